From an optimization exercise on the open Yosys and OpenROAD flow, aimed at small area and a short achievable clock period; shortcuts taken in it are not production practice.
Where RTL was checked, it was by simulation tests only, not by an equivalence proof against the original.
The runs stand in the order in which they began. Some may have run side by side, so a run need not build on the results above it, and the first need not be the original design.
Not every run is shown, and edits may drop behaviour that the tests do not exercise.
Function not checked in runs 2 to 7: the RTL went through the layout flow alone.
Power figures rest on the tool's default switching activity, not on a simulated workload.

==> flow/design.v <==
module quad(clk, rst, A, B, Z, zr, out);
parameter W=14;
input clk, rst, A, B, Z, zr;
reg [(W-1):0] c, i;
reg zl;
output [2*W:0] out;
assign out = { zl, i, c };
reg [2:0] Ad, Bd;
reg [2:0] Zc;
always @(posedge clk) Ad <= rst ? 3'b0 : {Ad[1:0], A};
always @(posedge clk) Bd <= rst ? 3'b0 : {Bd[1:0], B};
wire good_one = &Zc;
wire good_zero = ~|Zc;
reg last_good;
wire index_pulse = good_one && !last_good;
wire count_enable = Ad[1] ^ Ad[2] ^ Bd[1] ^ Bd[2];
wire count_direction = Ad[1] ^ Bd[2];
always @(posedge clk)
if(rst) begin
    Zc <= 0;
    last_good <= 0;
    c <= 0;
    i <= 0;
    zl <= 0;
end else begin
    if(Z && !good_one) Zc <= Zc + 2'b1;
    else if(!good_zero) Zc <= Zc - 2'b1;
    if(good_one) last_good <= 1;
    else if(good_zero) last_good <= 0;
    if(count_enable)
    begin
	if(count_direction) c <= c + 1'd1;
	else c <= c - 1'd1;
    end 
    if(index_pulse) begin
        i <= c;
        zl <= 1;
        end else if(zr) begin
        zl <= 0;
    end
end
endmodule
module pluto_spi_rspi(clk, SCK, MOSI, MISO, SSEL, LED, nRESET, quadA, quadB, quadZ, up, down, dout, din);
parameter QW=14;
input clk;
input SCK, SSEL, MOSI, nRESET;
output MISO;
output LED;
input [7:0] din;
input [3:0] quadA;
input [3:0] quadB;
input [3:0] quadZ;
wire rst = ~nRESET;
reg[9:0] real_dout;
output [9:0] dout; assign dout = real_dout;
wire[3:0] real_up;
output [3:0] up; assign up = real_up;
wire[3:0] real_down;
output [3:0] down; assign down = real_down;
reg Zpolarity;
wire pwm_at_top;
reg [10:0] pwmcnt;
wire [10:0] top = 11'd2047;
assign pwm_at_top = (pwmcnt == top);
reg [15:0] pwm0, pwm1, pwm2, pwm3;
always @(posedge clk) begin
    if(rst) pwmcnt <= 0;
    else if(pwm_at_top) pwmcnt <= 0;
    else pwmcnt <= pwmcnt + 11'd1;
end
wire [10:0] pwmrev = { 
    pwmcnt[4], pwmcnt[5], pwmcnt[6], pwmcnt[7], pwmcnt[8], pwmcnt[9],
    pwmcnt[10], pwmcnt[3:0]};
wire [10:0] pwmcmp0 = pwm0[14] ? pwmrev : pwmcnt;    
wire pwmact0 = pwm0[10:0] > pwmcmp0;
wire pwmact1 = pwm1[10:0] > pwmcmp0;
wire pwmact2 = pwm2[10:0] > pwmcmp0;
wire pwmact3 = pwm3[10:0] > pwmcmp0;
assign real_up[0] = pwm0[12] ^ (pwm0[15] ? 1'd0 : pwmact0);
assign real_up[1] = pwm1[12] ^ (pwm1[15] ? 1'd0 : pwmact1);
assign real_up[2] = pwm2[12] ^ (pwm2[15] ? 1'd0 : pwmact2);
assign real_up[3] = pwm3[12] ^ (pwm3[15] ? 1'd0 : pwmact3);
assign real_down[0] = pwm0[13] ^ (~pwm0[15] ? 1'd0 : pwmact0);
assign real_down[1] = pwm1[13] ^ (~pwm1[15] ? 1'd0 : pwmact1);
assign real_down[2] = pwm2[13] ^ (~pwm2[15] ? 1'd0 : pwmact2);
assign real_down[3] = pwm3[13] ^ (~pwm3[15] ? 1'd0 : pwmact3);
reg qtest;
wire [2*QW:0] quad0, quad1, quad2, quad3;
wire qr0 = 1'b0, qr1 = 1'b0, qr2 = 1'b0, qr3 = 1'b0;	 
quad q0(clk, rst, quadA[0], quadB[0], quadZ[0]^Zpolarity, qr0, quad0);
quad q1(clk, rst, quadA[1], quadB[1], quadZ[1]^Zpolarity, qr1, quad1);
quad q2(clk, rst, quadA[2], quadB[2], quadZ[2]^Zpolarity, qr2, quad2);
quad q3(clk, rst, quadA[3], quadB[3], quadZ[3]^Zpolarity, qr3, quad3);
reg [2:0] SCKr;
always @(posedge clk) SCKr <= rst ? 3'b0 : {SCKr[1:0], SCK};
wire SCK_risingedge = (SCKr[2:1]==2'b01);   
wire SCK_fallingedge = (SCKr[2:1]==2'b10);   
wire SCK_high = SCKr[1];   
reg [2:0] SSELr;
always @(posedge clk) SSELr <= rst ? 3'b0 : {SSELr[1:0], SSEL};
wire SSEL_active = ~SSELr[1];   
wire SSEL_startmessage = (SSELr[2:1]==2'b10);   
wire SSEL_endmessage = (SSELr[2:1]==2'b01);   
wire MOSI_data = MOSI;
reg [2:0] bitcnt;
reg byte_received;   
reg [4:0] spibytecnt;
reg [7:0] data_recvd;
reg [7:0] data_sent;
reg [7:0] data_outbuf;
always @(posedge clk) begin
	if(rst) begin
		bitcnt <= 0;
		byte_received <= 0;
		spibytecnt <= 0;
		data_recvd <= 0;
		data_sent <= 0;
	end else begin
	if(SSEL_startmessage) begin
		bitcnt <= 3'b000;
		spibytecnt <= 5'b00000;
	end
	if(SSEL_active) begin
		if(SCK_risingedge) begin
			data_recvd <= {data_recvd[6:0], MOSI_data};
			bitcnt <= bitcnt + 3'b001;
			if(bitcnt==3'b000)
				data_sent <= data_outbuf;
		end
		else if(SCK_fallingedge) begin
			data_sent <= {data_sent[6:0], 1'b0};
			if(bitcnt==3'b000) begin
				spibytecnt <= spibytecnt + 5'b00001;
			end
		end
		byte_received <= SCK_risingedge && (bitcnt==3'b111);
	end
	end
end
assign MISO = data_sent[7];   
reg [7:0] data_inbuf;
always @(posedge clk) begin
	if(rst) begin
		data_outbuf <= 0;
		data_inbuf <= 0;
		pwm0 <= 0;
		pwm1 <= 0;
		pwm2 <= 0;
		pwm3 <= 0;
		real_dout <= 0;
		Zpolarity <= 0;
		qtest <= 0;
	end else if(SSEL_active) begin
		if(spibytecnt == 5'b00000) begin	 
			data_outbuf <= quad0[7:0];
			if(byte_received)
				data_inbuf <= data_recvd;	 
		end
		else if(spibytecnt == 5'b00001) begin	 
			data_outbuf <= quad0[15:8];
			if(byte_received)
				pwm0 <= {data_recvd,data_inbuf};	 
		end
		else if(spibytecnt == 5'b00010) begin	 
			data_outbuf <= quad0[23:16];
			if(byte_received)
				data_inbuf <= data_recvd;	 
		end
		else if(spibytecnt == 5'b00011) begin	 
			data_outbuf <= {4'b0, quad0[27:24]};
			if(byte_received)
				pwm1 <= {data_recvd,data_inbuf};	 
		end
		else if(spibytecnt == 5'b00100) begin	 
			data_outbuf <= quad1[7:0];
			if(byte_received)
				data_inbuf <= data_recvd;	 
		end
		else if(spibytecnt == 5'b00101) begin	 
			data_outbuf <= quad1[15:8];
			if(byte_received)
				pwm2 <= {data_recvd,data_inbuf};	 
		end
		else if(spibytecnt == 5'b00110) begin	 
			data_outbuf <= quad1[23:16];
			if(byte_received)
				data_inbuf <= data_recvd;	 
		end
		else if(spibytecnt == 5'b00111) begin	 
			data_outbuf <= {4'b0, quad1[27:24]};
			if(byte_received)
				pwm3 <= {data_recvd,data_inbuf};	 
		end
		else if(spibytecnt == 5'b01000)  begin	 
			data_outbuf <= quad2[7:0];
			if(byte_received)
				data_inbuf <= data_recvd;	 
		end
		else if(spibytecnt == 5'b01001) begin	 
			data_outbuf <= quad2[15:8];
			if(byte_received) begin
				real_dout <= {data_recvd[1:0],data_inbuf};	 
				Zpolarity <= data_recvd[7];	 
				qtest <= data_recvd[5];	 
			end
		end
		else if(spibytecnt == 5'b01010) data_outbuf <= quad2[23:16];	 
		else if(spibytecnt == 5'b01011) data_outbuf <= {4'b0, quad2[27:24]};	 
		else if(spibytecnt == 5'b01100) data_outbuf <= quad3[7:0];
		else if(spibytecnt == 5'b01101) data_outbuf <= quad3[15:8];
		else if(spibytecnt == 5'b01110) data_outbuf <= quad3[23:16];
		else if(spibytecnt == 5'b01111) data_outbuf <= {4'b0, quad3[27:24]};
		else if(spibytecnt == 5'b10000) data_outbuf <= din;
		else if(spibytecnt == 5'b10001) data_outbuf <= {quadB, quadZ};
		else if(spibytecnt == 5'b10010) data_outbuf <= {4'b0, quadA};
		else if(spibytecnt == 5'b10011) data_outbuf <= 8'b0;
		else data_outbuf <= spibytecnt;
	end
end
assign LED = (real_up[0] ^ real_down[0]);
endmodule
==> flow/run.sh <==
#!/bin/bash
# synth_recipe.tcl (not shown) runs the flow's synth.tcl, then flattens the netlist and writes it again
# the make line also repeats each setting of config.mk as NAME=value (left out here)
make -C /OpenROAD-flow-scripts/flow DESIGN_CONFIG=/design/flow/config.mk WORK_HOME=/design/flow/orfs CLKGATE_MAP_FILE= SYNTH_SCRIPT=/design/flow/synth_recipe.tcl finish
==> flow/config.mk <==
export PLATFORM = sky130hd
export DESIGN_NAME = pluto_spi_rspi
export DESIGN_NICKNAME = pluto_spi_rspi
export VERILOG_FILES = /design/flow/design.v
export SDC_FILE = /design/flow/constraint.sdc
export NUM_CORES = 4
export LEC_CHECK = 0
export CAP_MARGIN = 20
export CORE_MARGIN = 2
export CORE_UTILIZATION = 40
export SLEW_MARGIN = 20
==> flow/constraint.sdc <==
create_clock -name core_clock -period 8.0 [get_ports {clk}]
set_input_delay 1.6000 -clock core_clock [delete_from_list [all_inputs] [get_ports {clk}]]
set_output_delay 1.6000 -clock core_clock [all_outputs]
set_load 0.01 [all_outputs]
==> impl_metrics.env, run 1 <==
export IMPL_die_h_microns=203
export IMPL_diodes=0
export IMPL_clock_skew_ns=0.0149
export IMPL_finalWirelength_microns=43700
export IMPL_hpwlAfterDp_microns=30900
export IMPL_wl_met2_microns=20000
export IMPL_crit_fanout=7
export IMPL_synth_edff_count=0
export IMPL_fmax_mhz=187
export IMPL_syn_to_final_growth_pct=11.5
export IMPL_start_util_pct=40.7
export IMPL_overflow=0
export IMPL_cp_slowest_cell="or4b_2"
export IMPL_setup_ws_ns=2.64
export IMPL_fin_crit_ns=5.36
export IMPL_start_kind="flip-flop"
export IMPL_cts_buffers=31
export IMPL_synth_area_leaders="dfxtp_1 (35%), ha_1 (8.0%), nand2_1 (7.0%), a21oi_1 (6.3%), mux2i_1 (4.5%)"
export IMPL_syn_nets=2056
export IMPL_hold_class="flip-flop to flip-flop"
export IMPL_cp_cell_sequence="mux2i_1, ha_1, and4_1, and3_1, or4b_2, nand4_1, clkdlybuf4s50_1"
export IMPL_min_from="q0.Ad[0]"
export IMPL_drc=0
export IMPL_synth_seq_area_share_pct=35.2
export IMPL_slew_headroom_pct=26.8
export IMPL_slowest_delay_ns=0.62
export IMPL_top_layer="met4"
export IMPL_r2r_end="data_outbuf[7]"
export IMPL_io_pins=45
export IMPL_final_setup_tns_ns=0
export IMPL_clk_latency_ns=0.58
export IMPL_yosysWarnings=2
export IMPL_num_rows=72
export IMPL_p_leak_uw=0.00663
export IMPL_outcome="timing/DRC/antenna clean"
export IMPL_yosys_most_used_dff="dfxtp_1"
export IMPL_finalSetupViolCount=0
export IMPL_rsz0062_at_grt="false"
export IMPL_seqPwrFrac_pct=40.1
export IMPL_dieArea_sq_mm=0.0411
export IMPL_power_density_mw_per_mm2=227
export IMPL_h_tree_depth=1
export IMPL_drive_above_1_share_pct=5.84
export IMPL_reg2reg_slack_ns=4.23
export IMPL_peakVddDrop_v=0.000177
export IMPL_grt_max_degree=82
export IMPL_whs_path_depth=1
export IMPL_num_fill_cells=3803
export IMPL_cts_resized=0
export IMPL_synth_top_cell_area_share_pct=35.2
export IMPL_netlist_instances=1922
export IMPL_synth_distinct_cells=95
export IMPL_nNetsFinal=2046
export IMPL_avgSynthCellArea_sq_um=8.21
export IMPL_rr_startpoint="spibytecnt[1]"
export IMPL_power_switching_uw=1220
export IMPL_cts_hold_fix_buffers=0
export IMPL_endpoint_kind="primary output"
export IMPL_cts_tree="done"
export IMPL_root_buffer="clkbuf_16"
export IMPL_finalCritPeriodShare_pct=67.0
export IMPL_grt_pass1_wl_microns=70300
export IMPL_grt_pass1_vias=12900
export IMPL_hold_path_end="q0.Ad[1]"
export IMPL_via_count=13700
export IMPL_crit_buf_inv=1
export IMPL_swShare_pct=30.4
export IMPL_cp_arrival_ns=3.76
export IMPL_p_int_uw=2780
export IMPL_gp_congestion=0.906
export IMPL_multi_input_area_sq_mm=0.00952
export IMPL_combPwrFrac_pct=21.8
export IMPL_pre_cts_ws_ns=3.24
export IMPL_cts_clk_slew_worst_paths_ns=0.06
export IMPL_ys_top_cells_by_count="nand2_1 (295), dfxtp_1 (278), a21oi_1 (200)"
export IMPL_seq_area_sq_mm=0.00557
export IMPL_yosys_area_top_type="dfxtp_1"
export IMPL_antenna_found_initial=0
export IMPL_cts_setup_buffers=0
export IMPL_crit_family="simple AND/OR/NAND/NOR gates"
export IMPL_wl_met3_microns=2290
export IMPL_core_sq_mm=0.0388
export IMPL_cts_sinks=278
export IMPL_synth_seq_cells=278
export IMPL_syn_area_sq_mm=0.0158
export IMPL_first_pass_iters=5
export IMPL_synthArstFlopShare_pct=0
export IMPL_maxCapViolCount=0
export IMPL_grt_usage_pct=21.1
export IMPL_clk_path_buf_depth=3
export IMPL_post_synth_top_count_cell="nand2_1"
export IMPL_wl_per_cell_microns=17.8
export IMPL_final_antenna_net_count=0
export IMPL_hold_violations=0
export IMPL_dr_first_iter_drc_count=1057
export IMPL_slew_viol_final=0
export IMPL_portBuffers=44
export IMPL_vias_per_cell=5.57
export IMPL_tightest_slew_ns=1.09
export IMPL_met1_length_microns=20000
export IMPL_p_clk_share_pct=38.1
export IMPL_timing_worst_setup_path_type="flip-flop to primary output"
export IMPL_die_w_microns=203
export IMPL_ff2ff_path_depth=9
export IMPL_final_util_pct=45.3
export IMPL_crit_required_ns=6.40
flip-flops by register name (all words and copies together), names as in the netlist, 10 cells and up:
name       count
pwmcnt        11
real_dout     10
pwm2          14
q0.i          14
q3.i          14
q2.i          14
pwm0          15
q2.c          14
q1.i          14
q3.c          14
q1.c          14
pwm3          14
pwm1          14
q0.c          14
kinds of logic after synthesis:
family                   share of synthesized area [%]
AND/OR/NAND/NOR                                   23.7
AO/OA/AOI/OAI                                     19.6
flip-flops                                        35.2
buffers and inverters                             4.49
adder cells (fa/ha/maj)                           9.02
multiplexers                                      4.72
XOR/XNOR                                          3.27
routing by layer:
layer	track usage, %	up-vias
li1	-	6814
met1	29.1	6396
met2	34.5	383
met3	2.50	77
met4	6.80	0
met5	0	-
placed cells by master, fill, tap and decap left out, types with 26 or more instances in the layout:
master and n:
mux2i_1 71, nand3_1 51, dfxtp_1 278, nor2b_1 26
a211oi_1 38, xnor2_1 34, a21oi_1 200, ha_1 101
inv_1 50, nand2_1 295, clkbuf_16 31, nor2_1 167
and2_1 43, o21ai_0 63, nor3_1 40, clkdlybuf4s50_1 43
per-stage QoR:
stage	hold WS (ns)	power [uW]	instance area [sq um]	std cells
2_1_floorplan	0.412	2270	15800	1922
3_3_place_gp	0.416	2470	16500	2396
3_5_place_dp	0.421	2500	16500	2396
4_1_cts	0.429	4030	17600	2453
5_1_grt	0.442	4220	17600	2454
6_report	0.426	4000	17600	2454
worst max path at each step:
stage | start | endpoint | slack, ns | depth (start not counted)
6_report | pwm0[14] | up[3] | 2.64 | 7
5_1_grt | pwm0[14] | up[3] | 2.44 | 8
4_1_cts | pwm0[14] | up[3] | 2.62 | 7
3_5_place_dp | pwm0[14] | up[3] | 3.24 | 7
3_3_place_gp | pwm0[14] | up[3] | 3.28 | 7
2_1_floorplan | pwm0[14] | up[3] | 4.02 | 7
worst reg2reg max path, delay by kind of cell, from the launching register on:
family	cells	cell delay, ns
AOI/OAI and AO/OA	5	1.86
DFF	1	0.44
adders and majority gates	2	0.97
and+or+nand+nor	1	0.27
buffers and inverters	1	0.14
layout make-up:
cell class,instances,share of cell area (%)
Inverter,54,1.18
Clock inverter,18,1.35
Clock buffer,39,4.86
Multi-Input combinational cell,1486,54.1
Timing Repair Buffer,61,3.19
Sequential cell,278,31.6
Tap cell,518,3.68
power by group through the flow:
stage / Sequential, uW / Combinational, uW / Clock [uW]
2_1_floorplan: 1570 / 709 / 0
3_3_place_gp: 1630 / 844 / 0
3_5_place_dp: 1630 / 866 / 0
4_1_cts: 1600 / 871 / 1560
5_1_grt: 1610 / 992 / 1610
6_report: 1600 / 872 / 1520
==> run 2: changes to the inputs <==
==> flow/design.v (replaced) <==
module quad(clk, rst, A, B, Z, c, i);
parameter W = 14;
input clk, rst, A, B, Z;
output reg [W-1:0] c;    
output reg [W-1:0] i;    
reg [1:0] Ad, Bd;        
reg en;                  
reg dir;                 
reg [2:0] Zc;            
reg last_good;
always @(posedge clk) begin
    if (rst) begin
        Ad <= 2'b0;
        Bd <= 2'b0;
        en <= 1'b0;
    end else begin
        Ad <= {Ad[0], A};
        Bd <= {Bd[0], B};
        en <= Ad[0] ^ Ad[1] ^ Bd[0] ^ Bd[1];
    end
    dir <= Ad[0] ^ Bd[1];
end
wire good_one = &Zc;
wire good_zero = ~|Zc;
wire index_pulse = good_one & ~last_good;
wire [W-1:0] p = dir ? c : ~c;
wire [W-1:0] t;
assign t[0] = en;
genvar k;
generate for (k = 1; k < W; k = k + 1) begin : g_t
    assign t[k] = en & (&p[k-1:0]);
end endgenerate
always @(posedge clk) begin
    if (rst) begin
        Zc <= 3'b0;
        last_good <= 1'b0;
        c <= {W{1'b0}};
        i <= {W{1'b0}};
    end else begin
        if (Z && !good_one) Zc <= Zc + 3'd1;
        else if (!good_zero) Zc <= Zc - 3'd1;
        if (good_one) last_good <= 1'b1;
        else if (good_zero) last_good <= 1'b0;
        c <= c ^ t;
        if (index_pulse) i <= c;
    end
end
endmodule
module pluto_spi_rspi(clk, SCK, MOSI, MISO, SSEL, LED, nRESET, quadA, quadB, quadZ, up, down, dout, din);
parameter QW = 14;
input clk;
input SCK, SSEL, MOSI, nRESET;
output MISO;
output LED;
input [7:0] din;
input [3:0] quadA;
input [3:0] quadB;
input [3:0] quadZ;
output [9:0] dout;
output [3:0] up;
output [3:0] down;
wire rst = ~nRESET;
reg [9:0] real_dout;
assign dout = real_dout;
reg Zpolarity;
wire [QW-1:0] c0, c1, c2, c3, i0, i1, i2, i3;
quad q0(clk, rst, quadA[0], quadB[0], quadZ[0] ^ Zpolarity, c0, i0);
quad q1(clk, rst, quadA[1], quadB[1], quadZ[1] ^ Zpolarity, c1, i1);
quad q2(clk, rst, quadA[2], quadB[2], quadZ[2] ^ Zpolarity, c2, i2);
quad q3(clk, rst, quadA[3], quadB[3], quadZ[3] ^ Zpolarity, c3, i3);
wire [27:0] quad0 = {i0, c0};
wire [27:0] quad1 = {i1, c1};
wire [27:0] quad2 = {i2, c2};
wire [27:0] quad3 = {i3, c3};
reg [2:0] SCKr, SSELr;
always @(posedge clk) begin
    SCKr  <= rst ? 3'b0 : {SCKr[1:0], SCK};
    SSELr <= rst ? 3'b0 : {SSELr[1:0], SSEL};
end
wire SCK_risingedge  = ~SCKr[2] & SCKr[1];
wire SCK_fallingedge = SCKr[2] & ~SCKr[1];
wire SSEL_active = ~SSELr[1];
wire SSEL_startmessage = SSELr[2] & ~SSELr[1];
reg [2:0] bitcnt;
reg byte_received;
reg [4:0] spibytecnt;
reg [7:0] data_recvd;
reg [7:0] data_sent;
reg [7:0] data_outbuf;
reg [7:0] data_inbuf;
always @(posedge clk) begin
    if (rst) begin
        bitcnt <= 3'b0;
        byte_received <= 1'b0;
        spibytecnt <= 5'b0;
        data_sent <= 8'b0;
    end else begin
        if (SSEL_startmessage) begin
            bitcnt <= 3'b000;
            spibytecnt <= 5'b00000;
        end
        if (SSEL_active) begin
            if (SCK_risingedge) begin
                bitcnt <= bitcnt + 3'b001;
                if (bitcnt == 3'b000) data_sent <= data_outbuf;
            end else if (SCK_fallingedge) begin
                data_sent <= {data_sent[6:0], 1'b0};
                if (bitcnt == 3'b000) spibytecnt <= spibytecnt + 5'b00001;
            end
            byte_received <= SCK_risingedge && (bitcnt == 3'b111);
        end
    end
end
assign MISO = data_sent[7];
always @(posedge clk)
    if (SSEL_active & SCK_risingedge) data_recvd <= {data_recvd[6:0], MOSI};
reg [7:0] outmux;
always @(*) begin
    case (spibytecnt)
    5'd0:  outmux = quad0[7:0];
    5'd1:  outmux = quad0[15:8];
    5'd2:  outmux = quad0[23:16];
    5'd3:  outmux = {4'b0, quad0[27:24]};
    5'd4:  outmux = quad1[7:0];
    5'd5:  outmux = quad1[15:8];
    5'd6:  outmux = quad1[23:16];
    5'd7:  outmux = {4'b0, quad1[27:24]};
    5'd8:  outmux = quad2[7:0];
    5'd9:  outmux = quad2[15:8];
    5'd10: outmux = quad2[23:16];
    5'd11: outmux = {4'b0, quad2[27:24]};
    5'd12: outmux = quad3[7:0];
    5'd13: outmux = quad3[15:8];
    5'd14: outmux = quad3[23:16];
    5'd15: outmux = {4'b0, quad3[27:24]};
    5'd16: outmux = din;
    5'd17: outmux = {quadB, quadZ};
    5'd18: outmux = {4'b0, quadA};
    5'd19: outmux = 8'b0;
    default: outmux = {3'b0, spibytecnt};
    endcase
end
always @(posedge clk) begin
    if (rst) data_outbuf <= 8'b0;
    else if (SSEL_active) data_outbuf <= outmux;
end
wire wr = SSEL_active & byte_received;
wire ld_inbuf = wr & ~spibytecnt[0] & ~spibytecnt[4] & (~spibytecnt[3] | (spibytecnt[2:1] == 2'b00));
wire ld0 = wr & (spibytecnt == 5'd1);
wire ld1 = wr & (spibytecnt == 5'd3);
wire ld2 = wr & (spibytecnt == 5'd5);
wire ld3 = wr & (spibytecnt == 5'd7);
wire ldd = wr & (spibytecnt == 5'd9);
always @(posedge clk) begin
    if (rst) data_inbuf <= 8'b0;
    else if (ld_inbuf) data_inbuf <= data_recvd;
end
always @(posedge clk) begin
    if (rst) begin
        real_dout <= 10'b0;
        Zpolarity <= 1'b0;
    end else if (ldd) begin
        real_dout <= {data_recvd[1:0], data_inbuf};
        Zpolarity <= data_recvd[7];
    end
end
wire [10:0] nv_duty = {data_recvd[2:0], data_inbuf};
wire nv_iu = data_recvd[4];
wire nv_id = data_recvd[5];
wire nv_pdm = data_recvd[6];
wire nv_sd = data_recvd[7];
reg [10:0] duty0, duty1, duty2, duty3;
reg [3:0] iu, id, sd;
reg pdm;
reg [10:0] pnext;
always @(posedge clk) pnext <= rst ? 11'd1 : pnext + 11'd1;
wire [10:0] duty0_n = ld0 ? nv_duty : duty0;
wire [10:0] duty1_n = ld1 ? nv_duty : duty1;
wire [10:0] duty2_n = ld2 ? nv_duty : duty2;
wire [10:0] duty3_n = ld3 ? nv_duty : duty3;
wire [3:0] ldv = {ld3, ld2, ld1, ld0};
wire [3:0] iu_n = (ldv & {4{nv_iu}}) | (~ldv & iu);
wire [3:0] id_n = (ldv & {4{nv_id}}) | (~ldv & id);
wire [3:0] sd_n = (ldv & {4{nv_sd}}) | (~ldv & sd);
wire pdm_n = ld0 ? nv_pdm : pdm;
always @(posedge clk) begin
    if (rst) begin
        duty0 <= 11'b0; duty1 <= 11'b0; duty2 <= 11'b0; duty3 <= 11'b0;
        iu <= 4'b0; id <= 4'b0; sd <= 4'b0; pdm <= 1'b0;
    end else begin
        duty0 <= duty0_n; duty1 <= duty1_n; duty2 <= duty2_n; duty3 <= duty3_n;
        iu <= iu_n; id <= id_n; sd <= sd_n; pdm <= pdm_n;
    end
end
wire [10:0] prev = {pnext[4], pnext[5], pnext[6], pnext[7], pnext[8], pnext[9],
                    pnext[10], pnext[3:0]};
wire [10:0] cmp_n = pdm_n ? prev : pnext;
wire [3:0] act_n = {duty3_n > cmp_n, duty2_n > cmp_n, duty1_n > cmp_n, duty0_n > cmp_n};
reg [3:0] up_r, down_r;
reg led_r;
always @(posedge clk) begin
    if (rst) begin
        up_r <= 4'b0;
        down_r <= 4'b0;
        led_r <= 1'b0;
    end else begin
        up_r <= iu_n ^ (~sd_n & act_n);
        down_r <= id_n ^ (sd_n & act_n);
        led_r <= iu_n[0] ^ id_n[0] ^ act_n[0];
    end
end
assign up = up_r;
assign down = down_r;
assign LED = led_r;
endmodule
==> run 2 against run 1 <==
Still clean; clock power barely moved; worst setup slack gained 0.75 ns; combinational power is 67% lower; total power is 14% lower; count of clock-buffer cells in the layout up 7; synthesized cell count down 23%.
==> impl_metrics.env, run 2 <==
export IMPL_outcome="timing/DRC/antenna clean"
export IMPL_power_switching_uw=855
export IMPL_syn_area_sq_mm=0.0137
export IMPL_holdWs_ns=0.432
export IMPL_crit_fanout=19
export IMPL_finalWirelength_microns=33200
export IMPL_num_rows=67
export IMPL_rr_startpoint="spibytecnt[2]"
export IMPL_ys_top_cells_by_count="dfxtp_1 (279), nand2_1 (183), and2_1 (112)"
export IMPL_slew_viol_final=0
export IMPL_slew_headroom_pct=22.4
export IMPL_synth_distinct_cells=64
export IMPL_die_h_microns=189
export IMPL_cts_sinks=287
export IMPL_yosysWarnings=2
export IMPL_first_pass_iters=6
export IMPL_hold_class="flip-flop to flip-flop"
export IMPL_peakVddDrop_v=0.000161
export IMPL_crit_required_ns=8.44
export IMPL_p_leak_uw=0.00624
export IMPL_synth_seq_area_share_pct=42.4
export IMPL_wl_per_cell_microns=17.0
export IMPL_clock_skew_ns=0.0232
export IMPL_finalSetupViolCount=0
export IMPL_slowest_delay_ns=1.03
export IMPL_vias_per_cell=5.34
export IMPL_p_int_uw=2570
export IMPL_cts_setup_buffers=0
export IMPL_synth_seq_cells=287
export IMPL_synthArstFlopShare_pct=0
export IMPL_h_tree_depth=2
export IMPL_cts_clk_slew_worst_paths_ns=0.06
export IMPL_hold_violations=0
export IMPL_fmax_mhz=217
export IMPL_synth_edff_count=8
export IMPL_grt_pass1_vias=9870
export IMPL_grt_pass1_wl_microns=53600
export IMPL_r2r_end="down_r[2]"
export IMPL_start_kind="flip-flop"
export IMPL_gp_congestion=0.861
export IMPL_cp_cell_sequence="nor4bb_2, nand2_1, mux2_2, ha_1, nand4_1, a2111oi_2, a21oi_1, nor3b_1, mux2i_1"
export IMPL_crit_buf_inv=0
export IMPL_cts_tree="done"
export IMPL_dr_first_iter_drc_count=830
export IMPL_rsz0062_at_grt="false"
export IMPL_clk_path_buf_depth=3
export IMPL_cp_arrival_ns=5.05
export IMPL_drc=0
export IMPL_clk_latency_ns=0.51
export IMPL_tightest_slew_ns=1.15
export IMPL_antenna_found_initial=0
export IMPL_seqPwrFrac_pct=46.8
export IMPL_layout_commonest_cell="dfxtp_1"
export IMPL_finalCritPeriodShare_pct=57.6
export IMPL_hpwlAfterDp_microns=22800
export IMPL_p_clk_share_pct=44.9
export IMPL_final_antenna_net_count=0
export IMPL_crit_family="simple AND/OR/NAND/NOR gates"
export IMPL_min_from="SSELr[0]"
export IMPL_io_pins=45
export IMPL_power_density_mw_per_mm2=220
export IMPL_cts_resized=0
export IMPL_syn_nets=1553
export IMPL_cts_hold_fix_buffers=0
export IMPL_dieArea_sq_mm=0.0359
export IMPL_root_buffer="clkbuf_16"
export IMPL_ff2ff_path_depth=9
export IMPL_drive_above_1_share_pct=7.69
export IMPL_yosys_area_top_type="dfxtp_1"
export IMPL_cp_slowest_cell="nor4bb_2"
export IMPL_diodes=0
export IMPL_portBuffers=44
export IMPL_core_sq_mm=0.0337
export IMPL_die_w_microns=189
export IMPL_swShare_pct=25.0
export IMPL_post_synth_top_count_cell="dfxtp_1"
export IMPL_yosys_most_used_dff="dfxtp_1"
export IMPL_avgSynthCellArea_sq_um=9.27
export IMPL_final_util_pct=46.2
export IMPL_synth_top_cell_area_share_pct=40.6
export IMPL_overflow=0
export IMPL_syn_to_final_growth_pct=13.3
export IMPL_cts_buffers=35
export IMPL_synth_area_leaders="dfxtp_1 (41%), and2_1 (5.1%), a21boi_0 (5.1%), nand2_1 (5.0%), mux2i_1 (4.0%)"
export IMPL_reg2reg_slack_ns=3.39
export IMPL_grt_usage_pct=18.7
export IMPL_grt_max_degree=99
export IMPL_hold_path_end="SSELr[1]"
export IMPL_via_count=10500
export IMPL_nNetsFinal=1554
export IMPL_combPwrFrac_pct=8.3
export IMPL_whs_path_depth=1
export IMPL_endpoint_kind="flip-flop"
export IMPL_timing_worst_setup_path_type="flip-flop to flip-flop"
export IMPL_final_setup_tns_ns=0
export IMPL_maxCapViolCount=0
export IMPL_final_cell_mix="dfxtp_1 (279), nand2_1 (183), and2_1 (112)"
export IMPL_fin_crit_ns=4.61
export IMPL_netlist_instances=1483
export IMPL_start_util_pct=40.8
-- run 2: cell count changes after synthesis, moves of 28 or more --
cell | before | now
inv_1 | 50 | 20
and2_1 | 43 | 112
ha_1 | 101 | 41
mux2_2 | 3 | 35
nor3_1 | 40 | 12
nand2_1 | 295 | 183
nor2_1 | 167 | 35
a21oi_1 | 200 | 30
a211oi_1 | 38 | 1
a21boi_0 | 5 | 93
a22oi_1 | 10 | 51
-- run 2: worst max path at each step --
stage / start / cells past startpoint / end
detailed placement: spibytecnt[2] / 9 / down_r[2]
global placement: spibytecnt[2] / 9 / down_r[2]
global route: spibytecnt[2] / 9 / down_r[2]
floorplan: spibytecnt[1] / 17 / led_r
CTS: spibytecnt[2] / 9 / down_r[2]
finish: spibytecnt[2] / 9 / down_r[2]
-- run 2: final cells by class --
cell class / instances / area [sq um]
fill: 3279 / 18100
multi-input combinational: 1090 / 7500
sequential: 287 / 5830
clock buffer: 46 / 1010
tap: 448 / 561
timing repair buffer: 50 / 487
clock inverter: 15 / 115
inverter: 20 / 75.1
-- run 2: metal layers --
metal	track usage (%)	wire [microns]	vias to the layer above
met5	0	0	-
met4	5.84	790	0
met3	2.84	1810	51
met2	29.0	14400	243
met1	26.6	16200	4980
li1	-	-	5179
-- run 2: cells by family after synthesis --
| logic type | Yosys count | synth area share (%) |
|---|---|---|
| flops | 287 | 42.4 |
| fa+ha+maj | 48 | 4.53 |
| xor+xnor | 101 | 6.44 |
| mux | 91 | 6.96 |
| compound gates | 296 | 15.2 |
| buf+inv | 106 | 3.11 |
| simple gates | 554 | 21.4 |
-- run 2: metrics by stage --
stage / power (uW) / setup slack, ns / instance area [sq um] / instances
final: 3430 / 3.39 / 15600 / 1956
after global placement: 1910 / 3.58 / 14400 / 1895
after global routing: 3590 / 3.15 / 15600 / 1956
after floorplan: 1830 / 4.54 / 13700 / 1483
after detailed placement: 1920 / 3.48 / 14400 / 1895
after CTS: 3470 / 3.48 / 15600 / 1956
-- run 2: power groups by stage --
stage          logic, uW  clock network (uW)  registers (uW)
2_1_floorplan        242                   0            1590
4_1_cts              287                1570            1600
6_report             284                1540            1600
3_3_place_gp         278                   0            1630
3_5_place_dp         286                   0            1630
5_1_grt              324                1650            1620
==> run 3: changes to the inputs <==
--- a/flow/config.mk
+++ b/flow/config.mk
@@ -9,3 +9,4 @@
 export CORE_MARGIN = 2
-export CORE_UTILIZATION = 40
+export CORE_UTILIZATION = 60
+export SETUP_SLACK_MARGIN = 5.0
 export SLEW_MARGIN = 20
==> run 3 against run 2 <==
Final cell count is 6.0% lower; largest power group unchanged; still clean on timing, DRC and antenna; critical path type unchanged; global-route usage is 9.1 points higher; critical endpoint is now led_r; sequential cell count unchanged; clock skew is 0.013 ns lower; critical path depth up 4; sequential power is essentially flat.
==> impl_metrics.env, run 3 <==
export IMPL_yosys_area_top_type="dfxtp_1"
export IMPL_endpoint_kind="flip-flop"
export IMPL_fmax_mhz=321
export IMPL_clock_skew_ns=0.0106
export IMPL_synth_distinct_cells=64
export IMPL_grt_pass1_vias=9777
export IMPL_reg2reg_slack_ns=4.88
export IMPL_hold_path_end="SSELr[1]"
export IMPL_fin_crit_ns=3.12
export IMPL_netlist_instances=1483
export IMPL_rsz0062_at_grt="true"
export IMPL_yosys_most_used_dff="dfxtp_1"
export IMPL_portBuffers=44
export IMPL_final_area_sq_mm=0.0161
export IMPL_drc=0
export IMPL_nNetsFinal=1600
export IMPL_clk_latency_ns=0.55
export IMPL_start_kind="flip-flop"
export IMPL_synth_seq_cells=287
export IMPL_peakVddDrop_v=0.000167
export IMPL_finalCritPeriodShare_pct=39.0
export IMPL_hpwlAfterDp_microns=23000
export IMPL_via_count=10800
export IMPL_min_from="SSELr[0]"
export IMPL_syn_nets=1553
export IMPL_final_cell_mix="dfxtp_1 (273), nand2_1 (178), and2_1 (112)"
export IMPL_synthArstFlopShare_pct=0
export IMPL_drive_above_1_share_pct=12.9
export IMPL_h_tree_depth=1
export IMPL_critPathLaunch="spibytecnt[1]"
export IMPL_holdWs_ns=0.436
export IMPL_die_h_microns=155
export IMPL_io_pins=45
export IMPL_syn_area_sq_mm=0.0137
export IMPL_root_buffer="clkbuf_16"
export IMPL_p_total_uw=3310
export IMPL_layout_commonest_cell="dfxtp_1"
export IMPL_p_leak_uw=0.00664
export IMPL_r2r_end="led_r"
export IMPL_core_sq_mm=0.0226
export IMPL_antenna_found_initial=0
export IMPL_slew_headroom_pct=30.9
export IMPL_synth_edff_count=8
export IMPL_slew_viol_final=0
export IMPL_tightest_slew_ns=1.03
export IMPL_finalWirelength_microns=34400
export IMPL_overflow=0
export IMPL_wl_per_cell_microns=18.7
export IMPL_hold_class="flip-flop to flip-flop"
export IMPL_diodes=0
export IMPL_gp_congestion=0.924
export IMPL_yosysWarnings=2
export IMPL_dr_first_iter_drc_count=846
export IMPL_final_setup_tns_ns=0
export IMPL_post_synth_top_count_cell="dfxtp_1"
export IMPL_power_density_mw_per_mm2=206
export IMPL_cts_tree="done"
export IMPL_start_util_pct=60.9
export IMPL_final_antenna_net_count=0
export IMPL_grt_usage_pct=27.7
export IMPL_cts_buffers=30
export IMPL_crit_fanout=6
export IMPL_synth_area_leaders="dfxtp_1 (41%), and2_1 (5.1%), a21boi_0 (5.1%), nand2_1 (5.0%), mux2i_1 (4.0%)"
export IMPL_maxCapViolCount=0
export IMPL_rr_startpoint="spibytecnt[1]"
export IMPL_avgSynthCellArea_sq_um=9.27
export IMPL_cts_sinks=287
export IMPL_finalSetupViolCount=0
export IMPL_grt_pass1_wl_microns=53700
export IMPL_num_rows=55
export IMPL_ys_top_cells_by_count="dfxtp_1 (279), nand2_1 (183), and2_1 (112)"
export IMPL_clk_path_buf_depth=3
export IMPL_syn_to_final_growth_pct=16.8
export IMPL_timing_worst_setup_path_type="flip-flop to flip-flop"
export IMPL_grt_max_degree=119
export IMPL_vias_per_cell=5.88
export IMPL_place_area_sq_mm=0.0143
export IMPL_cts_clk_slew_worst_paths_ns=0.06
export IMPL_synth_seq_area_share_pct=42.4
export IMPL_cp_arrival_ns=3.55
export IMPL_first_pass_iters=6
export IMPL_dieArea_sq_mm=0.0241
export IMPL_hold_violations=0
export IMPL_ff2ff_path_depth=13
export IMPL_synth_top_cell_area_share_pct=40.6
export IMPL_crit_required_ns=8.44
export IMPL_whs_path_depth=1
export IMPL_die_w_microns=155
export IMPL_outcome="timing/DRC/antenna clean"
==> run 3: cells by family after synthesis <==
kind of cell | after synthesis | synth area share, %
buffers and inverters | 106 | 3.11
flip-flops | 287 | 42.4
multiplexers | 91 | 6.96
AND/OR/NAND/NOR | 554 | 21.4
adder cells (fa/ha/maj) | 48 | 4.53
XOR/XNOR | 101 | 6.44
AO/OA/AOI/OAI | 296 | 15.2
==> run 3: worst max path at each step <==
| stage | to | slack (ns) | cells after the start |
|---|---|---|---|
| detailed placement | down_r[2] | 3.80 | 9 |
| floorplan | led_r | 5.00 | 17 |
| global route | down_r[0] | 4.74 | 14 |
| CTS | led_r | 4.97 | 16 |
| finish | led_r | 4.88 | 13 |
| global placement | up_r[2] | 3.90 | 11 |
==> run 3: stage by stage <==
step | setup slack (ns) | instances | util [%]
5_1_grt | 4.74 | 1839 | 71.1
2_1_floorplan | 5.00 | 1483 | -
6_report | 4.88 | 1839 | 71.1
4_1_cts | 4.97 | 1810 | 69.5
3_3_place_gp | 3.90 | 1733 | 63.4
3_5_place_dp | 3.80 | 1733 | 63.4
==> run 3: final cells by class <==
class | count | area, sq um
multi-input cells | 1091 | 7870
fillers | 1786 | 6520
repair buffers | 100 | 898
well taps | 285 | 357
flip-flops and latches | 287 | 5850
clock buffers | 40 | 850
inverters | 20 | 77.6
clock inverters | 16 | 155
==> run 3: what timing repair did <==
item	CTS	global route
resized for setup	67	25
setup endpoints to repair	36	12
cloned	0	1
hold buffers	0	0
buffers inserted	21	28
pin swaps	16	25
==> run 3: power by group <==
part	internal (uW)	switching (uW)	total, uW
combinational	154	143	297
clock	838	574	1410
sequential	1500	104	1600
total	2490	821	3310
==> run 3: worst max-delay path: stages (launching register included) <==
cell and delay [ns]:
dfxtp_4 0.36, inv_4 0.06, ha_4 0.14, nor4b_4 0.21, buf_4 0.19, a21bo_4 0.16, buf_4 0.12, a21bo_1 0.20
and2_1 0.38, xor2_1 0.23, or4_4 0.57, o211ai_4 0.13, xnor2_1 0.10, and2_1 0.15
==> run 3: layer usage <==
metal | track usage, % | part of all wire (%)
met1 | 41.7 | 48
met2 | 41.5 | 43
met3 | 4.93 | 7.0
met4 | 6.51 | 1.9
met5 | 0 | 0
==> run 4: changes to the inputs <==
--- a/flow/config.mk
+++ b/flow/config.mk
@@ -10,2 +10,5 @@
 export CORE_UTILIZATION = 60
+export CTS_BUF_LIST = sky130_fd_sc_hd__clkbuf_8 sky130_fd_sc_hd__clkbuf_16
+export CTS_CLUSTER_DIAMETER = 60
+export CTS_CLUSTER_SIZE = 20
 export SETUP_SLACK_MARGIN = 5.0
==> run 4 against run 3 <==
Sequential share of layout area fell by 0.16 points; critical path depth rose by 2; routed wire length rose by 1.9%; register-to-register slack improved by 0.04 ns; die area did not move; utilization rose by 0.30 points; total power fell by 3.5%; worst setup slack improved by 0.042 ns; synthesized cell count did not move; largest cell class unchanged.
==> impl_metrics.env, run 4 <==
export IMPL_syn_to_final_growth_pct=17.3
export IMPL_rsz0062_at_grt="true"
export IMPL_slowest_delay_ns=0.44
export IMPL_grt_pass1_vias=9707
export IMPL_root_buffer="clkbuf_16"
export IMPL_clk_latency_ns=0.56
export IMPL_setup_ws_ns=4.92
export IMPL_avgSynthCellArea_sq_um=9.27
export IMPL_start_kind="flip-flop"
export IMPL_yosys_area_top_type="dfxtp_1"
export IMPL_vias_per_cell=5.89
export IMPL_via_count=10900
export IMPL_cp_slowest_cell="or4_4"
export IMPL_peakVddDrop_v=0.000170
export IMPL_dr_first_iter_drc_count=936
export IMPL_synth_seq_area_share_pct=42.4
export IMPL_tightest_slew_ns=1.01
export IMPL_start_util_pct=60.9
export IMPL_seq_area_sq_mm=0.00585
export IMPL_finalCritPeriodShare_pct=38.4
export IMPL_num_fill_cells=1764
export IMPL_dieArea_sq_mm=0.0241
export IMPL_final_cell_mix="dfxtp_1 (273), nand2_1 (179), and2_1 (111)"
export IMPL_nNetsFinal=1618
export IMPL_drc=0
export IMPL_outcome="timing/DRC/antenna clean"
export IMPL_cp_arrival_ns=3.52
export IMPL_final_area_sq_mm=0.0161
export IMPL_multi_input_area_sq_mm=0.00793
export IMPL_fmax_mhz=325
export IMPL_synth_distinct_cells=64
export IMPL_antenna_found_initial=0
export IMPL_fin_crit_ns=3.08
export IMPL_finalSetupViolCount=0
export IMPL_die_h_microns=155
export IMPL_finalWirelength_microns=35000
export IMPL_syn_area_sq_mm=0.0137
export IMPL_grt_max_degree=119
export IMPL_crit_family="simple AND/OR/NAND/NOR gates"
export IMPL_final_antenna_net_count=0
export IMPL_clock_skew_ns=0.0206
export IMPL_syn_nets=1553
export IMPL_layout_commonest_cell="dfxtp_1"
export IMPL_timing_worst_setup_path_type="flip-flop to flip-flop"
export IMPL_maxCapViolCount=0
export IMPL_cts_sinks=287
export IMPL_grt_pass1_wl_microns=53400
export IMPL_hpwlAfterDp_microns=23000
export IMPL_cp_cell_sequence="inv_4, ha_4, nor4b_4, buf_4, nand2_8, buf_4, mux2_2, ha_1, nand4_1, nor2_1, o21ai_1, or4_4, o211ai_4, xnor2_1, and2_1"
export IMPL_ys_top_cells_by_count="dfxtp_1 (279), nand2_1 (183), and2_1 (112)"
export IMPL_p_leak_uw=0.00669
export IMPL_synth_top_cell_area_share_pct=40.6
export IMPL_portBuffers=44
export IMPL_core_sq_mm=0.0226
export IMPL_wl_per_cell_microns=18.9
export IMPL_place_area_sq_mm=0.0143
export IMPL_num_rows=55
export IMPL_first_pass_iters=5
export IMPL_overflow=0
export IMPL_hold_class="flip-flop to flip-flop"
export IMPL_die_w_microns=155
export IMPL_synthArstFlopShare_pct=0
export IMPL_h_tree_depth=1
export IMPL_cts_clk_slew_worst_paths_ns=0.08
export IMPL_crit_buf_inv=3
export IMPL_cts_buffers=26
export IMPL_post_synth_top_count_cell="dfxtp_1"
export IMPL_final_setup_tns_ns=0
export IMPL_yosysWarnings=2
export IMPL_gp_congestion=0.924
export IMPL_clk_path_buf_depth=3
export IMPL_slew_viol_final=0
export IMPL_synth_edff_count=8
export IMPL_netlist_instances=1483
export IMPL_hold_violations=0
export IMPL_synth_area_leaders="dfxtp_1 (41%), and2_1 (5.1%), a21boi_0 (5.1%), nand2_1 (5.0%), mux2i_1 (4.0%)"
export IMPL_power_density_mw_per_mm2=198
export IMPL_slew_headroom_pct=32.2
export IMPL_io_pins=45
export IMPL_drive_above_1_share_pct=14.4
export IMPL_crit_required_ns=8.45
export IMPL_cts_tree="done"
export IMPL_critPathMostFrequentCell="buf_4"
export IMPL_crit_fanout=7
export IMPL_cts_hold_fix_buffers=0
export IMPL_yosys_most_used_dff="dfxtp_1"
export IMPL_diodes=0
export IMPL_grt_usage_pct=27.6
export IMPL_pre_cts_ws_ns=3.80
export IMPL_synth_seq_cells=287
export IMPL_endpoint_kind="flip-flop"
run 4: changes by cell type in the layout (fill, tap and decap cells not counted), moves of 5 or more:
cell / before / now
buf_4: 49 / 70
clkinv_2: 7 / 0
inv_8: 0 / 6
clkbuf_1: 5 / 0
clkbuf_16: 31 / 26
run 4: what timing repair did:
item,in CTS,in global routing
gates resized for setup,57,43
endpoints found under the setup margin,38,11
gates cloned,0,2
pin swaps,12,24
buffers inserted,21,48
run 4: final timing paths:
check / start / to / slack (ns) / depth (start not counted)
worst min register to register: q2.Bd[1] / q2.dir / 0.44 / 1
worst max register to register: spibytecnt[1] / led_r / 4.92 / 15
worst min-delay path: q2.Bd[1] / q2.dir / 0.44 / 1
worst max-delay path: spibytecnt[1] / led_r / 4.92 / 15
run 4: cells by family after synthesis:
family          Yosys count  synth area share, %
compound gates          296                 15.2
xor+xnor                101                 6.44
fa+ha+maj                48                 4.53
buf+inv                 106                 3.11
flops                   287                 42.4
mux                      91                 6.96
simple gates            554                 21.4
run 4: power by group:
| part | leakage [uW] | switching [uW] | total (uW) | internal [uW] |
|---|---|---|---|---|
| clock network | 0.000443 | 644 | 1300 | 651 |
| registers | 0.00234 | 104 | 1600 | 1500 |
| logic | 0.00391 | 143 | 298 | 155 |
run 4: metal layers:
layer  share of wire [%]  GRT usage (%)  vias up
li1                    -              -     5315
met1                  48           41.9     5249
met2                  44           41.0      302
met3                 6.3           4.54       46
met4                 1.6           6.33        0
met5                   0              0        -
run 4: final cells by class:
| cell class | count | share of cell area [%] |
|---|---|---|
| Clock buffer | 27 | 4.12 |
| Clock inverter | 21 | 1.44 |
| Inverter | 20 | 0.481 |
| Multi-Input combinational cell | 1092 | 49.2 |
| Sequential cell | 287 | 36.3 |
| Timing Repair Buffer | 121 | 6.27 |
| Tap cell | 285 | 2.21 |
run 4: through the flow:
stage          cells  hold slack [ns]  power [uW]  utilization (%)
3_3_place_gp    1733            0.420        1910             63.4
5_1_grt         1853            0.451        3320             71.4
4_1_cts         1802            0.447        3210             68.8
3_5_place_dp    1733            0.425        1920             63.4
2_1_floorplan   1483            0.412        1830                -
6_report        1853            0.445        3190             71.4
==> run 5: changes to the inputs <==
--- a/flow/config.mk
+++ b/flow/config.mk
@@ -10,5 +10,5 @@
 export CORE_UTILIZATION = 60
-export CTS_BUF_LIST = sky130_fd_sc_hd__clkbuf_8 sky130_fd_sc_hd__clkbuf_16
-export CTS_CLUSTER_DIAMETER = 60
-export CTS_CLUSTER_SIZE = 20
+export CTS_BUF_LIST = sky130_fd_sc_hd__clkbuf_16
+export CTS_CLUSTER_DIAMETER = 80
+export CTS_CLUSTER_SIZE = 25
 export SETUP_SLACK_MARGIN = 5.0
==> run 5 against run 4 <==
Total power is 15% lower; routed wire length is 3.8% lower; worst setup slack worse by 0.016 ns; die area stayed put; hold slack hardly changed; count of clock-buffer cells in the layout is 12 lower; global-route usage is 0.12 points lower; highest routed layer unchanged; cell area is 3.9% lower; still clean; synthesized cell count stayed put; sequential power hardly changed; combinational power hardly changed; maximum frequency is 0.53% lower.
==> impl_metrics.env, run 5 <==
export IMPL_outcome="timing/DRC/antenna clean"
export IMPL_fin_crit_ns=3.09
export IMPL_power_density_mw_per_mm2=175
export IMPL_crit_required_ns=8.38
export IMPL_slowest_delay_ns=0.45
export IMPL_tightest_slew_ns=1.01
export IMPL_p_leak_uw=0.00647
export IMPL_dieArea_sq_mm=0.0241
export IMPL_finalCritPeriodShare_pct=38.6
export IMPL_netlist_instances=1483
export IMPL_stdcell_count=1808
export IMPL_cts_buffers=15
export IMPL_die_w_microns=155
export IMPL_clk_latency_ns=0.50
export IMPL_via_count=10600
export IMPL_synth_top_cell_area_share_pct=40.6
export IMPL_p_int_uw=2000
export IMPL_place_area_sq_mm=0.0143
export IMPL_syn_to_final_growth_pct=12.7
export IMPL_final_antenna_net_count=0
export IMPL_grt_pass1_wl_microns=53200
export IMPL_first_pass_iters=5
export IMPL_critPathMostFrequentCell="buf_4"
export IMPL_ys_top_cells_by_count="dfxtp_1 (279), nand2_1 (183), and2_1 (112)"
export IMPL_cts_sinks=287
export IMPL_vias_per_cell=5.87
export IMPL_clk_path_buf_depth=3
export IMPL_grt_max_degree=119
export IMPL_hpwlAfterDp_microns=23000
export IMPL_crit_buf_inv=2
export IMPL_h_tree_depth=1
export IMPL_peakVddDrop_v=0.000175
export IMPL_drive_above_1_share_pct=11.4
export IMPL_combPwrFrac_pct=10.9
export IMPL_nNetsFinal=1589
export IMPL_synth_area_leaders="dfxtp_1 (41%), and2_1 (5.1%), a21boi_0 (5.1%), nand2_1 (5.0%), mux2i_1 (4.0%)"
export IMPL_post_synth_top_count_cell="dfxtp_1"
export IMPL_hold_class="flip-flop to flip-flop"
export IMPL_synth_seq_cells=287
export IMPL_swShare_pct=26.2
export IMPL_final_area_sq_mm=0.0155
export IMPL_layout_commonest_cell="dfxtp_1"
export IMPL_finalWirelength_microns=33700
export IMPL_endpoint_kind="flip-flop"
export IMPL_portBuffers=44
export IMPL_dr_first_iter_drc_count=949
export IMPL_dp_cells=1733
export IMPL_gp_congestion=0.924
export IMPL_io_pins=45
export IMPL_syn_nets=1553
export IMPL_synth_edff_count=8
export IMPL_final_setup_tns_ns=0
export IMPL_num_rows=55
export IMPL_power_switching_uw=710
export IMPL_maxCapViolCount=0
export IMPL_pre_cts_ws_ns=3.80
export IMPL_grt_pass1_vias=9556
export IMPL_slew_headroom_pct=32.4
export IMPL_cts_tree="done"
export IMPL_rsz0062_at_grt="true"
export IMPL_setup_ws_ns=4.91
export IMPL_reg2reg_slack_ns=4.91
export IMPL_synthArstFlopShare_pct=0
export IMPL_wl_per_cell_microns=18.6
export IMPL_crit_family="simple AND/OR/NAND/NOR gates"
export IMPL_die_h_microns=155
export IMPL_cp_cell_sequence="nor4b_4, buf_4, nand2_8, buf_4, mux2_2, ha_1, nand4_1, nor2_1, o21ai_1, or4_4, o211ai_4, xnor2_1, and2_1"
export IMPL_core_sq_mm=0.0226
export IMPL_finalSetupViolCount=0
export IMPL_cts_hold_fix_buffers=0
export IMPL_slew_viol_final=0
export IMPL_root_buffer="clkbuf_16"
export IMPL_drc=0
export IMPL_yosys_most_used_dff="dfxtp_1"
export IMPL_start_kind="flip-flop"
export IMPL_diodes=0
export IMPL_start_util_pct=60.9
export IMPL_p_clk_share_pct=29.9
export IMPL_hold_violations=0
export IMPL_crit_fanout=16
export IMPL_cp_slowest_cell="dfxtp_2"
export IMPL_final_util_pct=68.6
export IMPL_cts_clk_slew_worst_paths_ns=0.10
export IMPL_clock_skew_ns=0.0194
export IMPL_synth_distinct_cells=64
export IMPL_antenna_found_initial=0
export IMPL_seqPwrFrac_pct=59.1
export IMPL_grt_usage_pct=27.5
export IMPL_yosys_area_top_type="dfxtp_1"
export IMPL_yosysWarnings=2
export IMPL_overflow=0
export IMPL_cp_arrival_ns=3.48
export IMPL_synth_seq_area_share_pct=42.4
export IMPL_final_cell_mix="dfxtp_1 (273), nand2_1 (179), and2_1 (111)"
export IMPL_timing_worst_setup_path_type="flip-flop to flip-flop"
export IMPL_avgSynthCellArea_sq_um=9.27
export IMPL_syn_area_sq_mm=0.0137
export IMPL_fmax_mhz=323
-- run 5: cell types whose count changed in the layout (fill, tap and decap cells not counted), sizes merged --
cell           before  now
buf                76   61
clkbuf             29   15
clkdlybuf4s50      23   26
clkinv              6    0
dlygate4sd2        20    7
dlymetal6s2s        0   10
inv                34   25
mux2               37   36
-- run 5: what timing repair did --
action,4_1_cts,5_1_grt
buffers inserted,28,24
hold endpoints to repair,0,0
gates resized for setup,52,35
endpoints found under the setup margin,22,29
gates cloned,0,1
pin swaps,19,20
-- run 5: layout make-up --
class | count | area (sq um)
Clock buffer | 15 | 375
Clock inverter | 6 | 31.3
Fill cell | 1837 | 7080
Inverter | 20 | 77.6
Multi-Input combinational cell | 1091 | 7850
Sequential cell | 287 | 5850
Tap cell | 285 | 357
Timing Repair Buffer | 104 | 948
-- run 5: logic make-up (layout without fill, tap and decap cells) --
logic type | Yosys count | in the layout | synth area share [%]
and+or+nand+nor | 554 | 555 | 21.4
AOI/OAI and AO/OA | 296 | 296 | 15.2
DFF | 287 | 287 | 42.4
buffers and inverters | 106 | 145 | 3.11
xor gates and xnor gates | 101 | 101 | 6.44
muxes | 91 | 91 | 6.96
adders and majority gates | 48 | 48 | 4.53
-- run 5: layer usage --
layer / vias up / track usage (%) / wire [microns]
li1: 5228 / - / -
met1: 5046 / 42.5 / 16200
met2: 305 / 40.9 / 14700
met3: 39 / 4.04 / 2250
met4: 0 / 5.16 / 509
met5: - / 0 / 0
-- run 5: final timing paths --
path              depth (start not counted)        to           from
setup / recovery                         13     led_r  spibytecnt[4]
hold / removal                            1  SSELr[1]       SSELr[0]
setup reg to reg                         13     led_r  spibytecnt[4]
hold reg to reg                           1  SSELr[1]       SSELr[0]
-- run 5: power by group through the flow --
stage | clock, uW | sequential, uW | combinational [uW]
floorplan | 0 | 1590 | 243
global placement | 0 | 1630 | 278
detailed placement | 0 | 1630 | 286
CTS | 827 | 1600 | 291
global route | 876 | 1610 | 335
finish | 811 | 1600 | 296
-- run 5: per-stage QoR --
step | power (uW) | hold slack (ns)
final | 2710 | 0.445
after global routing | 2820 | 0.458
after CTS | 2720 | 0.448
after detailed placement | 1920 | 0.425
after global placement | 1910 | 0.420
after floorplan | 1830 | 0.412
==> run 6: changes to the inputs <==
--- a/flow/design.v
+++ b/flow/design.v
@@ -146,9 +146,20 @@
 end
-wire wr = SSEL_active & byte_received;
-wire ld_inbuf = wr & ~spibytecnt[0] & ~spibytecnt[4] & (~spibytecnt[3] | (spibytecnt[2:1] == 2'b00));
-wire ld0 = wr & (spibytecnt == 5'd1);
-wire ld1 = wr & (spibytecnt == 5'd3);
-wire ld2 = wr & (spibytecnt == 5'd5);
-wire ld3 = wr & (spibytecnt == 5'd7);
-wire ldd = wr & (spibytecnt == 5'd9);
+wire br_next = SSEL_active ? (SCK_risingedge & (bitcnt == 3'b111)) : byte_received;
+wire wr_next = ~SSELr[0] & br_next;
+wire [4:0] sbc_next = SSEL_startmessage ? 5'd0 : spibytecnt;
+reg ld_inbuf, ld0, ld1, ld2, ld3, ldd;
+always @(posedge clk) begin
+    if (rst) begin
+        ld_inbuf <= 1'b0;
+        {ld3, ld2, ld1, ld0} <= 4'b0;
+        ldd <= 1'b0;
+    end else begin
+        ld_inbuf <= wr_next & ~sbc_next[0] & ~sbc_next[4] & (~sbc_next[3] | (sbc_next[2:1] == 2'b00));
+        ld0 <= wr_next & (sbc_next == 5'd1);
+        ld1 <= wr_next & (sbc_next == 5'd3);
+        ld2 <= wr_next & (sbc_next == 5'd5);
+        ld3 <= wr_next & (sbc_next == 5'd7);
+        ldd <= wr_next & (sbc_next == 5'd9);
+    end
+end
 always @(posedge clk) begin
--- a/flow/config.mk
+++ b/flow/config.mk
@@ -7,2 +7,3 @@
 export LEC_CHECK = 0
+export ABC_AREA = 1
 export CAP_MARGIN = 20
==> run 6 against run 5 <==
First-iteration DRC count shrank 12%; clock skew grew 0.0034 ns; non-clock buffer count shrank 50; utilization shrank 3.0 points; die area shrank 1.1%; synthesized cell count grew 23%; worst setup slack gained 0.15 ns; maximum frequency grew 5.0%; sequential power is essentially flat; final cell count grew 18%; hold slack lost 0.014 ns; critical endpoint is now down[3].
==> impl_metrics.env, run 6 <==
export IMPL_use_met1_pct=34.9
export IMPL_yosysWarnings=2
export IMPL_final_setup_tns_ns=0
export IMPL_yosys_area_top_type="dfxtp_1"
export IMPL_drc=0
export IMPL_pre_cts_ws_ns=4.24
export IMPL_yosys_most_used_dff="dfxtp_1"
export IMPL_avgSynthCellArea_sq_um=7.43
export IMPL_synth_edff_count=8
export IMPL_peakVddDrop_v=0.000184
export IMPL_num_rows=55
export IMPL_syn_area_sq_mm=0.0136
export IMPL_grt_use_met2_pct=51.3
export IMPL_cp_depth=1
export IMPL_hold_violations=0
export IMPL_crit_required_ns=6.40
export IMPL_synth_distinct_cells=47
export IMPL_root_buffer="clkbuf_16"
export IMPL_crit_buf_inv=1
export IMPL_power_switching_uw=748
export IMPL_multi_input_area_sq_mm=0.00667
export IMPL_cp_cell_sequence="clkdlybuf4s50_1"
export IMPL_grt_pass1_vias=11000
export IMPL_seqPwrFrac_pct=57.0
export IMPL_swShare_pct=26.7
export IMPL_synthArstFlopShare_pct=0
export IMPL_hpwlAfterDp_microns=24900
export IMPL_layout_commonest_cell="nand2_1"
export IMPL_cts_hold_fix_buffers=0
export IMPL_whs_path_depth=2
export IMPL_fin_crit_ns=2.94
export IMPL_gp_congestion=0.926
export IMPL_via_count=11900
export IMPL_timing_worst_setup_path_type="flip-flop to primary output"
export IMPL_final_util_pct=65.6
export IMPL_clock_skew_ns=0.0229
export IMPL_core_sq_mm=0.0224
export IMPL_slew_viol_final=0
export IMPL_cts_tree="done"
export IMPL_num_fill_cells=2036
export IMPL_finalSetupViolCount=0
export IMPL_grt_usage_pct=28.7
export IMPL_rr_startpoint="ld0"
export IMPL_cts_buffers=16
export IMPL_grt_pass1_wl_microns=55300
export IMPL_die_w_microns=154
export IMPL_finalWirelength_microns=34300
export IMPL_dr_first_iter_drc_count=831
export IMPL_syn_to_final_growth_pct=8.43
export IMPL_cts_clk_slew_worst_paths_ns=0.09
export IMPL_nNetsFinal=1918
export IMPL_reg2reg_slack_ns=5.17
export IMPL_tightest_slew_ns=0.673
export IMPL_cp_arrival_ns=1.34
export IMPL_cp_slowest_cell="clkdlybuf4s50_1"
export IMPL_drive_above_1_share_pct=4.71
export IMPL_r2r_end="up_r[2]"
export IMPL_antenna_found_initial=0
export IMPL_ff2ff_path_depth=13
export IMPL_overflow=0
export IMPL_critPathLaunch="down_r[3]"
export IMPL_p_leak_uw=0.00648
export IMPL_rsz0062_at_grt="true"
export IMPL_endpoint="down[3]"
export IMPL_netlist_instances=1827
export IMPL_synth_top_cell_area_share_pct=42.0
export IMPL_combPwrFrac_pct=11.5
export IMPL_vias_per_cell=5.58
export IMPL_slowest_delay_ns=0.52
export IMPL_grtUsageMet3_pct=3.95
export IMPL_clk_latency_ns=0.51
export IMPL_start_kind="flip-flop"
export IMPL_synth_seq_cells=293
export IMPL_die_h_microns=154
export IMPL_clk_path_buf_depth=3
export IMPL_setup_ws_ns=5.06
export IMPL_crit_family="buffers and inverters"
export IMPL_power_density_mw_per_mm2=190
export IMPL_slew_headroom_pct=55.1
export IMPL_synth_area_leaders="dfxtp_1 (42%), nand2_1 (11%), a21oi_1 (7.5%), o21ai_0 (7.4%), inv_1 (5.1%)"
export IMPL_finalCritPeriodShare_pct=36.8
export IMPL_seq_area_sq_mm=0.00595
export IMPL_cts_sinks=293
export IMPL_p_clk_share_pct=31.5
export IMPL_maxCapViolCount=0
export IMPL_diodes=0
export IMPL_synth_seq_area_share_pct=43.8
export IMPL_wl_per_cell_microns=16.1
export IMPL_io_pins=45
export IMPL_hold_class="flip-flop to flip-flop"
export IMPL_grt_busiest_layer="met2"
export IMPL_p_int_uw=2050
export IMPL_grt_max_degree=101
export IMPL_h_tree_depth=1
export IMPL_first_pass_iters=6
export IMPL_final_cell_mix="nand2_1 (413), dfxtp_1 (283), a21oi_1 (202)"
export IMPL_post_synth_top_count_cell="nand2_1"
export IMPL_outcome="timing/DRC/antenna clean"
export IMPL_fmax_mhz=340
export IMPL_crit_fanout=1
export IMPL_dieArea_sq_mm=0.0239
export IMPL_final_antenna_net_count=0
export IMPL_endpoint_kind="primary output"
export IMPL_portBuffers=44
export IMPL_start_util_pct=60.5
export IMPL_syn_nets=1905
export IMPL_ys_top_cells_by_count="nand2_1 (415), dfxtp_1 (285), a21oi_1 (203)"
run 6: cell count changes after synthesis, sizes merged, moves of 112 or more:
| cell | before | now |
|---|---|---|
| nand2 | 184 | 426 |
| a21oi | 30 | 207 |
| inv | 20 | 194 |
| o21ai | 59 | 207 |
| nor2 | 35 | 148 |
| and2 | 112 | 0 |
run 6: final cells by class:
type,count,share of cell area [%]
clock buffers,17,2.89
clock inverters,7,0.348
inverters,197,5.07
multi-input cells,1278,45.3
flip-flops and latches,293,40.4
well taps,285,2.42
repair buffers,54,3.56
run 6: worst min path at each step:
stage / startpoint / endpoint / slack, ns
floorplan: SCKr[0] / SCKr[1] / 0.39
global placement: SCKr[0] / SCKr[1] / 0.40
detailed placement: SCKr[0] / SCKr[1] / 0.41
CTS: SCKr[0] / SCKr[1] / 0.43
global route: SCKr[0] / SCKr[1] / 0.46
finish: SCKr[0] / SCKr[1] / 0.43
run 6: kinds of logic after synthesis:
family,count (synthesis),synth area share [%]
AND/OR/NAND/NOR,706,22.1
AO/OA/AOI/OAI,484,19.5
flip-flops,293,43.8
buffers and inverters,256,7.30
adder cells (fa/ha/maj),53,5.10
XOR/XNOR,35,2.26
run 6: metal layers:
layer	vias up	share of wire (%)
li1	6089	-
met1	5438	42
met2	284	49
met3	79	4.5
met4	0	4.5
met5	-	0
run 6: per-stage QoR:
step / cell area (sq um) / hold WS (ns) / power (uW) / std cells
5_1_grt: 14700 / 0.459 / 2930 / 2131
2_1_floorplan: 13600 / 0.390 / 1860 / 1827
4_1_cts: 14700 / 0.433 / 2820 / 2129
6_report: 14700 / 0.430 / 2800 / 2131
3_5_place_dp: 14200 / 0.411 / 1950 / 2105
3_3_place_gp: 14200 / 0.402 / 1940 / 2105
run 6: power groups by stage:
stage | Combinational (uW) | Clock (uW) | Sequential [uW]
CTS | 322 | 903 | 1600
global route | 369 | 958 | 1610
floorplan | 244 | 0 | 1610
global placement | 313 | 0 | 1630
detailed placement | 321 | 0 | 1630
finish | 321 | 882 | 1600
run 6: timing repair:
action | 4_1_cts | 5_1_grt
gates resized for setup | 20 | 15
endpoints found under the setup margin | 32 | 18
pin swaps | 0 | 1
buffers inserted | 0 | 2
==> run 7: changes to the inputs <==
==> flow/flow/run.sh (new file) <==
#!/bin/bash
# Standard layout (standard.sh), with the port buffers made from
# buf_2 cells instead of the buffer that buffer_ports picks by default.
set -e
export BUFFER_PORTS_ARGS="-buffer_cell sky130_fd_sc_hd__buf_2"
bash standard.sh > standard.log 2>&1
==> flow/standard.sh (new file) <==
#!/bin/bash
# synth_recipe.tcl (not shown) runs the flow's synth.tcl, then flattens the netlist and writes it again
# the make line also repeats each setting of config.mk as NAME=value (left out here)
make -C /OpenROAD-flow-scripts/flow DESIGN_CONFIG=/design/flow/config.mk WORK_HOME=/design/flow/orfs CLKGATE_MAP_FILE= SYNTH_SCRIPT=/design/flow/synth_recipe.tcl "${@:-finish}"
removed: flow/run.sh
==> run 7 against run 6 <==
Still clean; routed wire length is 0.81% higher; critical path depth is 10 higher; via count is 0.30% higher; global-route usage is 0.19 points higher; highest routed layer unchanged.
==> impl_metrics.env, run 7 <==
export IMPL_final_cell_mix="nand2_1 (414), dfxtp_1 (283), a21oi_1 (202)"
export IMPL_hold_violations=0
export IMPL_pre_cts_ws_ns=4.26
export IMPL_die_h_microns=154
export IMPL_synth_edff_count=8
export IMPL_synth_area_leaders="dfxtp_1 (42%), nand2_1 (11%), a21oi_1 (7.5%), o21ai_0 (7.4%), inv_1 (5.1%)"
export IMPL_tightest_slew_ns=0.830
export IMPL_final_util_pct=64.7
export IMPL_portBuffers=44
export IMPL_die_w_microns=154
export IMPL_yosys_most_used_dff="dfxtp_1"
export IMPL_io_pins=45
export IMPL_syn_nets=1905
export IMPL_slowest_delay_ns=0.65
export IMPL_clk_latency_ns=0.52
export IMPL_finalCritPeriodShare_pct=34.5
export IMPL_peakVddDrop_v=0.000187
export IMPL_grt_max_degree=97
export IMPL_avgSynthCellArea_sq_um=7.43
export IMPL_outcome="timing/DRC/antenna clean"
export IMPL_cts_hold_fix_buffers=0
export IMPL_diodes=0
export IMPL_final_antenna_net_count=0
export IMPL_crit_required_ns=8.41
export IMPL_hpwlAfterDp_microns=24800
export IMPL_cts_sinks=293
export IMPL_layout_commonest_cell="nand2_1"
export IMPL_start_util_pct=60.5
export IMPL_hold_class="flip-flop to flip-flop"
export IMPL_slew_headroom_pct=44.5
export IMPL_yosys_area_top_type="dfxtp_1"
export IMPL_root_buffer="clkbuf_16"
export IMPL_cp_cell_sequence="inv_1, nor2_1, nand2_1, nand4_1, nor2_1, nand2_1, inv_2, nor3_1, nand4_1, nand2_1, nand2_1"
export IMPL_fmax_mhz=362
export IMPL_netlist_instances=1827
export IMPL_endpoint_kind="flip-flop"
export IMPL_cp_arrival_ns=3.17
export IMPL_synth_seq_area_share_pct=43.8
export IMPL_grt_usage_pct=28.9
export IMPL_antenna_found_initial=0
export IMPL_cts_tree="done"
export IMPL_cts_clk_slew_worst_paths_ns=0.10
export IMPL_wl_per_cell_microns=16.2
export IMPL_dr_first_iter_drc_count=843
export IMPL_grt_pass1_wl_microns=55600
export IMPL_final_area_sq_mm=0.0145
export IMPL_synth_seq_cells=293
export IMPL_crit_fanout=12
export IMPL_gp_congestion=0.981
export IMPL_cts_buffers=16
export IMPL_final_setup_tns_ns=0
export IMPL_timing_worst_setup_path_type="flip-flop to flip-flop"
export IMPL_critPathMostFrequentCell="nand2_1"
export IMPL_dieArea_sq_mm=0.0239
export IMPL_overflow=0
export IMPL_setup_ws_ns=5.24
export IMPL_grt_pass1_vias=11000
export IMPL_synth_top_cell_area_share_pct=42.0
export IMPL_slew_viol_final=0
export IMPL_fin_crit_ns=2.76
export IMPL_finalWirelength_microns=34600
export IMPL_cp_slowest_cell="nor2_1"
export IMPL_yosysWarnings=2
export IMPL_syn_to_final_growth_pct=6.92
export IMPL_p_leak_uw=0.00641
export IMPL_power_density_mw_per_mm2=194
export IMPL_core_sq_mm=0.0224
export IMPL_drive_above_1_share_pct=6.98
export IMPL_first_pass_iters=6
export IMPL_h_tree_depth=1
export IMPL_synthArstFlopShare_pct=0
export IMPL_num_rows=55
export IMPL_synth_distinct_cells=47
export IMPL_syn_area_sq_mm=0.0136
export IMPL_clock_skew_ns=0.0164
export IMPL_rsz0062_at_grt="true"
export IMPL_nNetsFinal=1919
export IMPL_place_area_sq_mm=0.0140
export IMPL_ys_top_cells_by_count="nand2_1 (415), dfxtp_1 (285), a21oi_1 (203)"
export IMPL_post_synth_top_count_cell="nand2_1"
export IMPL_finalSetupViolCount=0
export IMPL_drc=0
export IMPL_maxCapViolCount=0
export IMPL_clk_path_buf_depth=3
export IMPL_start_kind="flip-flop"
export IMPL_via_count=11900
export IMPL_vias_per_cell=5.59
[run 7: changes by cell type in the layout (fill, tap and decap cells not counted), moves of 2 or more]
cell             before  now
buf_2                 0   43
clkdlybuf4s50_1      29    0
dlygate4sd2_1        10    0
dlymetal6s2s_1        4    0
clkinv_1              1    3
[run 7: worst max-delay path: cells and delay by family (launching register included)]
kind	cells	cell delay (ns)
flops	1	0.54
simple gates	9	1.90
buf+inv	2	0.23
[run 7: path summary, 6_finish.rpt]
check	startpoint	endpoint	depth (start not counted)	slack, ns
max	spibytecnt[3]	data_outbuf[0]	11	5.24
min	SCKr[0]	SCKr[1]	2	0.43
max reg2reg	spibytecnt[3]	data_outbuf[0]	11	5.24
min reg2reg	SCKr[0]	SCKr[1]	2	0.43
[run 7: kinds of logic (layout without fill, tap and decap cells)]
kind of cell | after synthesis | in the layout | synth area share (%)
AOI/OAI and AO/OA | 484 | 484 | 19.5
buffers and inverters | 256 | 278 | 7.30
adders and majority gates | 53 | 53 | 5.10
xor gates and xnor gates | 35 | 35 | 2.26
DFF | 293 | 293 | 43.8
and+or+nand+nor | 706 | 706 | 22.1
[run 7: layout make-up]
type	count	area, sq um
fillers	2067	7910
flip-flops and latches	293	5950
inverters	197	747
clock inverters	9	56.3
multi-input cells	1278	6670
well taps	285	357
repair buffers	55	319
clock buffers	17	425
[run 7: per-stage QoR]
step / power [uW] / hold slack, ns / cells
6_report: 2810 / 0.432 / 2134
3_3_place_gp: 1930 / 0.399 / 2105
3_5_place_dp: 1940 / 0.421 / 2105
5_1_grt: 2930 / 0.453 / 2134
4_1_cts: 2830 / 0.435 / 2131
2_1_floorplan: 1860 / 0.390 / 1827
[run 7: power by group]
part	internal (uW)	switching, uW
logic	114	203
registers	1530	63.1
clock network	395	504
[run 7: metal layers]
| layer | vias up | part of all wire, % | routed length (microns) | GRT usage, % |
|---|---|---|---|---|
| met3 | 88 | 4.4 | 1510 | 2.94 |
| li1 | 6094 | - | - | - |
| met1 | 5449 | 42 | 14400 | 34.9 |
| met2 | 295 | 49 | 16900 | 52.0 |
| met5 | - | 0 | 0 | 0 |
| met4 | 0 | 5.1 | 1760 | 13.0 |
[run 7: repair_timing]
item / CTS / global route
buffers inserted: 0 / 3
pin swaps: 0 / 2
endpoints found under the setup margin: 22 / 26
gates resized for setup: 11 / 8
==> run 8: changes to the inputs <==
--- a/flow/design.v
+++ b/flow/design.v
@@ -208,3 +208,7 @@
 wire [10:0] cmp_n = pdm_n ? prev : pnext;
-wire [3:0] act_n = {duty3_n > cmp_n, duty2_n > cmp_n, duty1_n > cmp_n, duty0_n > cmp_n};
+wire [3:0] act_n;
+pwm_gt g0(duty0_n, cmp_n, act_n[0]);
+pwm_gt g1(duty1_n, cmp_n, act_n[1]);
+pwm_gt g2(duty2_n, cmp_n, act_n[2]);
+pwm_gt g3(duty3_n, cmp_n, act_n[3]);
 reg [3:0] up_r, down_r;
@@ -226 +230,11 @@
 endmodule
+module pwm_gt(a, b, gt);
+input [10:0] a, b;
+output reg gt;
+integer k;
+always @(*) begin
+    gt = 1'b0;
+    for (k = 0; k < 11; k = k + 1)
+        gt = (a[k] & ~b[k]) | ((a[k] | ~b[k]) & gt);
+end
+endmodule
==> run 8 against run 7 <==
Maximum frequency decreased by 2.5%; sequential cell count unchanged; first-iteration DRC count decreased by 9.4%; cell area decreased by 4.2%; die area decreased by 3.2%; worst setup slack got worse by 0.072 ns; clock power decreased by 9.3%; largest cell class unchanged.
==> impl_metrics.env, run 8 <==
export IMPL_outcome="timing/DRC/antenna clean"
export IMPL_start_util_pct=60.6
export IMPL_crit_required_ns=8.42
export IMPL_yosysWarnings=3
export IMPL_nNetsFinal=1834
export IMPL_cts_buffers=15
export IMPL_overflow=0
export IMPL_first_pass_iters=6
export IMPL_reg2reg_slack_ns=5.17
export IMPL_endpoint_kind="flip-flop"
export IMPL_cts_clk_slew_worst_paths_ns=0.11
export IMPL_io_pins=45
export IMPL_start_kind="flip-flop"
export IMPL_core_sq_mm=0.0217
export IMPL_portBuffers=44
export IMPL_cts_sinks=293
export IMPL_maxCapViolCount=0
export IMPL_fin_crit_ns=2.83
export IMPL_synthArstFlopShare_pct=0
export IMPL_syn_to_final_growth_pct=5.87
export IMPL_vias_per_cell=5.40
export IMPL_avgSynthCellArea_sq_um=7.35
export IMPL_wl_per_cell_microns=14.5
export IMPL_root_buffer="clkbuf_16"
export IMPL_die_w_microns=152
export IMPL_hold_class="flip-flop to flip-flop"
export IMPL_final_setup_tns_ns=0
export IMPL_rsz0062_at_grt="false"
export IMPL_clock_skew_ns=0.0247
export IMPL_finalSetupViolCount=0
export IMPL_synth_top_cell_area_share_pct=43.4
export IMPL_final_antenna_net_count=0
export IMPL_syn_nets=1825
export IMPL_post_synth_top_count_cell="nand2_1"
export IMPL_h_tree_depth=1
export IMPL_cts_setup_buffers=0
export IMPL_peakVddDrop_v=0.000239
export IMPL_dieArea_sq_mm=0.0231
export IMPL_antenna_found_initial=0
export IMPL_synth_distinct_cells=57
export IMPL_yosys_most_used_dff="dfxtp_1"
export IMPL_grt_max_degree=107
export IMPL_final_cell_mix="nand2_1 (395), dfxtp_1 (285), inv_1 (221)"
export IMPL_drc=0
export IMPL_ys_top_cells_by_count="nand2_1 (395), dfxtp_1 (285), inv_1 (218)"
export IMPL_gp_congestion=0.949
export IMPL_syn_area_sq_mm=0.0131
export IMPL_hold_violations=0
export IMPL_yosys_area_top_type="dfxtp_1"
export IMPL_cp_arrival_ns=3.26
export IMPL_hpwlAfterDp_microns=21300
export IMPL_netlist_instances=1787
export IMPL_slew_headroom_pct=27.5
export IMPL_clk_path_buf_depth=3
export IMPL_drive_above_1_share_pct=7.22
export IMPL_grt_pass1_vias=10400
export IMPL_crit_fanout=8
export IMPL_layout_commonest_cell="nand2_1"
export IMPL_synth_edff_count=8
export IMPL_p_leak_uw=0.00596
export IMPL_tightest_slew_ns=1.06
export IMPL_finalCritPeriodShare_pct=35.4
export IMPL_holdWs_ns=0.419
export IMPL_via_count=11200
export IMPL_synth_seq_area_share_pct=45.3
export IMPL_clk_latency_ns=0.51
export IMPL_cts_hold_fix_buffers=0
export IMPL_dr_first_iter_drc_count=764
export IMPL_synth_area_leaders="dfxtp_1 (43%), nand2_1 (11%), o21ai_0 (8.0%), inv_1 (6.2%), a21oi_1 (6.1%)"
export IMPL_synth_seq_cells=293
export IMPL_finalWirelength_microns=30200
export IMPL_timing_worst_setup_path_type="flip-flop to flip-flop"
export IMPL_cts_tree="done"
export IMPL_die_h_microns=152
export IMPL_grt_usage_pct=26.0
export IMPL_grt_pass1_wl_microns=50500
export IMPL_num_rows=54
export IMPL_slew_viol_final=0
export IMPL_power_density_mw_per_mm2=193
export IMPL_diodes=0
export IMPL_num_fill_cells=2045
export IMPL_fmax_mhz=353
## run 8: cell types whose count changed after synthesis, sizes merged, moves of 14 or more
cell / previous run / this run
a21oi: 207 / 160
ha: 49 / 9
inv: 194 / 227
nand2: 426 / 401
nor2: 148 / 163
o21ai: 207 / 221
or2: 4 / 18
## run 8: cells by family (layout without fill, tap and decap cells)
family | after synthesis | in the layout | share of synthesized area [%]
buffers and inverters | 288 | 301 | 8.65
and+or+nand+nor | 689 | 689 | 22.1
xor gates and xnor gates | 46 | 46 | 3.18
AOI/OAI and AO/OA | 458 | 458 | 19.3
adders and majority gates | 13 | 13 | 1.47
DFF | 293 | 293 | 45.3
## run 8: routing by layer
metal / track usage [%] / share of wire, % / vias to the layer above / wire (microns)
met5: 0 / 0 / - / 0
met2: 45.4 / 48 / 207 / 14600
met4: 6.54 / 2.4 / 0 / 715
li1: - / - / 5833 / -
met1: 34.7 / 45 / 5151 / 13700
met3: 2.57 / 4.0 / 40 / 1220
## run 8: per-stage QoR
step,power (uW),worst slack (ns),instance area (sq um),std cells,utilization (%)
finish,2690,5.17,13900,2080,64.1
global route,2810,5.05,13900,2080,64.1
CTS,2700,5.12,13900,2080,64.1
detailed placement,1900,4.37,13500,2059,62.2
global placement,1890,4.41,13500,2059,62.2
floorplan,1830,5.25,13100,1787,-
## run 8: final cells by class
cell class	count	area (sq um)	area share (%)
multi-input cells	1206	6050	43.5
flip-flops and latches	293	5950	42.8
inverters	228	856	6.15
clock buffers	15	375	2.70
well taps	280	350	2.52
repair buffers	52	294	2.11
clock inverters	6	31.3	0.225
## run 8: worst paths after layout
path | end | cells past startpoint | start
max reg2reg | data_outbuf[4] | 9 | spibytecnt[1]
min | pnext[0] | 1 | pnext[0]
min reg2reg | pnext[0] | 1 | pnext[0]
max | data_outbuf[4] | 9 | spibytecnt[1]
## run 8: power by group
group | total [uW] | internal [uW] | switching, uW
Combinational | 274 | 106 | 168
Clock | 815 | 346 | 469
Sequential | 1600 | 1530 | 64.4
Total | 2690 | 1980 | 702
## run 8: timing repair
item,CTS,global route
endpoints found under the setup margin,43,11
endpoints found under the hold margin,0,0
gates resized for setup,2,1
## run 8: critical path: stages (launching register included)
cell	delay [ns]
dfxtp_1	0.51
inv_1	0.16
ha_1	0.21
inv_1	0.10
nor2_1	0.10
nand2_1	0.26
o22ai_1	0.16
a2111oi_0	0.94
a41o_1	0.26
inv_1	0.04
==> run 9: changes to the inputs <==
==> flow/run.sh (new file) <==
#!/bin/bash
# synth_recipe.tcl (not shown) runs the flow's synth.tcl, then flattens the netlist and writes it again
# the make line also repeats each setting of config.mk as NAME=value (left out here)
make -C /OpenROAD-flow-scripts/flow DESIGN_CONFIG=/design/flow/config.mk WORK_HOME=/design/flow/orfs CLKGATE_MAP_FILE= SYNTH_SCRIPT=/design/flow/synth_recipe.tcl finish
removed: flow/flow/run.sh
removed: flow/standard.sh
==> run 9 against run 8 <==
Global-route usage rose by 0.059 points; via count is 0.29% higher; non-clock buffer count is the same; still clean on timing, DRC and antenna; count of clock-buffer cells in the layout increased by 2; utilization increased by 1.5 points; critical endpoint is now down[2]; clock power rose by 9.0%; maximum frequency decreased by 4.2%; hold slack better by 0.012 ns; register-to-register slack better by 0.04 ns.
==> impl_metrics.env, run 9 <==
export IMPL_slowest_delay_ns=0.52
export IMPL_pre_cts_ws_ns=4.36
export IMPL_crit_family="buffers and inverters"
export IMPL_endpoint_kind="primary output"
export IMPL_grt_pass1_vias=10600
export IMPL_layout_commonest_cell="nand2_1"
export IMPL_root_buffer="clkbuf_16"
export IMPL_synth_seq_area_share_pct=45.3
export IMPL_hold_class="flip-flop to flip-flop"
export IMPL_rsz0062_at_grt="true"
export IMPL_maxCapViolCount=0
export IMPL_overflow=0
export IMPL_endpoint="down[2]"
export IMPL_finalSetupViolCount=0
export IMPL_yosys_most_used_dff="dfxtp_1"
export IMPL_via_count=11300
export IMPL_reg2reg_slack_ns=5.21
export IMPL_final_cell_mix="nand2_1 (395), dfxtp_1 (285), inv_1 (221)"
export IMPL_grt_usage_pct=26.0
export IMPL_dr_first_iter_drc_count=775
export IMPL_p_leak_uw=0.00615
export IMPL_critPathLaunch="down_r[2]"
export IMPL_antenna_found_initial=0
export IMPL_crit_buf_inv=1
export IMPL_syn_area_sq_mm=0.0131
export IMPL_setup_ws_ns=5.04
export IMPL_portBuffers=44
export IMPL_synth_seq_cells=293
export IMPL_p_int_uw=2040
export IMPL_outcome="timing/DRC/antenna clean"
export IMPL_rr_startpoint="spibytecnt[1]"
export IMPL_r2r_end="data_outbuf[4]"
export IMPL_swShare_pct=26.3
export IMPL_cp_depth=1
export IMPL_ys_top_cells_by_count="nand2_1 (395), dfxtp_1 (285), inv_1 (218)"
export IMPL_crit_fanout=1
export IMPL_final_antenna_net_count=0
export IMPL_syn_to_final_growth_pct=8.27
export IMPL_crit_required_ns=6.40
export IMPL_num_rows=54
export IMPL_yosysWarnings=3
export IMPL_tightest_slew_ns=1.00
export IMPL_start_util_pct=60.6
export IMPL_drc=0
export IMPL_wl_per_cell_microns=14.7
export IMPL_nNetsFinal=1835
export IMPL_avgSynthCellArea_sq_um=7.35
export IMPL_cp_arrival_ns=1.36
export IMPL_gp_congestion=0.875
export IMPL_slew_viol_final=0
export IMPL_synth_area_leaders="dfxtp_1 (43%), nand2_1 (11%), o21ai_0 (8.0%), inv_1 (6.2%), a21oi_1 (6.1%)"
export IMPL_diodes=0
export IMPL_netlist_instances=1787
export IMPL_slew_headroom_pct=31.6
export IMPL_power_switching_uw=727
export IMPL_finalCritPeriodShare_pct=36.9
export IMPL_fmax_mhz=338
export IMPL_h_tree_depth=1
export IMPL_finalWirelength_microns=30600
export IMPL_peakVddDrop_v=0.000227
export IMPL_grt_max_degree=104
export IMPL_cts_buffers=16
export IMPL_clk_path_buf_depth=3
export IMPL_cts_tree="done"
export IMPL_hpwlAfterDp_microns=21600
export IMPL_syn_nets=1825
export IMPL_vias_per_cell=5.41
export IMPL_cts_sinks=293
export IMPL_ff2ff_path_depth=9
export IMPL_clk_latency_ns=0.51
export IMPL_synth_distinct_cells=57
export IMPL_core_sq_mm=0.0217
export IMPL_die_w_microns=152
export IMPL_synth_top_cell_area_share_pct=43.4
export IMPL_synth_edff_count=8
export IMPL_drive_above_1_share_pct=4.99
export IMPL_fin_crit_ns=2.96
export IMPL_cts_clk_slew_worst_paths_ns=0.10
export IMPL_dieArea_sq_mm=0.0231
export IMPL_seqPwrFrac_pct=57.7
export IMPL_post_synth_top_count_cell="nand2_1"
export IMPL_timing_worst_setup_path_type="flip-flop to primary output"
export IMPL_cp_cell_sequence="clkdlybuf4s50_1"
export IMPL_start_kind="flip-flop"
export IMPL_first_pass_iters=5
export IMPL_p_clk_share_pct=32.1
export IMPL_yosys_area_top_type="dfxtp_1"
export IMPL_final_setup_tns_ns=0
export IMPL_synthArstFlopShare_pct=0
export IMPL_cp_slowest_cell="clkdlybuf4s50_1"
export IMPL_hold_violations=0
export IMPL_power_density_mw_per_mm2=195
export IMPL_die_h_microns=152
export IMPL_io_pins=45
export IMPL_combPwrFrac_pct=10.2
export IMPL_clock_skew_ns=0.0257
export IMPL_grt_pass1_wl_microns=50700
run 9: routing by layer:
layer,wire (microns),global-route usage (%),vias up
met4,1130,9.57,0
li1,-,-,5841
met2,14700,46.0,252
met5,0,0,-
met1,13400,32.7,5116
met3,1330,3.08,55
run 9: cells by family (layout without fill, tap and decap cells):
family                     count (synthesis)  in the layout  share of synthesized area, %
AOI/OAI and AO/OA                        458            458                          19.3
xor gates and xnor gates                  46             46                          3.18
adders and majority gates                 13             13                          1.47
buffers and inverters                    288            304                          8.65
DFF                                      293            293                          45.3
and+or+nand+nor                          689            689                          22.1
run 9: final cells by class:
class                           count  area, sq um
Sequential cell                   293         5950
Inverter                          228          856
Clock buffer                       17          425
Fill cell                        1925         7470
Tap cell                          280          350
Clock inverter                      7         58.8
Timing Repair Buffer               52          532
Multi-Input combinational cell   1206         6050
run 9: worst min-delay path by stage:
stage	startpoint	to	slack [ns]	cells past startpoint
after floorplan	pnext[0]	pnext[0]	0.39	1
after global placement	SCKr[0]	SCKr[1]	0.40	2
after detailed placement	SCKr[0]	SCKr[1]	0.41	2
after CTS	pnext[0]	pnext[0]	0.43	1
after global routing	q1.Bd[0]	q1.Bd[1]	0.46	2
final	SCKr[0]	SCKr[1]	0.43	2
run 9: power by group through the flow:
stage / Sequential [uW] / Clock (uW) / Combinational, uW
3_3_place_gp: 1630 / 0 / 272
2_1_floorplan: 1610 / 0 / 227
3_5_place_dp: 1630 / 0 / 279
4_1_cts: 1600 / 903 / 283
6_report: 1600 / 888 / 282
5_1_grt: 1610 / 954 / 326
run 9: worst register-to-register path: stages (launching register included):
cell,delay [ns]
dfxtp_1,0.49
inv_1,0.15
ha_1,0.21
inv_1,0.11
nor2_1,0.10
nand2_1,0.27
o22ai_1,0.17
a2111oi_0,0.90
a41o_1,0.27
inv_1,0.04
run 9: repair_timing:
action / CTS / global route
buffers inserted: 0 / 0
setup endpoints to repair: 12 / 23
gates resized for setup: 4 / 11
hold buffers: 0 / 0
hold endpoints to repair: 0 / 0
run 9: metrics by stage:
step | hold WS (ns) | util, % | instance area, sq um | power (uW) | cells
finish | 0.431 | 65.6 | 14200 | 2770 | 2083
global route | 0.458 | 65.6 | 14200 | 2890 | 2083
CTS | 0.434 | 65.4 | 14200 | 2780 | 2083
detailed placement | 0.411 | 63.2 | 13700 | 1910 | 2059
global placement | 0.405 | 63.2 | 13700 | 1900 | 2059
floorplan | 0.385 | - | 13100 | 1830 | 1787
==> run 10: changes to the inputs <==
==> flow/flow/run.sh (new file) <==
#!/bin/bash
# Standard layout (standard.sh) with two changes to how it is made:
# the port buffers are buf_2 cells instead of the buffer buffer_ports picks
# by default, and timing repair aims for 5.4 ns of setup slack.
set -e
export BUFFER_PORTS_ARGS="-buffer_cell sky130_fd_sc_hd__buf_2"
export SETUP_SLACK_MARGIN=5.4
bash standard.sh > standard.log 2>&1
==> flow/standard.sh (new file) <==
#!/bin/bash
# synth_recipe.tcl (not shown) runs the flow's synth.tcl, then flattens the netlist and writes it again
# the make line also repeats each setting of config.mk as NAME=value (left out here)
make -C /OpenROAD-flow-scripts/flow DESIGN_CONFIG=/design/flow/config.mk WORK_HOME=/design/flow/orfs CLKGATE_MAP_FILE= SYNTH_SCRIPT=/design/flow/synth_recipe.tcl "${@:-finish}"
--- a/flow/config.mk
+++ b/flow/config.mk
@@ -14,3 +14,2 @@
 export CTS_CLUSTER_SIZE = 25
-export SETUP_SLACK_MARGIN = 5.0
 export SLEW_MARGIN = 20
removed: flow/run.sh
==> run 10 against run 9 <==
Register-to-register slack improved by 0.32 ns; worst setup slack improved by 0.38 ns; largest cell class unchanged; cell area is 0.62% lower; sequential share of layout area rose by 0.38 points.
==> impl_metrics.env, run 10 <==
export IMPL_final_cell_mix="nand2_1 (394), dfxtp_1 (271), inv_1 (221)"
export IMPL_clock_skew_ns=0.0188
export IMPL_die_h_microns=152
export IMPL_rsz0062_at_grt="true"
export IMPL_finalSetupViolCount=0
export IMPL_finalCritPeriodShare_pct=32.2
export IMPL_io_pins=45
export IMPL_clk_path_buf_depth=3
export IMPL_synth_distinct_cells=57
export IMPL_portBuffers=44
export IMPL_cp_slowest_cell="dfxtp_2"
export IMPL_reg2reg_slack_ns=5.53
export IMPL_wl_per_cell_microns=14.5
export IMPL_cts_setup_buffers=0
export IMPL_grt_usage_pct=25.9
export IMPL_tightest_slew_ns=0.711
export IMPL_setup_ws_ns=5.42
export IMPL_hold_violations=0
export IMPL_met1_length_microns=13800
export IMPL_slew_viol_final=0
export IMPL_cp_cell_sequence="buf_6"
export IMPL_p_int_uw=2060
export IMPL_synthArstFlopShare_pct=0
export IMPL_slew_headroom_pct=52.3
export IMPL_post_synth_top_count_cell="nand2_1"
export IMPL_core_sq_mm=0.0217
export IMPL_start_util_pct=60.6
export IMPL_layout_commonest_cell="nand2_1"
export IMPL_root_buffer="clkbuf_16"
export IMPL_hold_class="flip-flop to flip-flop"
export IMPL_yosys_area_top_type="dfxtp_1"
export IMPL_power_switching_uw=731
export IMPL_peakVddDrop_v=0.000191
export IMPL_slowest_delay_ns=0.34
export IMPL_synth_edff_count=8
export IMPL_maxCapViolCount=0
export IMPL_p_total_uw=2790
export IMPL_cp_arrival_ns=0.98
export IMPL_power_density_mw_per_mm2=197
export IMPL_combPwrFrac_pct=10.1
export IMPL_drc=0
export IMPL_crit_required_ns=6.40
export IMPL_synth_seq_area_share_pct=45.3
export IMPL_syn_nets=1825
export IMPL_netlist_instances=1787
export IMPL_final_antenna_net_count=0
export IMPL_yosysWarnings=3
export IMPL_dieArea_sq_mm=0.0231
export IMPL_p_clk_share_pct=32.6
export IMPL_swShare_pct=26.2
export IMPL_diodes=0
export IMPL_grt_pass1_wl_microns=50500
export IMPL_finalWirelength_microns=30300
export IMPL_wl_met3_microns=1170
export IMPL_holdWs_ns=0.418
export IMPL_cts_sinks=293
export IMPL_cts_clk_slew_worst_paths_ns=0.10
export IMPL_nNetsFinal=1835
export IMPL_clk_latency_ns=0.52
export IMPL_grt_pass1_vias=10400
export IMPL_fmax_mhz=388
export IMPL_dr_first_iter_drc_count=803
export IMPL_pre_cts_ws_ns=4.29
export IMPL_fin_crit_ns=2.58
export IMPL_synth_area_leaders="dfxtp_1 (43%), nand2_1 (11%), o21ai_0 (8.0%), inv_1 (6.2%), a21oi_1 (6.1%)"
export IMPL_cts_buffers=16
export IMPL_first_pass_iters=7
export IMPL_cts_tree="done"
export IMPL_synth_seq_cells=293
export IMPL_vias_per_cell=5.39
export IMPL_avgSynthCellArea_sq_um=7.35
export IMPL_ys_top_cells_by_count="nand2_1 (395), dfxtp_1 (285), inv_1 (218)"
export IMPL_via_count=11200
export IMPL_crit_family="flip-flops"
export IMPL_die_w_microns=152
export IMPL_final_setup_tns_ns=0
export IMPL_dp_cells=2059
export IMPL_stdcell_count=2084
export IMPL_cts_hold_fix_buffers=0
export IMPL_crit_fanout=2
export IMPL_num_rows=54
export IMPL_drive_above_1_share_pct=8.81
export IMPL_seqPwrFrac_pct=57.3
export IMPL_overflow=0
export IMPL_hpwlAfterDp_microns=21300
export IMPL_endpoint_kind="primary output"
export IMPL_synth_top_cell_area_share_pct=43.4
export IMPL_h_tree_depth=1
export IMPL_timing_worst_setup_path_type="flip-flop to primary output"
export IMPL_syn_to_final_growth_pct=7.60
export IMPL_start_kind="flip-flop"
export IMPL_crit_buf_inv=1
export IMPL_wl_met2_microns=14500
export IMPL_syn_area_sq_mm=0.0131
export IMPL_grt_max_degree=93
export IMPL_yosys_most_used_dff="dfxtp_1"
export IMPL_top_layer="met4"
export IMPL_outcome="timing/DRC/antenna clean"
export IMPL_antenna_found_initial=0
export IMPL_gp_congestion=0.851
export IMPL_num_fill_cells=1957
export IMPL_p_leak_uw=0.00604
[run 10: timing repair]
action,CTS,global route
endpoints found under the setup margin,175,105
pin swaps,0,0
endpoints found under the hold margin,0,0
gates resized for setup,10,28
[run 10: kinds of logic (layout without fill, tap and decap cells)]
| kind of cell | Yosys count | in the layout | share of synthesized area [%] |
|---|---|---|---|
| AOI/OAI and AO/OA | 458 | 458 | 19.3 |
| buffers and inverters | 288 | 305 | 8.65 |
| DFF | 293 | 293 | 45.3 |
| and+or+nand+nor | 689 | 689 | 22.1 |
| adders and majority gates | 13 | 13 | 1.47 |
| xor gates and xnor gates | 46 | 46 | 3.18 |
[run 10: worst paths after layout]
path / startpoint / to / cells past startpoint
min: pnext[0] / pnext[0] / 1
max reg2reg: spibytecnt[0] / data_outbuf[3] / 10
min reg2reg: pnext[0] / pnext[0] / 1
max: real_dout[9] / dout[9] / 1
[run 10: cell type report]
| class | instances | area, sq um | area share [%] |
|---|---|---|---|
| multi-input cells | 1206 | 6120 | 43.3 |
| flip-flops and latches | 293 | 5960 | 42.2 |
| inverters | 228 | 858 | 6.07 |
| clock buffers | 18 | 450 | 3.19 |
| well taps | 280 | 350 | 2.48 |
| repair buffers | 52 | 343 | 2.43 |
| clock inverters | 7 | 47.5 | 0.336 |
[run 10: per-stage QoR]
| step | util, % | instance area [sq um] |
|---|---|---|
| global placement | 62.3 | 13500 |
| global route | 65.2 | 14100 |
| CTS | 64.8 | 14000 |
| floorplan | - | 13200 |
| detailed placement | 62.3 | 13500 |
| finish | 65.2 | 14100 |
[run 10: power by group through the flow]
stage / Clock [uW] / Sequential, uW / Combinational, uW
after floorplan: 0 / 1610 / 234
after global placement: 0 / 1630 / 272
after detailed placement: 0 / 1630 / 277
after CTS: 930 / 1600 / 280
after global routing: 981 / 1610 / 324
final: 910 / 1600 / 282
[run 10: routing by layer]
metal / global-route usage [%] / vias to the layer above
met5: 0 / -
met4: 6.68 / 0
met3: 2.94 / 45
met2: 45.7 / 226
met1: 33.9 / 5102
li1: - / 5857
==> run 11: changes to the inputs <==
==> flow/flow/run.sh (replaced) <==
#!/bin/bash
# Standard layout (standard.sh) with two changes to how it is made:
# the port buffers are buf_2 cells instead of the buffer buffer_ports picks
# by default, and timing repair aims for 5.7 ns of setup slack.
set -e
export BUFFER_PORTS_ARGS="-buffer_cell sky130_fd_sc_hd__buf_2"
export SETUP_SLACK_MARGIN=5.7
bash standard.sh > standard.log 2>&1
==> run 11 against run 10 <==
Clock skew rose by 0.0048 ns; non-clock buffer count up 29; count of clock-buffer cells in the layout decreased by 3; clock power decreased by about 10%; worst setup slack better by 0.0086 ns; routed wire length is 5.8% higher; cell area rose by 5.0%; maximum frequency is 0.34% higher; utilization up 3.3 points; sequential power hardly changed; sequential cell count did not move; critical path type unchanged; largest cell class unchanged; highest routed layer unchanged.
==> impl_metrics.env, run 11 <==
export IMPL_outcome="timing/DRC/antenna clean"
export IMPL_via_count=11600
export IMPL_post_synth_top_count_cell="nand2_1"
export IMPL_grt_busiest_layer="met2"
export IMPL_p_total_uw=2730
export IMPL_first_pass_iters=8
export IMPL_avgSynthCellArea_sq_um=7.35
export IMPL_finalSetupViolCount=0
export IMPL_syn_nets=1825
export IMPL_die_w_microns=152
export IMPL_layout_commonest_cell="nand2_1"
export IMPL_endpoint_kind="primary output"
export IMPL_fmax_mhz=390
export IMPL_cp_cell_sequence="buf_6"
export IMPL_yosysWarnings=3
export IMPL_rsz0062_at_grt="true"
export IMPL_synth_seq_cells=293
export IMPL_grt_pass1_vias=10600
export IMPL_cts_clk_slew_worst_paths_ns=0.10
export IMPL_start_util_pct=60.6
export IMPL_netlist_instances=1787
export IMPL_ys_top_cells_by_count="nand2_1 (395), dfxtp_1 (285), inv_1 (218)"
export IMPL_crit_buf_inv=1
export IMPL_min_from="pnext[0]"
export IMPL_crit_family="flip-flops"
export IMPL_num_rows=54
export IMPL_ff2ff_path_depth=10
export IMPL_timing_worst_setup_path_type="flip-flop to primary output"
export IMPL_overflow=0
export IMPL_grt_use_met2_pct=48.6
export IMPL_drive_above_1_share_pct=13.9
export IMPL_finalCritPeriodShare_pct=32.1
export IMPL_yosys_most_used_dff="dfxtp_1"
export IMPL_tightest_slew_ns=0.699
export IMPL_cp_slowest_cell="dfxtp_2"
export IMPL_wl_per_cell_microns=15.2
export IMPL_whs_path_depth=1
export IMPL_slew_viol_final=0
export IMPL_peakVddDrop_v=0.000182
export IMPL_hold_path_end="pnext[0]"
export IMPL_crit_required_ns=6.40
export IMPL_clock_skew_ns=0.0235
export IMPL_p_leak_uw=0.00625
export IMPL_cts_hold_fix_buffers=0
export IMPL_syn_to_final_growth_pct=13.0
export IMPL_r2r_end="data_outbuf[0]"
export IMPL_syn_area_sq_mm=0.0131
export IMPL_slew_headroom_pct=53.4
export IMPL_synth_area_leaders="dfxtp_1 (43%), nand2_1 (11%), o21ai_0 (8.0%), inv_1 (6.2%), a21oi_1 (6.1%)"
export IMPL_synth_seq_area_share_pct=45.3
export IMPL_hpwlAfterDp_microns=21500
export IMPL_fin_crit_ns=2.57
export IMPL_dieArea_sq_mm=0.0231
export IMPL_final_setup_tns_ns=0
export IMPL_antenna_found_initial=0
export IMPL_holdWs_ns=0.424
export IMPL_reg2reg_slack_ns=5.77
export IMPL_root_buffer="clkbuf_16"
export IMPL_final_cell_mix="nand2_1 (377), dfxtp_1 (261), inv_1 (211)"
export IMPL_nNetsFinal=1864
export IMPL_grtUsageMet3_pct=2.65
export IMPL_drc=0
export IMPL_diodes=0
export IMPL_grt_max_degree=73
export IMPL_synthArstFlopShare_pct=0
export IMPL_slowest_delay_ns=0.36
export IMPL_hold_class="flip-flop to flip-flop"
export IMPL_portBuffers=44
export IMPL_die_h_microns=152
export IMPL_crit_fanout=2
export IMPL_core_sq_mm=0.0217
export IMPL_h_tree_depth=1
export IMPL_synth_distinct_cells=57
export IMPL_final_antenna_net_count=0
export IMPL_critPathLaunch="real_dout[8]"
export IMPL_cts_tree="done"
export IMPL_grt_pass1_wl_microns=52600
export IMPL_power_density_mw_per_mm2=184
export IMPL_vias_per_cell=5.50
export IMPL_synth_edff_count=8
export IMPL_clk_latency_ns=0.51
export IMPL_dr_first_iter_drc_count=794
export IMPL_cts_sinks=293
export IMPL_synth_top_cell_area_share_pct=43.4
export IMPL_yosys_area_top_type="dfxtp_1"
export IMPL_io_pins=45
export IMPL_rr_startpoint="spibytecnt[1]"
export IMPL_start_kind="flip-flop"
export IMPL_gp_congestion=0.952
export IMPL_maxCapViolCount=0
export IMPL_cts_buffers=15
export IMPL_grt_usage_pct=27.0
export IMPL_cp_arrival_ns=0.97
export IMPL_hold_violations=0
export IMPL_clk_path_buf_depth=3
export IMPL_finalWirelength_microns=32100
export IMPL_use_met1_pct=35.1
run 11: layout make-up:
| class | instances | area (sq um) |
|---|---|---|
| flip-flops and latches | 293 | 5990 |
| clock buffers | 15 | 375 |
| fillers | 1869 | 6840 |
| multi-input cells | 1207 | 6460 |
| clock inverters | 6 | 31.3 |
| inverters | 228 | 878 |
| well taps | 280 | 350 |
| repair buffers | 81 | 758 |
run 11: cells by family (layout without fill, tap and decap cells):
group,after synthesis,after routing,synth area share [%]
xor gates and xnor gates,46,46,3.18
buffers and inverters,288,330,8.65
DFF,293,293,45.3
and+or+nand+nor,689,690,22.1
adders and majority gates,13,13,1.47
AOI/OAI and AO/OA,458,458,19.3
run 11: what timing repair did:
| item | CTS | global route |
|---|---|---|
| resized for setup | 82 | 63 |
| cloned | 2 | 2 |
| setup buffers | 8 | 17 |
| setup endpoints to repair | 238 | 58 |
| pin swaps | 16 | 18 |
run 11: metrics by stage:
stage / utilization (%) / worst slack, ns / std cells / instance area [sq um]
5_1_grt: 68.4 / 5.39 / 2110 / 14800
6_report: 68.4 / 5.43 / 2110 / 14800
4_1_cts: 66.7 / 5.41 / 2091 / 14500
3_3_place_gp: 62.5 / 4.42 / 2060 / 13600
3_5_place_dp: 62.5 / 4.38 / 2060 / 13600
2_1_floorplan: - / 5.34 / 1787 / 13200
run 11: routing by layer:
metal  up-vias  part of all wire [%]
met1      5399                    44
met3        60                   4.1
li1       5908                     -
met2       234                    49
met5         -                     0
met4         0                   3.0
run 11: worst max path at each step:
stage	to	slack, ns	cells past startpoint
2_1_floorplan	q3.Zc[2]	5.34	6
3_3_place_gp	data_outbuf[4]	4.42	5
3_5_place_dp	up_r[2]	4.38	8
4_1_cts	dout[8]	5.41	1
5_1_grt	dout[8]	5.39	1
6_report	dout[8]	5.43	1
run 11: power by group:
| group | internal, uW | switching [uW] |
|---|---|---|
| registers | 1530 | 67.8 |
| logic | 129 | 182 |
| clock network | 346 | 470 |
==> run 12: changes to the inputs <==
--- a/flow/design.v
+++ b/flow/design.v
@@ -116,28 +116,20 @@
     if (SSEL_active & SCK_risingedge) data_recvd <= {data_recvd[6:0], MOSI};
-reg [7:0] outmux;
-always @(*) begin
-    case (spibytecnt)
-    5'd0:  outmux = quad0[7:0];
-    5'd1:  outmux = quad0[15:8];
-    5'd2:  outmux = quad0[23:16];
-    5'd3:  outmux = {4'b0, quad0[27:24]};
-    5'd4:  outmux = quad1[7:0];
-    5'd5:  outmux = quad1[15:8];
-    5'd6:  outmux = quad1[23:16];
-    5'd7:  outmux = {4'b0, quad1[27:24]};
-    5'd8:  outmux = quad2[7:0];
-    5'd9:  outmux = quad2[15:8];
-    5'd10: outmux = quad2[23:16];
-    5'd11: outmux = {4'b0, quad2[27:24]};
-    5'd12: outmux = quad3[7:0];
-    5'd13: outmux = quad3[15:8];
-    5'd14: outmux = quad3[23:16];
-    5'd15: outmux = {4'b0, quad3[27:24]};
-    5'd16: outmux = din;
-    5'd17: outmux = {quadB, quadZ};
-    5'd18: outmux = {4'b0, quadA};
-    5'd19: outmux = 8'b0;
-    default: outmux = {3'b0, spibytecnt};
-    endcase
-end
+wire [19:0] bsel;
+genvar gb;
+generate for (gb = 0; gb < 20; gb = gb + 1) begin : g_bsel
+    assign bsel[gb] = (spibytecnt == gb);
+end endgenerate
+wire bhi = (spibytecnt[4] & (spibytecnt[3] | spibytecnt[2]));   
+wire [7:0] outmux =
+      ({8{bsel[0]}}  & quad0[7:0])   | ({8{bsel[1]}}  & quad0[15:8])
+    | ({8{bsel[2]}}  & quad0[23:16]) | ({8{bsel[3]}}  & {4'b0, quad0[27:24]})
+    | ({8{bsel[4]}}  & quad1[7:0])   | ({8{bsel[5]}}  & quad1[15:8])
+    | ({8{bsel[6]}}  & quad1[23:16]) | ({8{bsel[7]}}  & {4'b0, quad1[27:24]})
+    | ({8{bsel[8]}}  & quad2[7:0])   | ({8{bsel[9]}}  & quad2[15:8])
+    | ({8{bsel[10]}} & quad2[23:16]) | ({8{bsel[11]}} & {4'b0, quad2[27:24]})
+    | ({8{bsel[12]}} & quad3[7:0])   | ({8{bsel[13]}} & quad3[15:8])
+    | ({8{bsel[14]}} & quad3[23:16]) | ({8{bsel[15]}} & {4'b0, quad3[27:24]})
+    | ({8{bsel[16]}} & din)          | ({8{bsel[17]}} & {quadB, quadZ})
+    | ({8{bsel[18]}} & {4'b0, quadA})
+    | ({8{bhi}} & {3'b0, spibytecnt});
 always @(posedge clk) begin
==> flow/flow/run.sh (replaced) <==
#!/bin/bash
# Standard layout (standard.sh) with two changes to how it is made:
# the port buffers are buf_2 cells instead of the buffer buffer_ports picks
# by default, and timing repair aims for 5.5 ns of setup slack.
set -e
export BUFFER_PORTS_ARGS="-buffer_cell sky130_fd_sc_hd__buf_2"
export SETUP_SLACK_MARGIN=5.5
bash standard.sh > standard.log 2>&1
==> run 12 against run 11 <==
Synthesized cell count decreased by 1.7%; global-route usage is 0.67 points higher; utilization is 2.1 points lower; register-to-register slack lost 0.12 ns; clock power increased by 3.7%; maximum frequency is 0.49% higher; cell area shrank 5.5%; critical path depth unchanged; count of clock-buffer cells in the layout stayed put; sequential share of layout area rose by 2.2 points; via count shrank 2.7%; first-iteration DRC count up 2.9%; largest power group unchanged; highest routed layer unchanged.
==> impl_metrics.env, run 12 <==
export IMPL_outcome="timing/DRC/antenna clean"
export IMPL_grt_max_degree=96
export IMPL_cp_slowest_cell="dfxtp_2"
export IMPL_first_pass_iters=6
export IMPL_cp_arrival_ns=0.95
export IMPL_grt_usage_pct=27.7
export IMPL_dr_first_iter_drc_count=817
export IMPL_drive_above_1_share_pct=8.54
export IMPL_vias_per_cell=5.52
export IMPL_syn_to_final_growth_pct=7.87
export IMPL_die_w_microns=151
export IMPL_syn_nets=1794
export IMPL_endpoint_kind="primary output"
export IMPL_cp_cell_sequence="buf_6"
export IMPL_setup_ws_ns=5.45
export IMPL_ys_top_cells_by_count="nand2_1 (371), dfxtp_1 (285), o21ai_0 (221)"
export IMPL_drc=0
export IMPL_post_synth_top_count_cell="nand2_1"
export IMPL_slew_viol_final=0
export IMPL_cts_buffers=15
export IMPL_slowest_delay_ns=0.34
export IMPL_fmax_mhz=391
export IMPL_layout_commonest_cell="nand2_1"
export IMPL_yosysWarnings=3
export IMPL_peakVddDrop_v=0.000176
export IMPL_crit_buf_inv=1
export IMPL_num_fill_cells=1857
export IMPL_synth_edff_count=8
export IMPL_dieArea_sq_mm=0.0229
export IMPL_io_pins=45
export IMPL_crit_family="flip-flops"
export IMPL_wl_per_cell_microns=15.7
export IMPL_finalCritPeriodShare_pct=31.9
export IMPL_num_rows=53
export IMPL_clk_path_buf_depth=3
export IMPL_antenna_found_initial=0
export IMPL_slew_headroom_pct=48.1
export IMPL_clock_skew_ns=0.0130
export IMPL_diodes=0
export IMPL_h_tree_depth=1
export IMPL_start_util_pct=61.5
export IMPL_final_cell_mix="nand2_1 (371), dfxtp_1 (262), o21ai_0 (221)"
export IMPL_hold_violations=0
export IMPL_via_count=11300
export IMPL_synth_seq_area_share_pct=45.7
export IMPL_crit_fanout=2
export IMPL_cts_sinks=293
export IMPL_rsz0062_at_grt="true"
export IMPL_crit_required_ns=6.40
export IMPL_synth_top_cell_area_share_pct=43.9
export IMPL_finalSetupViolCount=0
export IMPL_start_kind="flip-flop"
export IMPL_fin_crit_ns=2.55
export IMPL_final_setup_tns_ns=0
export IMPL_grt_pass1_vias=10100
export IMPL_yosys_most_used_dff="dfxtp_1"
export IMPL_synthArstFlopShare_pct=0
export IMPL_synth_area_leaders="dfxtp_1 (44%), nand2_1 (11%), o21ai_0 (8.5%), inv_1 (6.3%), a21oi_1 (6.2%)"
export IMPL_hold_class="flip-flop to flip-flop"
export IMPL_syn_area_sq_mm=0.0130
export IMPL_nNetsFinal=1802
export IMPL_maxCapViolCount=0
export IMPL_core_sq_mm=0.0212
export IMPL_cts_clk_slew_worst_paths_ns=0.10
export IMPL_yosys_area_top_type="dfxtp_1"
export IMPL_cts_tree="done"
export IMPL_reg2reg_slack_ns=5.65
export IMPL_clk_latency_ns=0.50
export IMPL_p_leak_uw=0.00579
export IMPL_pre_cts_ws_ns=4.04
export IMPL_finalWirelength_microns=32100
export IMPL_netlist_instances=1756
export IMPL_overflow=0
export IMPL_timing_worst_setup_path_type="flip-flop to primary output"
export IMPL_synth_seq_cells=293
export IMPL_tightest_slew_ns=0.775
export IMPL_root_buffer="clkbuf_16"
export IMPL_grt_pass1_wl_microns=50700
export IMPL_power_density_mw_per_mm2=194
export IMPL_final_antenna_net_count=0
export IMPL_portBuffers=44
export IMPL_die_h_microns=151
export IMPL_gp_congestion=0.971
export IMPL_hpwlAfterDp_microns=22700
export IMPL_synth_distinct_cells=52
export IMPL_avgSynthCellArea_sq_um=7.41
[run 12: changes by cell type after synthesis, moves of 5 or more]
cell	previous run	this run
nor2_1	149	139
o21ai_0	211	221
nand4_1	11	6
nor2_2	8	3
o21ai_1	3	8
a31oi_1	8	13
nand3_1	63	56
nand2_1	395	371
[run 12: stage by stage]
step           total power (uW)  hold WS [ns]  util, %  area (sq um)  std cells
3_5_place_dp               1900         0.404     63.2         13400       2020
5_1_grt                    2840         0.469     66.3         14000       2044
4_1_cts                    2740         0.428     65.8         13900       2042
2_1_floorplan              1830         0.385        -         13000       1756
3_3_place_gp               1890         0.403     63.2         13400       2020
6_report                   2720         0.425     66.3         14000       2044
[run 12: metal layers]
metal  vias up  part of all wire (%)  global-route usage (%)  routed length (microns)
met1      5147                    43                    35.3                    13900
met4         0                   2.6                    6.78                      831
met2       308                    49                    50.0                    15700
li1       5779                     -                       -                        -
met3        54                   5.1                    3.16                     1650
met5         -                     0                       0                        0
[run 12: kinds of logic (layout without fill, tap and decap cells)]
logic type | count (synthesis) | count (layout) | synth area share [%]
flops | 293 | 293 | 45.7
xor+xnor | 42 | 42 | 2.83
fa+ha+maj | 13 | 13 | 1.48
compound gates | 477 | 477 | 20.4
buf+inv | 287 | 300 | 8.66
simple gates | 644 | 644 | 21.0
[run 12: timing repair]
item,CTS,global route
hold buffers,0,0
resized for setup,33,26
setup buffers,0,1
cloned,0,1
setup endpoints to repair,181,44
hold endpoints to repair,0,0
[run 12: area by class of cell]
type	instances	area [sq um]	share of cell area [%]
sequential	293	5970	42.6
tap	275	344	2.45
clock buffer	15	375	2.67
multi-input combinational	1176	5970	42.6
timing repair buffer	53	462	3.29
inverter	225	847	6.04
clock inverter	7	57.6	0.410
[run 12: worst reg2reg max path, stage by stage (launching register included)]
cell	delay, ns
dfxtp_1	0.47
inv_1	0.16
ha_1	0.22
inv_1	0.07
nor2_1	0.06
inv_1	0.13
nor2_1	0.11
inv_1	0.16
o22ai_1	0.09
a221oi_1	0.27
nand3_1	0.17
a21oi_1	0.21
a31oi_1	0.11
[run 12: report_power, final]
| part | internal (uW) | total, uW | switching [uW] |
|---|---|---|---|
| Clock | 378 | 846 | 468 |
| Sequential | 1530 | 1600 | 67.5 |
| Combinational | 108 | 278 | 170 |
[run 12: final timing paths]
path | from | to | cells past startpoint
worst min register to register | SCKr[0] | SCKr[1] | 2
worst min-delay path | SCKr[0] | SCKr[1] | 2
worst max-delay path | real_dout[9] | dout[9] | 1
worst max register to register | spibytecnt[1] | data_outbuf[2] | 12
==> run 13: changes to the inputs <==
==> flow/flow/run.sh (replaced) <==
#!/bin/bash
# Standard layout (standard.sh) with two changes to how it is made:
# the port buffers are buf_2 cells instead of the buffer buffer_ports picks
# by default, and timing repair aims for 5.4 ns of setup slack.
set -e
export BUFFER_PORTS_ARGS="-buffer_cell sky130_fd_sc_hd__buf_2"
export SETUP_SLACK_MARGIN=5.4
bash standard.sh > standard.log 2>&1
==> run 13 against run 12 <==
Routed wire length fell by 1.5%; combinational power fell by 2%; total power up 1.1%; final cell count about the same; largest cell class unchanged; largest power group unchanged; highest routed layer unchanged.
==> impl_metrics.env, run 13 <==
export IMPL_vias_per_cell=5.56
export IMPL_critPathLaunch="real_dout[2]"
export IMPL_start_kind="flip-flop"
export IMPL_synth_seq_area_share_pct=45.7
export IMPL_fmax_mhz=391
export IMPL_slowest_delay_ns=0.33
export IMPL_cts_buffers=16
export IMPL_num_fill_cells=1947
export IMPL_endpoint_kind="primary output"
export IMPL_dp_cells=2020
export IMPL_fin_crit_ns=2.56
export IMPL_layout_commonest_cell="nand2_1"
export IMPL_root_buffer="clkbuf_16"
export IMPL_grt_pass1_vias=10400
export IMPL_outcome="timing/DRC/antenna clean"
export IMPL_place_area_sq_mm=0.0134
export IMPL_r2r_end="data_outbuf[0]"
export IMPL_timing_worst_setup_path_type="flip-flop to primary output"
export IMPL_crit_family="flip-flops"
export IMPL_hold_violations=0
export IMPL_netlist_instances=1756
export IMPL_first_pass_iters=5
export IMPL_io_pins=45
export IMPL_tightest_slew_ns=0.675
export IMPL_clk_path_buf_depth=3
export IMPL_clock_skew_ns=0.0252
export IMPL_hpwlAfterDp_microns=22700
export IMPL_die_w_microns=151
export IMPL_final_util_pct=65.7
export IMPL_ys_top_cells_by_count="nand2_1 (371), dfxtp_1 (285), o21ai_0 (221)"
export IMPL_hold_class="flip-flop to flip-flop"
export IMPL_syn_to_final_growth_pct=6.82
export IMPL_finalCritPeriodShare_pct=32.0
export IMPL_whs_path_depth=1
export IMPL_synth_top_cell_area_share_pct=43.9
export IMPL_h_tree_depth=1
export IMPL_yosys_area_top_type="dfxtp_1"
export IMPL_ff2ff_path_depth=10
export IMPL_drc=0
export IMPL_cts_tree="done"
export IMPL_cp_cell_sequence="buf_4"
export IMPL_rsz0062_at_grt="true"
export IMPL_rr_startpoint="spibytecnt[0]"
export IMPL_synth_distinct_cells=52
export IMPL_crit_required_ns=6.40
export IMPL_gp_congestion=0.948
export IMPL_slew_headroom_pct=54.8
export IMPL_synthArstFlopShare_pct=0
export IMPL_num_rows=53
export IMPL_crit_fanout=2
export IMPL_grt_max_degree=114
export IMPL_synth_edff_count=8
export IMPL_crit_buf_inv=1
export IMPL_synth_area_leaders="dfxtp_1 (44%), nand2_1 (11%), o21ai_0 (8.5%), inv_1 (6.3%), a21oi_1 (6.2%)"
export IMPL_slew_viol_final=0
export IMPL_endpoint="dout[2]"
export IMPL_final_cell_mix="nand2_1 (371), dfxtp_1 (275), o21ai_0 (221)"
export IMPL_wl_per_cell_microns=15.5
export IMPL_syn_nets=1794
export IMPL_start_util_pct=61.5
export IMPL_diodes=0
export IMPL_grt_pass1_wl_microns=51200
export IMPL_dieArea_sq_mm=0.0229
export IMPL_p_leak_uw=0.00576
export IMPL_antenna_found_initial=0
export IMPL_final_setup_tns_ns=0
export IMPL_cts_clk_slew_worst_paths_ns=0.10
export IMPL_nNetsFinal=1801
export IMPL_avgSynthCellArea_sq_um=7.41
export IMPL_cp_depth=1
export IMPL_maxCapViolCount=0
export IMPL_final_area_sq_mm=0.0139
export IMPL_reg2reg_slack_ns=5.64
export IMPL_yosysWarnings=3
export IMPL_clk_latency_ns=0.51
export IMPL_power_density_mw_per_mm2=198
export IMPL_peakVddDrop_v=0.000233
export IMPL_stdcell_count=2045
export IMPL_final_antenna_net_count=0
export IMPL_dr_first_iter_drc_count=737
export IMPL_yosys_most_used_dff="dfxtp_1"
export IMPL_finalSetupViolCount=0
export IMPL_via_count=11400
export IMPL_synth_seq_cells=293
export IMPL_drive_above_1_share_pct=7.46
export IMPL_cp_slowest_cell="dfxtp_2"
export IMPL_cts_sinks=293
export IMPL_grt_usage_pct=27.9
export IMPL_core_sq_mm=0.0212
export IMPL_overflow=0
export IMPL_syn_area_sq_mm=0.0130
export IMPL_post_synth_top_count_cell="nand2_1"
export IMPL_portBuffers=44
export IMPL_cp_arrival_ns=0.96
export IMPL_die_h_microns=151
export IMPL_finalWirelength_microns=31600
export IMPL_p_total_uw=2750
## run 13: cell types whose count changed in the layout (fill, tap and decap cells not counted), sizes merged
cell	previous run	this run
bufinv	1	0
buf	52	50
clkbuf	16	18
clkinvlp	0	2
clkinv	1	2
inv	230	229
## run 13: worst min-delay path by stage
| stage | end | from |
|---|---|---|
| final | pnext[0] | pnext[0] |
| after global routing | pnext[0] | pnext[0] |
| after CTS | pnext[0] | pnext[0] |
| after detailed placement | pnext[0] | pnext[0] |
| after global placement | pnext[0] | pnext[0] |
| after floorplan | pnext[0] | pnext[0] |
## run 13: logic make-up (layout without fill, tap and decap cells)
kind of cell | after synthesis | after routing | synth area share (%)
and+or+nand+nor | 644 | 644 | 21.0
buffers and inverters | 287 | 301 | 8.66
AOI/OAI and AO/OA | 477 | 477 | 20.4
DFF | 293 | 293 | 45.7
xor gates and xnor gates | 42 | 42 | 2.83
adders and majority gates | 13 | 13 | 1.48
## run 13: layout make-up
| cell class | count | area (sq um) | area share [%] |
|---|---|---|---|
| Sequential cell | 293 | 5960 | 42.9 |
| Multi-Input combinational cell | 1176 | 5950 | 42.8 |
| Inverter | 225 | 850 | 6.11 |
| Clock buffer | 17 | 425 | 3.06 |
| Tap cell | 275 | 344 | 2.48 |
| Timing Repair Buffer | 51 | 315 | 2.27 |
| Clock inverter | 8 | 55.1 | 0.396 |
## run 13: metal layers
metal	track usage, %	wire length [microns]
met4	10.3	1250
met1	34.5	13400
met2	49.8	15400
met5	0	0
met3	3.43	1550
## run 13: through the flow
step / setup slack (ns) / hold slack, ns
final: 5.44 / 0.434
after detailed placement: 4.37 / 0.417
after global routing: 5.38 / 0.455
after CTS: 5.40 / 0.439
after floorplan: 5.34 / 0.385
after global placement: 4.40 / 0.410
## run 13: what timing repair did
action | 4_1_cts | 5_1_grt
hold buffers | 0 | 0
buffers inserted | 0 | 0
gates resized for setup | 6 | 18
endpoints found under the setup margin | 180 | 103
## run 13: power by group
part | switching [uW] | internal [uW]
clock | 489 | 395
sequential | 65.2 | 1530
combinational | 168 | 105

## static timing again, ports no longer ideal
The flow's constraints put no driver on any port. The routed layouts listed below were extracted and timed again, unchanged, in two steps.
Step 1, drivers: a clkbuf_16 drives clk and a buf_2 each remaining input, both assumed.
Step 2 times the ports against the registers' clock, not the clock port: input delays grow and output delays shrink by t, the midpoint of the rising clock arrivals with the driver on.
Three values: ideal, step 1, step 2; two values: the first two.
run	t (ns)	setup WS [ns]	worst hold slack (ns)	worst register clock-pin slew, ns	cell pins on the clock port's net
run 1	0.622	2.643 / 2.591 / 3.213	0.426 / 0.426 / 0.426	0.07 / 0.07	1
run 2	0.554	3.392 / 3.392 / 3.392	0.432 / 0.432 / 0.432	0.06 / 0.06	1
run 3	0.593	4.883 / 4.883 / 4.524	0.436 / 0.436 / 0.436	0.07 / 0.07	1
run 4	0.595	4.925 / 4.925 / 4.488	0.445 / 0.445 / 0.445	0.08 / 0.08	1
run 5	0.538	4.908 / 4.908 / 4.482	0.445 / 0.445 / 0.445	0.10 / 0.10	1
run 6	0.553	5.055 / 5.005 / 4.583	0.430 / 0.430 / 0.430	0.11 / 0.11	1
run 7	0.556	5.240 / 5.240 / 4.703	0.432 / 0.432 / 0.432	0.11 / 0.11	1
run 8	0.546	5.168 / 5.168 / 4.774	0.419 / 0.419 / 0.419	0.11 / 0.11	1
run 9	0.544	5.044 / 4.996 / 4.579	0.431 / 0.431 / 0.431	0.10 / 0.10	1
run 10	0.553	5.424 / 5.377 / 4.914	0.418 / 0.418 / 0.418	0.10 / 0.10	1
run 11	0.543	5.433 / 5.384 / 5.183	0.424 / 0.424 / 0.424	0.10 / 0.10	1
run 12	0.545	5.446 / 5.399 / 5.025	0.425 / 0.425 / 0.425	0.10 / 0.10	1
run 13	0.548	5.442 / 5.393 / 4.971	0.434 / 0.434 / 0.434	0.10 / 0.10	1
After both steps every run listed still meets setup and hold. The setup slack of run 7, which loses most, moves by 0.000 ns with the drivers and by -0.537 ns with both steps.
